Background: an optimization exercise with open tools, aiming at a short achievable clock period and few clock cycles. Do not read the settings as production practice.
RTL that was checked went through simulation tests only; none was proved equivalent to the original.
Order is by start time. A run may have started before the one above it ended, and the first run may already hold edits.
Not every run is shown, and edits may drop behaviour that the tests do not exercise.
The RTL of run 3 was laid out without a check of its function.
In run 5 the design's own scripts or RTL, not TritonCTS, make the clock network.
The clock input has no modelled driver; a real chip could not lean on it and would need a root buffer or a full tree.
Power figures rest on the tool's default switching activity, not on a simulated workload.

==> design.v <==
module partial_full_adder1b (
    input a, b, c_i,
    output s, p, g
);
wire w1;
    xor U1 (w1, a, b);
    xor U2 (s, w1, c_i);
    or U3 (p, a, b);
    and U4 (g, a, b);
endmodule
module cla_adder8b(
    input [7:0] a, b,  
    input c_i,  
    output c_o,  
    output [7:0] s
  );
    wire c1, c2, c3, c4, c5, c6, c7;
    wire p0, p1, p2, p3, p4, p5, p6, p7;
    wire pc1, pc2, pc3, pc4, pc5, pc6, pc7, pc8;
    wire g1, g2, g3, g4, g5, g6, g7, g8;
    and p01 (pc1, p0, c_i);
    or c01 (c1, g1, pc1);
    and p02 (pc2, p1, c1);
    or c02 (c2, g2, pc2);
    and p03 (pc3, p2, c2);
    or c03 (c3, g3, pc3);
    and p04 (pc4, p3, c3);
    or c04 (c4, g4, pc4);
    and p05 (pc5, p4, c4);
    or c05 (c5, g5, pc5);
    and p06 (pc6, p5, c5);
    or c06 (c6, g6, pc6);
    and p07 (pc7, p6, c6);
    or c07 (c7, g7, pc7);
    and p08 (pc8, p7, c7);
    or c08 (c_o, g8, pc8);
    partial_full_adder1b u0 (.a(a[0]), .b(b[0]), .c_i, .s(s[0]), .p(p0), .g(g1));
    partial_full_adder1b u1 (.a(a[1]), .b(b[1]), .c_i(c1), .s(s[1]), .p(p1), .g(g2));
    partial_full_adder1b u2 (.a(a[2]), .b(b[2]), .c_i(c2), .s(s[2]), .p(p2), .g(g3));
    partial_full_adder1b u3 (.a(a[3]), .b(b[3]), .c_i(c3), .s(s[3]), .p(p3), .g(g4));
    partial_full_adder1b u4 (.a(a[4]), .b(b[4]), .c_i(c4), .s(s[4]), .p(p4), .g(g5));
    partial_full_adder1b u5 (.a(a[5]), .b(b[5]), .c_i(c5), .s(s[5]), .p(p5), .g(g6));
    partial_full_adder1b u6 (.a(a[6]), .b(b[6]), .c_i(c6), .s(s[6]), .p(p6), .g(g7));
    partial_full_adder1b u7 (.a(a[7]), .b(b[7]), .c_i(c7), .s(s[7]), .p(p7), .g(g8));
endmodule
module adder32b (
    input [31:0] a, b,
    input sub,
    output c_o,
    output [31:0] s
);
    wire [31:0] c;
    wire c1, c2, c3;
    assign c = b ^ {32{sub}};
    cla_adder8b u7_0 (.a(a[7:0]), .b(c[7:0]), .c_i(sub), .s(s[7:0]), .c_o(c1));
    cla_adder8b u15_8 (.a(a[15:8]), .b(c[15:8]), .c_i(c1), .s(s[15:8]), .c_o(c2));
    cla_adder8b u23_16 (.a(a[23:16]), .b(c[23:16]), .c_i(c2), .s(s[23:16]), .c_o(c3));
    cla_adder8b u31_24 (.a(a[31:24]), .b(c[31:24]), .c_i(c3), .s(s[31:24]), .c_o(c_o));
endmodule
module and32b (
    input [31:0] a, b,
    output [31:0] s
);
    assign s = a & b;
endmodule
module or32b (
    input [31:0] a, b,
    output [31:0] s
);
    assign s = a | b;
endmodule
module xor32b (
    input [31:0] a, b,
    output [31:0] s
);
    assign s = a ^ b;
endmodule
module left_lshifter (
    input [31:0] a, b,
    output [31:0] s
    );
    assign s = a << b[4:0];
endmodule
module right_shifter (
    input signed [31:0] a, b,
    input sra,
    output reg [31:0] s
);
    always @ (a, b, sra)
        if (sra == 1'b0) s = a >> b[4:0];
        else s = a >>> b[4:0];
endmodule
module comparator_eq (
  input wire [31:0] s,  
  output wire eq
);
  assign eq = ~(|s);
endmodule
module comparator_lt_unsigned (
  input wire c_o, eq,  
  output wire lu 
);
  assign lu = ~(c_o | eq);  
endmodule
module comparator_lt_signed (
  input wire a_sign, b_sign, s_sign, eq,
  output wire ls
);
  assign ls = (a_sign & ~b_sign) | (~eq & s_sign) & (~b_sign | a_sign);
endmodule
module comparator (
  input wire a_sign, b_sign, c_o,  
  input wire [31:0] s,  
  output wire eq, lu, ls
);
  comparator_eq E0 (.s, .eq);
  comparator_lt_unsigned CU0 (.c_o, .eq, .lu);
  comparator_lt_signed CS0 (.a_sign, .b_sign, .s_sign(s[31]), .eq, .ls);
endmodule
module alu (
  input [31:0] a, b,  
  input [2:0] func,  
  input sub_sra,  
  output reg [31:0] s,  
  output wire eq, lu, ls  
);
  wire [31:0] add, b_xor, b_and, b_or, shift_right, shift_left;
  wire c_o;
  adder32b a0 (.a, .b, .s(add), .sub(sub_sra), .c_o);
  and32b band0 (.a, .b, .s(b_and));
  or32b bor0 (.a, .b, .s(b_or));
  xor32b bxor0 (.a, .b, .s(b_xor));
  left_lshifter lefts0 (.a, .b, .s(shift_left));
  right_shifter rights0 (.a, .b, .sra(sub_sra), .s(shift_right));
  comparator c0 (.a_sign(a[31]), .b_sign(b[31]), .s(add), .c_o, .eq, .ls, .lu);
  always @(*) begin
    case (func)
      3'b000: s = add;
      3'b001: s = shift_left;
      3'b010: s = {31'b0, ls};
      3'b011: s = {31'b0, lu};
      3'b100: s = b_xor;
      3'b101: s = shift_right;
      3'b110: s = b_or;
      3'b111: s = b_and;
    endcase
  end
endmodule
module op_decoder (
    input [31:0] insn,
    output [9:0] code
);
wire WU0, WU1, WU2;
    and A0 (code[0], WU0, WU1, ~insn[4]);  
    and A1 (code[1], WU0, ~WU1, ~insn[4]);  
    and A2 (code[2], WU0, WU1, insn[4]);  
    and A3 (code[3], WU0, ~WU1, insn[4]);  
    and A4 (code[4], ~WU0, ~WU1, ~insn[4], WU2);  
    and A5 (code[5], ~WU0, WU1, insn[4]);  
    and A6 (code[6], ~WU0, WU1, ~insn[4]);  
    and A7 (code[7], ~WU0, ~WU1, insn[4], ~WU2);  
    and A8 (code[8], ~WU0, ~WU1, ~insn[4], ~WU2);  
    and A9 (code[9], ~WU0, ~WU1, insn[4], WU2);  
    and U0 (WU0, insn[0], insn[1], insn[2]);
    xor U1 (WU1, insn[6], insn[5], insn[3]);
    and U2 (WU2, insn[6], insn[5]);
endmodule
module immx (
    input [31:0] insn,  
    input [9:0] code,  
    output [31:0] imm  
);
reg [31:0] imm_r;
always @(insn) begin
    case (code)
        10'b0000000001: imm_r = {{12{insn[31]}}, insn[19:12], insn[20], insn[30:21], 1'b0};  
        10'b0000000010, 10'b0010000000, 10'b0100000000: imm_r = {{20{insn[31]}}, insn[31:20]};  
        10'b0000000100, 10'b0000001000: imm_r = {insn[31:12], 12'b0};  
        10'b0000010000: imm_r = {{20{insn[31]}}, insn[7], insn[30:25], insn[11:8], 1'b0};   
        10'b0001000000, 10'b1000000000: imm_r = {{20{insn[31]}}, insn[31:25], insn[11:7]};  
        default: imm_r = 32'hxxxxxxxx;  
    endcase
end
assign imm = imm_r;
endmodule
module decoder_b_insn (
  input wire [31:0] insn,  
  input wire EQ, LS, LU,  
  output reg pc_alu_sel  
);
  wire [2:0] func;  
  assign func = insn[14:12]; 
  always @(insn, EQ, LS, LU) begin
    case (func)
      3'b000: pc_alu_sel = (EQ);
      3'b001: pc_alu_sel = (~EQ);
      3'b100: pc_alu_sel = (LS);
      3'b101: pc_alu_sel = (~LS);
      3'b110: pc_alu_sel = (LU);
      3'b111: pc_alu_sel = (~LU);
      default: pc_alu_sel = 1'bx;
    endcase
  end
endmodule
module decoder_i_insn_alu (
  input wire [31:0] insn,  
  output wire sub_sra  
);
  wire [2:0] func;   
  assign func = insn[14:12];
  assign sub_sra = (~func[2] & func[1]) | (func[2] & ~func[1] & func[0] & insn[30]);
endmodule
module decoder_r_insn (
  input wire [31:0] insn,  
  output wire sub_sra  
);
  assign sub_sra = ((~insn[14]) & insn[13]) | insn[30]; 
endmodule
module gate (
  input wire [9:0] code, dec_data,
  output wire S
);
  assign S = |(code & dec_data);
endmodule
module insn_decoder_clks (
  input wire [31:0] insn,  
  input wire [9:0] code,  
  input wire ex,  
  input wire EQ, LS, LU,  
  output wire sub_sra, addr_sel, pc_next_sel, pc_alu_sel,
  output wire rd_we, mem_we  
);
  wire sub_sra_IA, sub_sra_R;
  wire pc_alu_sel_B;
  wire [9:0] addr_sel_c, pc_next_sel_c, sub_sra_c, pc_alu_sel_c, rd_we_c, mem_we_c;
  decoder_b_insn D0 (.insn(insn), .EQ(EQ), .LS(LS), .LU(LU), .pc_alu_sel(pc_alu_sel_B));
  decoder_i_insn_alu D1 (.insn(insn), .sub_sra(sub_sra_IA));
  decoder_r_insn D5 (.insn(insn), .sub_sra(sub_sra_R));
  assign addr_sel_c = {1'b0, ex, 1'b0, ex, 1'b0, 1'b0, 1'b0, 1'b0, 1'b0, 1'b0};
  assign pc_next_sel_c = {1'b1, 1'b0, 1'b0, 1'b0, 1'b0, 1'b0, 1'b0, 1'b0, 1'b1, ex};
  assign sub_sra_c = {1'b0, 1'b0, sub_sra_IA, 1'b0, sub_sra_R, 1'b1, 1'b0, 1'bx, 1'b0, 1'b0};
  assign pc_alu_sel_c = {1'b0, 1'b0, 1'b0, 1'b0, 1'b0, pc_alu_sel_B, 1'b0,  1'b0, 1'b0, ~ex};
  assign rd_we_c = {1'b0, ex, ex, 1'b0, ex, 1'b0, ex, ex, ex, ex};
  assign mem_we_c = {1'b0, 1'b0, 1'b0, ex, 1'b0, 1'b0, 1'b0, 1'b0, 1'b0, 1'b0};
  gate G0 (.code(code), .dec_data(addr_sel_c), .S(addr_sel));
  gate G1 (.code(code), .dec_data(pc_next_sel_c), .S(pc_next_sel));
  gate G2 (.code(code), .dec_data(sub_sra_c), .S(sub_sra));
  gate G3 (.code(code), .dec_data(pc_alu_sel_c), .S(pc_alu_sel));
  gate G4 (.code(code), .dec_data(rd_we_c), .S(rd_we));
  gate G5 (.code(code), .dec_data(mem_we_c), .S(mem_we));
endmodule
module alu_sel_a (code, alu_sel_a, insn);
input [9:0] code;
input [31:0] insn;
output alu_sel_a;
wire W1;
    assign W1 = (~code[9] & ~code[8] & ~code[7] & ~code[6] & ~code[5] & ~code[4] & ~code[3] & ~code[2] & ~code[1] & code[0]) | (~code[9] & ~code[8] & ~code[7] & ~code[6] & ~code[5] & ~code[4] & code[3] & ~code[2] & ~code[1] & ~code[0]) ;
    assign alu_sel_a = W1 | (code[9] & insn[20]);
endmodule
module alu_sel_b (code, alu_sel_b);
input [9:0] code;
output alu_sel_b;
    assign alu_sel_b = (code[9]|code[8]|code[7]|code[6]|code[5]|~code[4]|code[3]|code[2]|code[1]|code[0]) & (code[9]|code[8]|code[7]|code[6]|~code[5]|code[4]|code[3]|code[2]|code[1]|code[0]);
endmodule
module func_mux (
    code, insn, func
);
    input [2:0] insn;  
    input [9:0] code;  
    output [2:0] func;  
    and U0 (func[0], insn[0], ~code[0], ~code[1], ~code[3], ~code[6], ~code[8], ~code[4]);
    and U1 (func[1], insn[1], ~code[0], ~code[1], ~code[3], ~code[6], ~code[8], ~code[4]);
    and U2 (func[2], insn[2], ~code[0], ~code[1], ~code[3], ~code[6], ~code[8], ~code[4]);
endmodule
module rd_sel (code, rd_sel);
input [9:0] code;
output [1:0] rd_sel;
    assign rd_sel[1] = (code[9]|~code[8]|code[7]|code[6]|code[5]|code[4]|code[3]|code[2]|code[1]|code[0]) & (code[9]|code[8]|code[7]|code[6]|code[5]|code[4]|code[3]|~code[2]|code[1]|code[0]);
    assign rd_sel[0] = (~code[9] & ~code[8] & ~code[7] & ~code[6] & ~code[5] & ~code[4] & ~code[3] & ~code[2] & ~code[1] & code[0]) | (~code[9] & ~code[8] & ~code[7] & ~code[6] & ~code[5] & ~code[4] & ~code[3] & ~code[2] & code[1] & ~code[0]) | (~code[9] & ~code[8] & ~code[7] & ~code[6] & ~code[5] & ~code[4] & ~code[3] & code[2] & ~code[1] & ~code[0]);
endmodule
module control_unit (
  input ex,  
  input [31:0] insn,  
  input LU, LS, EQ,  
  output addr_sel, alu_sel_a, alu_sel_b, pc_next_sel,  pc_alu_sel,  
  output rd_we, mem_we, pc_en, insn_en,  
  output sub_sra,  
  output [31:0] imm,  
  output [1:0] mem_size,  
  output [2:0] mem_extend,  
  output [2:0] func,  
  output [1:0] rd_sel,  
  output [4:0] rs1, rs2, rd  
);
  wire [9:0] code;
  op_decoder OPD0 (.insn(insn), .code(code));
  immx IMMX0 (.insn(insn), .imm(imm), .code(code));  
  insn_decoder_clks IDC0 (.insn(insn), .code(code), .ex(ex), .EQ(EQ), .LS(LS), .LU(LU), .addr_sel(addr_sel), .pc_next_sel(pc_next_sel), .sub_sra(sub_sra), .pc_alu_sel(pc_alu_sel), .rd_we(rd_we), .mem_we(mem_we));  
  alu_sel_a ASA0 (.code(code), .alu_sel_a(alu_sel_a), .insn(insn));  
  alu_sel_b ASB0 (.code(code), .alu_sel_b(alu_sel_b));  
  func_mux F3M0 (.code(code), .insn(insn[14:12]), .func(func));  
  rd_sel RS0 (.code(code), .rd_sel(rd_sel));  
  assign rs1 = insn[19:15];
  assign rs2 = insn[24:20];
  assign rd = insn[11:7];
  assign mem_extend = insn[14:12];
  assign mem_size = insn[13:12];
  assign insn_en = ~ex;
  assign pc_en = ex;
endmodule
module memsx (
    input [2:0] mem_extend,  
    input [31:0] mem_value,  
    output [31:0] mem_extended  
);
reg [31:0] mem_extended_r;
always @(*) begin
    case (mem_extend)
        3'b000: mem_extended_r = {{24{mem_value[7]}},mem_value[7:0]};  
        3'b001: mem_extended_r = {{16{mem_value[15]}}, mem_value[15:0]};  
        3'b010: mem_extended_r = mem_value;  
        3'b100: mem_extended_r = {{24{1'b0}}, mem_value[7:0]};  
        3'b101: mem_extended_r = {{16{1'b0}}, mem_value[15:0]};  
        default: mem_extended_r = 32'hxxxxxxxx;
    endcase    
end
assign mem_extended = mem_extended_r;
endmodule
module mux2to1 (
  input select,  
  input [31:0] I0, I1,  
  output [31:0] data_o  
);
  reg [31:0] data_o_r;  
  always @(*) begin
    case (select)
      1'd0: data_o_r = I0;  
      1'd1: data_o_r = I1;  
    endcase
  end
  assign data_o = data_o_r;
endmodule
module mux4to1 (
  input [1:0] select,  
  input [31:0] I0, I1, I2, I3,  
  output [31:0] data_o  
);
  reg [31:0] data_o_r;  
  always @(*) begin
    case (select)
      2'd0: data_o_r = I0;  
      2'd1: data_o_r = I1;  
      2'd2: data_o_r = I2;  
      2'd3: data_o_r = I3;  
    endcase
  end
  assign data_o = data_o_r;
endmodule
module decoder #(
	parameter InputSize = 3  
) (
    input [InputSize - 1:0] data_i,  
    output reg [(1 << InputSize) - 1:0] data_o  
);
	always @* begin
		data_o = 0;
		data_o[data_i] = 1'b1; 
	end
endmodule
module register #(
    parameter Size = 1  
) (
    input clk,  
    input [Size - 1:0] data_i,  
    input load,  
    output reg [Size - 1:0] data_o  
);
    always @(posedge clk) begin
      if (load) data_o <= data_i;  
    end
endmodule
module regfile #(
    parameter Size = 32
) (
    input clk,  
    input load,  
    input [4:0] rd_addr,  
    input [4:0] rs1_addr,  
    input [4:0] rs2_addr,  
    input [Size - 1:0] rd_i,  
    output [Size - 1:0] rs1_o,  
    output [Size - 1:0] rs2_o  
);
    wire [Size - 1:0] rs[31:0];  
    wire [31:0] dec_o;
	wire [31:0] load_reg;  
    assign rs[0] = {Size{1'b0}};  
    assign load_reg = dec_o & {32{load}};
    assign rs1_o = rs[rs1_addr];
    assign rs2_o = rs[rs2_addr];
    decoder #(5) dec5to32 (.data_i(rd_addr), .data_o(dec_o));
    genvar i;
    generate
        for (i = 1; i < 32; i = i + 1) begin : registers
            register #(.Size(Size)) ri (.clk, .data_i(rd_i), .load(load_reg[i]), .data_o(rs[i]));
		end
	endgenerate   
endmodule
module reg32bit (
    input clk,  
    input rs_i,  
    input en,  
    input [31:0] data_i,
    output reg [31:0] data_o
);
    always @(posedge clk) begin
      if (rs_i) begin
        data_o <= 32'h00000000;
      end
      else if (en) begin
        data_o <= data_i;
      end
    end
endmodule
module dataflow (
  input clk,  
  input sub_sra,  
  input insn_en, pc_en, rd_we,  
  input reset,  
  input pc_next_sel,  
  input pc_alu_sel,  
  input alu_sel_a, alu_sel_b,  
  input addr_sel,  
  input [1:0] rd_sel,  
  input [2:0] func, mem_extend,  
  input [4:0] rs1, rs2, rd,  
  input [31:0] data_o,  
  input [31:0] imm,  
  output [31:0] addr,  
  output [31:0] insn_out,  
  output [31:0] rs2_mem_i,  
  output EQ, LS, LU  
);
  wire [31:0] mem_extended;  
  wire [31:0] insn;  
  wire [31:0] alu_val;  
  wire [31:0] pc;  
  wire [31:0] pc_inc;  
  wire [31:0] pc_selected;  
  wire [31:0] rd_val;  
  wire [31:0] pc_alu_selected;   
  wire [31:0] rs1_val;  
  wire [31:0] rs2_val;  
  wire [31:0] alu_val_a, alu_val_b;  
  wire pc_add_c_o;  
  memsx M0 (.mem_value(data_o), .mem_extended(mem_extended), .mem_extend(mem_extend));
  reg32bit INSNreg (.clk(clk), .rs_i(reset), .en(insn_en), .data_i({data_o[7:0], data_o[15:8], data_o[23:16], data_o[31:24]}), .data_o(insn));
  mux2to1 PCNEXTSEL (.select(pc_next_sel), .I0(pc_inc), .I1(alu_val), .data_o(pc_selected));
  reg32bit PCreg (.clk(clk), .rs_i(reset), .en(pc_en), .data_i(pc_selected), .data_o(pc));
  adder32b PCADD (.a(pc), .b(pc_alu_selected), .sub(1'b0), .s(pc_inc), .c_o(pc_add_c_o));
  mux2to1 PCALUSEL (.select(pc_alu_sel), .I0(32'h00000004), .I1(imm), .data_o(pc_alu_selected));
  mux4to1 RDSEL (.select(rd_sel), .I0(mem_extended), .I1(imm), .I2(alu_val), .I3(pc_inc), .data_o(rd_val));
  regfile #(.Size(32)) REG (.clk(clk), .load(rd_we), .rd_addr(rd), .rs1_addr(rs1), .rs2_addr(rs2), .rd_i(rd_val), .rs1_o(rs1_val), .rs2_o(rs2_val));
  mux2to1 ALUASEL (.select(alu_sel_a), .I0(rs1_val), .I1(pc), .data_o(alu_val_a));
  mux2to1 ALUBSEL (.select(alu_sel_b), .I0(rs2_val), .I1(imm), .data_o(alu_val_b));
  alu ALU0 (.a(alu_val_a), .b(alu_val_b), .func(func), .sub_sra(sub_sra), .s(alu_val), .eq(EQ), .ls(LS), .lu(LU));
  mux2to1 ADDRSEL (.select(addr_sel), .I0(pc), .I1(alu_val), .data_o(addr));
  assign rs2_mem_i = rs2_val;
  assign insn_out = insn;
endmodule
module phase_gen (
    input clk,
    input reset,  
    output reg ex
);
    always @(posedge clk) begin
      if (reset) ex <= 1'b0;
      else ex <= ~ex;
    end
endmodule
module cpu (
  input clk,
  input reset,  
	input wire [31:0] data_o,  
	output mem_we,  
	output [1:0] mem_size,
	output [31:0] addr, data_i
);
  wire sub_sra;  
  wire insn_en, pc_en, rd_we;  
  wire pc_next_sel;  
  wire pc_alu_sel;  
  wire alu_sel_a, alu_sel_b;  
  wire addr_sel;  
  wire [1:0] rd_sel;  
  wire [2:0] func, mem_extend;  
  wire [4:0] rs1, rs2, rd;  
  wire [31:0] insn, imm, dout, rs2_mem_i;  
  wire EQ, LS, LU;  
  wire ex;  
  phase_gen PH0 (.clk(clk), .reset(reset), .ex(ex));
  control_unit CONTROL0 (
    .addr_sel(addr_sel)
    ,.insn(insn)
    ,.pc_next_sel(pc_next_sel)
    ,.pc_alu_sel(pc_alu_sel)
    ,.sub_sra(sub_sra)
    ,.rd_we(rd_we)
    ,.mem_we(mem_we)
    ,.alu_sel_a(alu_sel_a)
    ,.alu_sel_b(alu_sel_b)
    ,.pc_en(pc_en)
    ,.insn_en(insn_en)
    ,.mem_size(mem_size)
    ,.mem_extend(mem_extend)
    ,.func(func)
    ,.rd_sel(rd_sel)
    ,.rs1(rs1)
    ,.rs2(rs2)
    ,.rd(rd)
    ,.EQ(EQ)
    ,.LS(LS)
    ,.LU(LU)
    ,.imm(imm)
    ,.ex(ex));
  dataflow DF0 (
    .clk(clk)
    ,.sub_sra(sub_sra)
    ,.insn_out(insn)
    ,.insn_en(insn_en)
    ,.pc_en(pc_en)
    ,.rd_we(rd_we)
    ,.reset(reset)
    ,.pc_next_sel(pc_next_sel)
    ,.pc_alu_sel(pc_alu_sel)
    ,.alu_sel_a(alu_sel_a)
    ,.alu_sel_b(alu_sel_b)
    ,.addr_sel(addr_sel)
    ,.rd_sel(rd_sel)
    ,.func(func)
    ,.mem_extend(mem_extend)
    ,.rs1(rs1)
    ,.rs2(rs2)
    ,.rd(rd)
    ,.data_o(data_o)
    ,.addr(addr)
    ,.rs2_mem_i(data_i)
    ,.EQ(EQ)
    ,.LS(LS)
    ,.LU(LU)
    ,.imm(imm)
  );
endmodule
==> run.sh <==
#!/bin/bash
# synth_recipe.tcl (not shown) runs the flow's synth.tcl, then flattens the netlist and writes it again
# the make line also repeats each setting of config.mk as NAME=value (left out here)
make -C /OpenROAD-flow-scripts/flow DESIGN_CONFIG=/design/flow/config.mk WORK_HOME=/design/flow/orfs CLKGATE_MAP_FILE= SYNTH_SCRIPT=/design/flow/synth_recipe.tcl finish
==> config.mk <==
export PLATFORM = sky130hd
export DESIGN_NAME = cpu
export DESIGN_NICKNAME = cpu
export VERILOG_FILES = /design/flow/design.v
export SDC_FILE = /design/flow/constraint.sdc
export NUM_CORES = 4
export LEC_CHECK = 0
export CAP_MARGIN = 20
export CORE_MARGIN = 2
export CORE_UTILIZATION = 40
export SLEW_MARGIN = 20
==> constraint.sdc <==
create_clock -name core_clock -period 28.0 [get_ports {clk}]
set_input_delay 5.6000 -clock core_clock [delete_from_list [all_inputs] [get_ports {clk}]]
set_output_delay 5.6000 -clock core_clock [all_outputs]
set_load 0.01 [all_outputs]
==> flow_summary_export.csv, run 1 <==
group,metric,value,unit
synthesis,ys_seq_elements,1057,
grt,grt_usage,0.5150,
drt,wirelength,393.8,mm
die,die_area,148800,µm²
sta,drv_slew,0,
critical_path,crit_path_top_delay_cell,"nor3_4",
drt,dr.pass1.iters,10,
flow_run,cap_violations,0,
placement,place.detailed.hpwl,269.2,mm
final_layout,nets,5793,
sta,slew_headroom,0.1388,
synthesis,yosys.area_share.simple,0.1463,
synthesis,syn_area,58280,µm²
final_layout,area_delta_synth_final,20.91,%
drt,drt-wirelength-per-cell,51.30,µm
grt,grt_pass1_vias,53815,
die,die_y,385.7,µm
critical_path,critPathMostFrequentCell,"fa_2",
sta,rsz0062_at_grt,"false",
critical_path,startpoint_type,"register",
synthesis,yosys_warnings,12,
die,core_area,145200,µm²
die,initial_core_util,0.4014,
clocking,cts_root_buffer,"clkbuf_16",
critical_path,cp.required,28.51,ns
drt,drcViolationCount,0,
critical_path,path_max_fanout,15,
clocking,cts_buffers,114,
critical_path,slowest_delay,0.55,ns
final_layout,final_area,70470,µm²
clocking,clk_latency,0.80,ns
drt,drtAntennaViolNets,0,
clocking,clk_pin_slew,0.07,ns
sta,setup_violations,0,
clocking,htreeDepth,3,
final_layout,final_layout_size_suffix_gt1_frac,0.2136,
power_and_ir_drop,power.leakage,0.02443,µW
drt,drtIter0Drc,12767,
critical_path,crit_type,"register to register",
synthesis,syn_nets,5323,
die,io_pins,101,
placement,place_congestion,1.068,
clocking,clockBufferDepth,3,
synthesis,synth-xor-area-share,0.006311,
synthesis,synth-async-reset-ratio,0,
synthesis,synthFlopType,"edfxtp_1",
grt,grt_antenna_before_repair,43,
sta,period_share,0.9802,
worst_hold_path,hold_path.class,"register to register",
synthesis,synth_area_per_cell,11.30,µm²
placement,placed_area,66000,µm²
sta,finalHoldViolCount,0,
sta,min_period,27.45,ns
sta,timing.fmax,36.44,MHz
synthesis,ys_seq_area_frac,0.5334,
power_and_ir_drop,p_per_area,70.64,nW/µm²
critical_path,cp-end-kind,"register",
grt,grt_max_degree,75,
synthesis,synthMuxAreaShare,0.03787,
clocking,cts_hold_buf,0,
sta,worstMarginPinSlew,1.292,ns
clocking,cts_tree,"yes",
synthesis,synth_top_family_by_area,"compound AO/OA/AOI/OAI gates",
drt,vias_per_cell,7.720,
synthesis,syn_inst,5156,
clocking,cts_sinks,1057,
status,status,"complete, no violations",
drt,vias,59262,
power_and_ir_drop,power,4978,µW
grt,overflow,0,
synthesis,synth.distinct_cells,108,
synthesis,synth-edff-count,992,
die,row_count,140,
die,die_width,385.7,µm
critical_path,cp.arrival,27.95,ns
sta,skew,0.08564,ns
grt,grt_pass1_wl,507.8,mm
synthesis,synthAdderAreaFrac,0.03641,
power_and_ir_drop,worst_ir_drop_vdd,0.05906,mV
placement,io_buffers,100,
synthesis,synth_compound_area_frac,0.2005,
[power by group]
group          switching (µW)  internal (µW)
Clock                     706            913
Combinational            1060            375
Sequential               18.4           1910
[cell families after synthesis]
| group | count (synthesis) |
|---|---|
| simple gates | 1604 |
| compound gates | 1574 |
| flops | 1057 |
| buf+inv | 536 |
| mux | 209 |
| fa+ha+maj | 133 |
| xor+xnor | 42 |
| other cells | 1 |
[state kept, by name (all words and copies together), names as in the netlist]
register / count
DF0.INSNreg.data_o: 32
DF0.REG.registers.ri.data_o: 992
DF0.PCreg.data_o: 32
PH0.ex: 1
[worst max-delay path: cells and delay by family (launching register included)]
kind,cells,cell delay [ns]
flip-flops,1,0.40
adder cells (fa/ha/maj),61,22.60
AND/OR/NAND/NOR,6,1.22
buffers and inverters,12,1.45
AO/OA/AOI/OAI,9,1.46
[cell usage after synthesis (72+ instances only)]
cell | n | area share
a2111oi_0 | 74 | 0.011
a211oi_1 | 85 | 0.011
a21oi_1 | 218 | 0.019
a221oi_1 | 97 | 0.015
a22o_1 | 96 | 0.014
a22oi_1 | 394 | 0.051
and3_1 | 268 | 0.029
buf_2 | 102 | 0.0088
clkbuf_1 | 255 | 0.016
edfxtp_1 | 992 | 0.51
ha_1 | 72 | 0.015
inv_1 | 110 | 0.0071
mux2i_1 | 167 | 0.029
nand2_1 | 230 | 0.015
nand3_1 | 218 | 0.019
nand4_1 | 103 | 0.011
nor2_1 | 359 | 0.023
nor3_1 | 112 | 0.0096
o21ai_0 | 168 | 0.014
[path summary, 6_finish.rpt]
check                    startpoint                                   to  slack, ns  cells past startpoint
max reg2reg  DF0.INSNreg.data_o[17]  DF0.REG.registers[20].ri.data_o[30]       0.55                     88
min reg2reg    DF0.PCreg.data_o[15]                 DF0.PCreg.data_o[15]       0.50                      2
min            DF0.PCreg.data_o[15]                 DF0.PCreg.data_o[15]       0.50                      2
max          DF0.INSNreg.data_o[17]  DF0.REG.registers[20].ri.data_o[30]       0.55                     88
[cell type report]
type                    count  area, µm²
fillers                 13127      74740
flip-flops and latches   1057      31130
multi-input cells        3564      26210
repair buffers            771       6261
clock buffers             139       3019
well taps                1917       2399
clock inverters            77      934.6
inverters                 118      445.4
diodes                     33      82.58
[stage by stage]
stage	setup WS [ns]	setup TNS, ns	cells	util	hold slack, ns
after CTS	0.05810	0	7638	0.4836	0.4992
after global routing	0.05108	0	7646	0.4848	0.5261
after detailed placement	-1.011	-76.38	7414	0.4545	0.4840
after global placement	-0.9464	-69.90	7412	0.4541	0.4829
after floorplan	0.007743	0	5156	-	0.4657
final	0.5543	0	7676	0.4853	0.5029
[cells in the final DEF (no fill, tap or decap), drive strengths merged, types with 46 or more instances in the layout]
master / Yosys / layout
nand4: 104 / 104
nand3: 218 / 218
clkdlybuf4s50: 0 / 99
clkbuf: 255 / 140
inv: 116 / 123
and3: 268 / 268
ha: 72 / 72
dfxtp: 65 / 65
fa: 61 / 61
a22oi: 394 / 394
clkinv: 2 / 46
mux2i: 168 / 168
edfxtp: 992 / 992
nor2: 368 / 368
a22o: 96 / 96
a211oi: 88 / 88
a2111oi: 77 / 77
a221oi: 98 / 98
nand2: 230 / 230
a21oi: 219 / 220
o21ai: 182 / 182
buf: 163 / 671
nor3: 114 / 114
[metal layers]
| layer | share of wire | global-route usage | vias up |
|---|---|---|---|
| li1 | - | - | 21672 |
| met2 | 0.39 | 0.7089 | 6574 |
| met1 | 0.34 | 0.6281 | 28927 |
| met4 | 0.10 | 0.4081 | 52 |
| met5 | 0.0023 | 0.02242 | - |
| met3 | 0.16 | 0.2167 | 2037 |
[what timing repair did]
item | CTS | global route
pin swaps | 24 | 59
gates cloned | 2 | 0
buffers inserted | 7 | 4
endpoints found under the setup margin | 127 | 95
resized for setup | 50 | 24
Testbench counts, summed over its fixed seeds: cycles 250,908.
==> run 2: changes to the inputs <==
==> design.v (replaced) <==
module cpu (
  input clk,
  input reset,  
  input wire [31:0] data_o,  
  output mem_we,  
  output [1:0] mem_size,
  output [31:0] addr, data_i
);
  parameter BTB_BITS = 4;  
  localparam NB = 1 << BTB_BITS;
  localparam TAGW = 30 - BTB_BITS;
  reg [31:0] addr_q;    
  reg        we_q;      
  reg [1:0]  size_q;
  reg [31:0] wdata_q;
  reg        mem_q;     
  reg        ld_q;      
  reg [4:0]  ldrd_q;    
  reg [2:0]  ldf3_q;
  reg [31:0] npc_q;     
  reg        lw_q;      
  reg [31:0] lwdata_q;
  reg [31:0] ir_q;      
  reg [31:0] irpc_q;    
  reg        irv_q;     
  reg        irpred_q;  
  reg        halt_q;    
  assign addr = addr_q;
  assign mem_we = we_q;
  assign mem_size = size_q;
  assign data_i = wdata_q;
  reg [NB-1:0]   bv;
  reg [TAGW-1:0] btag [0:NB-1];
  reg [29:0]     btgt [0:NB-1];
  wire [BTB_BITS-1:0] fidx = addr_q[BTB_BITS+1:2];
  wire fhit = bv[fidx] && (btag[fidx] == addr_q[31:BTB_BITS+2]);
  wire [31:0] fpc4 = addr_q + 32'd4;
  wire [31:0] pred_next = fhit ? {btgt[fidx], 2'b00} : fpc4;
  wire [31:0] ir = ir_q;
  wire [4:0] op = ir[6:2];
  wire [2:0] f3 = ir[14:12];
  wire [4:0] rs1 = ir[19:15];
  wire [4:0] rs2 = ir[24:20];
  wire [4:0] rd = ir[11:7];
  wire is_lui   = op == 5'b01101;
  wire is_auipc = op == 5'b00101;
  wire is_jal   = op == 5'b11011;
  wire is_jalr  = op == 5'b11001;
  wire is_br    = op == 5'b11000;
  wire is_ld    = op == 5'b00000;
  wire is_st    = op == 5'b01000;
  wire is_opi   = op == 5'b00100;
  wire is_op    = op == 5'b01100;
  wire is_sys   = op == 5'b11100;
  wire [31:0] immI = {{20{ir[31]}}, ir[31:20]};
  wire [31:0] immS = {{20{ir[31]}}, ir[31:25], ir[11:7]};
  wire [31:0] immB = {{19{ir[31]}}, ir[31], ir[7], ir[30:25], ir[11:8], 1'b0};
  wire [31:0] immU = {ir[31:12], 12'b0};
  wire [31:0] immJ = {{11{ir[31]}}, ir[31], ir[19:12], ir[20], ir[30:21], 1'b0};
  wire ev = irv_q & ~mem_q & ~halt_q;  
  reg [31:0] lv;  
  always @(*) begin
    case (ldf3_q)
      3'b000: lv = {{24{lwdata_q[7]}}, lwdata_q[7:0]};
      3'b001: lv = {{16{lwdata_q[15]}}, lwdata_q[15:0]};
      3'b100: lv = {24'b0, lwdata_q[7:0]};
      3'b101: lv = {16'b0, lwdata_q[15:0]};
      default: lv = lwdata_q;
    endcase
  end
  wire [32*32-1:0] rfw;
  wire weE;
  wire [31:0] resE;
  assign rfw[31:0] = 32'b0;
  genvar gi;
  generate
    for (gi = 1; gi < 32; gi = gi + 1) begin : g_rf
      reg [31:0] r;
      always @(posedge clk) begin
        if (weE && rd == gi) r <= resE;
        else if (lw_q && ldrd_q == gi) r <= lv;
      end
      assign rfw[gi*32 +: 32] = r;
    end
  endgenerate
  wire [31:0] rf1 = rfw[rs1*32 +: 32];
  wire [31:0] rf2 = rfw[rs2*32 +: 32];
  wire byp1 = lw_q && ldrd_q == rs1 && rs1 != 5'd0;
  wire byp2 = lw_q && ldrd_q == rs2 && rs2 != 5'd0;
  wire [31:0] rs1v = byp1 ? lv : rf1;
  wire [31:0] rs2v = byp2 ? lv : rf2;
  wire [31:0] a = rs1v;
  wire [31:0] b = is_op ? rs2v : (is_st ? immS : immI);
  wire [31:0] sum = a + b;
  wire [31:0] diff = a - b;
  wire signed [31:0] as = a;
  wire signed [31:0] bs = b;
  wire slt = as < bs;
  wire sltu = a < b;
  wire [4:0] sh = b[4:0];
  wire [31:0] sra = as >>> sh;
  reg [31:0] alu;
  always @(*) begin
    case (f3)
      3'd0: alu = (is_op & ir[30]) ? diff : sum;
      3'd1: alu = a << sh;
      3'd2: alu = {31'b0, slt};
      3'd3: alu = {31'b0, sltu};
      3'd4: alu = a ^ b;
      3'd5: alu = ir[30] ? sra : (a >> sh);
      3'd6: alu = a | b;
      default: alu = a & b;
    endcase
  end
  wire [31:0] pc4 = irpc_q + 32'd4;
  wire [31:0] pcimm = irpc_q + (is_jal ? immJ : is_br ? immB : immU);
  assign resE = is_lui ? immU : is_auipc ? pcimm : (is_jal | is_jalr) ? pc4 : alu;
  assign weE = ev & (is_lui | is_auipc | is_jal | is_jalr | is_op | is_opi) & (rd != 5'd0);
  wire beq = rs1v == rs2v;
  wire signed [31:0] rs1s = rs1v;
  wire signed [31:0] rs2s = rs2v;
  wire blt = rs1s < rs2s;
  wire bltu = rs1v < rs2v;
  reg cond;
  always @(*) begin
    case (f3)
      3'b000: cond = beq;
      3'b001: cond = ~beq;
      3'b100: cond = blt;
      3'b101: cond = ~blt;
      3'b110: cond = bltu;
      default: cond = ~bltu;
    endcase
  end
  wire taken = is_jal | is_jalr | (is_br & cond);
  wire [31:0] target = is_jalr ? sum : pcimm;
  wire [31:0] actual_next = taken ? target : pc4;
  wire mispred = taken ? (target != addr_q) : irpred_q;
  wire [31:0] fw = {data_o[7:0], data_o[15:8], data_o[23:16], data_o[31:24]};
  always @(posedge clk) begin
    if (reset) begin
      addr_q <= 32'b0;
      we_q <= 1'b0;
      mem_q <= 1'b0;
      ld_q <= 1'b0;
      lw_q <= 1'b0;
      irv_q <= 1'b0;
      halt_q <= 1'b0;
    end else if (halt_q) begin
      we_q <= 1'b0;
      lw_q <= 1'b0;
    end else if (mem_q) begin
      we_q <= 1'b0;
      mem_q <= 1'b0;
      ld_q <= 1'b0;
      addr_q <= npc_q;
      lw_q <= ld_q;
      lwdata_q <= data_o;
    end else begin
      lw_q <= 1'b0;
      if (ev && is_sys) begin
        halt_q <= 1'b1;
        irv_q <= 1'b0;
      end else if (ev && (is_ld || is_st)) begin
        mem_q <= 1'b1;
        ld_q <= is_ld;
        we_q <= is_st & ~(f3[1] & f3[0]);
        size_q <= f3[1:0];
        wdata_q <= rs2v;
        addr_q <= sum;
        ldrd_q <= rd;
        ldf3_q <= f3;
        if (mispred) begin
          irv_q <= 1'b0;
          npc_q <= pc4;
        end else begin
          ir_q <= fw;
          irpc_q <= addr_q;
          irv_q <= 1'b1;
          irpred_q <= fhit;
          npc_q <= pred_next;
        end
      end else if (ev && mispred) begin
        irv_q <= 1'b0;
        addr_q <= actual_next;
      end else begin
        ir_q <= fw;
        irpc_q <= addr_q;
        irv_q <= 1'b1;
        irpred_q <= fhit;
        addr_q <= pred_next;
      end
    end
  end
  wire [BTB_BITS-1:0] eidx = irpc_q[BTB_BITS+1:2];
  always @(posedge clk) begin
    if (reset) begin
      bv <= {NB{1'b0}};
    end else if (ev && !is_sys) begin
      if (taken) begin
        bv[eidx] <= 1'b1;
        btag[eidx] <= irpc_q[31:BTB_BITS+2];
        btgt[eidx] <= target[31:2];
      end else if (irpred_q) begin
        bv[eidx] <= 1'b0;
      end
    end
  end
endmodule
==> flow_summary_export.csv, run 2 <==
group,metric,value,unit
drt,wirelength,489.1,mm
final_layout,layout_commonest_cell,"edfxtp_1",
synthesis,yosys-top-cells-area,"edfxtp_1 (53%), mux4_2 (13%), a21oi_1 (3.9%)",
synthesis,synth.distinct_cells,102,
grt,grt_usage,0.3197,
synthesis,synth-async-reset-ratio,0,
worst_hold_path,hold_path.class,"register to register",
synthesis,synthFlopType,"edfxtp_1",
power_and_ir_drop,worst_ir_drop_vdd,0.06127,mV
drt,drcViolationCount,0,
clocking,clk_latency,0.96,ns
clocking,cts-resized-gates,0,
placement,place.detailed.hpwl,319.1,mm
synthesis,synth_commonest_cells,"edfxtp_1 (2055), nor2_1 (952), a21oi_1 (919), nand2_1 (885), mux4_2 (686)",
die,initial_core_util,0.4024,
critical_path,crit_type,"register to register",
power_and_ir_drop,switching_share,0.3138,
clocking,cts_hold_buf,0,
power_and_ir_drop,pwr-share-seq,0.421,
die,row_count,198,
grt,grt_pass1_vias,84698,
drt,drt-wirelength-per-cell,36.27,µm
die,die_y,545.2,µm
clocking,postCtsSetupRepairBufs,0,
sta,setup_tns,0,ns
critical_path,cp.arrival,11.53,ns
final_layout,regMostFlops,"g_rf.r",
clocking,cts_root_buffer,"clkbuf_16",
synthesis,syn_area,117100,µm²
critical_path,path_max_fanout,98,
final_layout,multi_input_area,50840,µm²
clocking,clk_pin_slew,0.06,ns
synthesis,ys_seq_elements,2113,
drt,vias_per_cell,6.599,
final_layout,reg_top3,"g_rf.r: 992 flops, btgt: 480 flops, btag: 416 flops",
critical_path,cp.required,28.51,ns
placement,dpl.cell_count,13062,
synthesis,synth_top_area_share,0.5268,
critical_path,ff2ff_setup_slack,16.99,ns
clocking,cts_buffers,227,
sta,skew,0.1053,ns
placement,place_congestion,1.008,
synthesis,synth_area_per_cell,12.24,µm²
power_and_ir_drop,power_frac_comb,0.223,
sta,drv_slew,0,
final_layout,largest_register_ffs,992,
die,die_width,545.2,µm
synthesis,syn_inst,9572,
die,die_area,297200,µm²
power_and_ir_drop,p_sw,2679,µW
sta,rsz0062_at_grt,"false",
sta,min_period,11.02,ns
placement,io_buffers,100,
final_layout,ff_latch_area,62890,µm²
synthesis,ys_seq_area_frac,0.5367,
grt,grt_antenna_before_repair,20,
drt,vias,88983,
power_and_ir_drop,p_per_area,65.31,nW/µm²
status,status,"complete, no violations",
synthesis,synth_top_area_cell,"edfxtp_1",
final_layout,final_layout_size_suffix_gt1_frac,0.1836,
sta,finalHoldViolCount,0,
final_layout,stdcell_count,13485,
synthesis,synth-edff-count,2055,
critical_path,startpoint_type,"register",
die,core_area,291100,µm²
synthesis,yosys_warnings,1,
final_layout,nets,9593,
drt,drtAntennaViolNets,0,
sta,timing.fmax,90.79,MHz
grt,grt_pass1_wl,676.4,mm
drt,dr.pass1.iters,9,
clocking,htreeDepth,4,
final_layout,layout_common_cells,"edfxtp_1 (2055), nor2_1 (920), a21oi_1 (912)",
power_and_ir_drop,clkPwrFrac,0.357,
sta,slew_headroom,0.1252,
clocking,clockBufferDepth,4,
synthesis,syn_nets,9773,
power_and_ir_drop,power.leakage,0.04507,µW
final_layout,area_delta_synth_final,11.62,%
sta,setup_violations,0,
critical_path,cp-end-kind,"register",
flow_run,cap_violations,0,
die,io_pins,101,
drt,drtIter0Drc,14099,
synthesis,post-synth-top-count-cell,"edfxtp_1",
sta,period_share,0.3934,
grt,overflow,0,
clocking,cts_tree,"yes",
grt,grt_max_degree,112,
clocking,cts_sinks,2113,
sta,worstMarginPinSlew,1.301,ns
final_layout,n_fill_cell,26028,
power_and_ir_drop,p_int,5860,µW
==> run 2: changes by cell type in the layout (fill, tap and decap cells not counted), sizes merged, moves of 270 or more <==
cell    delta
edfxtp  +1063
a21oi    +730
mux4     +681
nand2    +655
nor2     +584
o21ai    +500
a22oi    -318
mux2i    +282
buf      -270
==> run 2: per-layer routing <==
layer  part of all wire  GRT usage  wire length (µm)
met5            0.00030          0               148
met4              0.084     0.2159             41240
met3               0.11    0.07315             54380
met2               0.45     0.5030            222200
met1               0.35     0.3929            171100
==> run 2: final cells by class <==
cell class | instances | share of cell area
Sequential cell | 2113 | 0.4809
Multi-Input combinational cell | 6382 | 0.3888
Clock buffer | 271 | 0.04535
Tap cell | 3900 | 0.03732
Timing Repair Buffer | 501 | 0.03185
Clock inverter | 145 | 0.01084
Inverter | 167 | 0.004794
Antenna cell | 6 | 0.0001148
==> run 2: final timing paths <==
| path | startpoint | end | depth (start not counted) |
|---|---|---|---|
| max | ir_q[16] | irpc_q[6] | 25 |
| min | npc_q[27] | addr_q[27] | 2 |
| min reg2reg | npc_q[27] | addr_q[27] | 2 |
| max reg2reg | ir_q[16] | irpc_q[6] | 25 |
==> run 2: metrics by stage <==
step | total power, µW | setup WS, ns | utilization | area, µm² | hold WS [ns]
after global placement | 5489 | 17.65 | 0.4238 | 123400 | 0.4713
after floorplan | 4716 | 16.08 | - | 117100 | 0.4244
after CTS | 8502 | 17.49 | 0.4491 | 130700 | 0.4766
final | 8539 | 16.99 | 0.4492 | 130800 | 0.4933
after detailed placement | 5494 | 17.49 | 0.4238 | 123400 | 0.4808
after global routing | 8733 | 16.95 | 0.4492 | 130700 | 0.5104
==> run 2: worst max-delay path: stages, from the launching register on <==
cell       delay, ns
edfxtp_1        0.32
buf_4           0.62
buf_12          0.49
buf_4           0.79
buf_4           0.81
mux4_2          0.41
mux2i_1         0.13
mux2i_1         0.11
o2bb2ai_1       0.46
o21ai_1         0.13
buf_4           0.21
ha_1            0.41
inv_1           0.16
nor2_1          0.25
o211ai_1        0.39
o21a_1          0.38
o31ai_1         0.27
xnor2_1         0.15
buf_4           0.20
mux2_2          0.45
xor2_1          0.30
nor4_1          0.70
o2111ai_1       0.50
and2_2          0.69
nor3_2          0.32
buf_4           0.57
==> run 2: cells by family (layout without fill, tap and decap cells) <==
kind of cell	count (synthesis)	in the layout	synth area share
AO/OA/AOI/OAI	2374	2374	0.1224
AND/OR/NAND/NOR	2356	2356	0.08534
flip-flops	2113	2113	0.5367
multiplexers	1288	1288	0.1850
buffers and inverters	1077	1084	0.03748
XOR/XNOR	197	197	0.01508
adder cells (fa/ha/maj)	167	167	0.01803
other	0	6	0
==> run 2: power by group through the flow <==
stage	clock [µW]	sequential (µW)	combinational [µW]
detailed placement	0	3660	1840
global placement	0	3660	1830
CTS	3070	3590	1840
global route	3190	3590	1950
finish	3050	3590	1900
floorplan	0	3630	1090
Testbench counts for the RTL of run 2, summed over its fixed seeds: cycles 147,209.
==> run 3: changes to the inputs <==
--- a/design.v
+++ b/design.v
@@ -7,8 +7,10 @@
   output [31:0] addr, data_i
 );
   parameter BTB_BITS = 4;  
+  parameter [1:0] INIT_CTR = 2'b10;
   localparam NB = 1 << BTB_BITS;
-  localparam TAGW = 30 - BTB_BITS;
+  parameter TAGW = 8;   
+  localparam TGTW = 12;  
   reg [31:0] addr_q;    
   reg        we_q;      
   reg [1:0]  size_q;
@@ -31,11 +33,12 @@
   assign data_i = wdata_q;
   reg [NB-1:0]   bv;
   reg [TAGW-1:0] btag [0:NB-1];
-  reg [29:0]     btgt [0:NB-1];
+  reg [TGTW-1:0] btgt [0:NB-1];
+  reg [1:0]      bctr [0:NB-1];  
   wire [BTB_BITS-1:0] fidx = addr_q[BTB_BITS+1:2];
-  wire fhit = bv[fidx] && (btag[fidx] == addr_q[31:BTB_BITS+2]);
+  wire fhit = bv[fidx] && bctr[fidx][1] && (btag[fidx] == addr_q[BTB_BITS+TAGW+1:BTB_BITS+2]);
   wire [31:0] fpc4 = addr_q + 32'd4;
-  wire [31:0] pred_next = fhit ? {btgt[fidx], 2'b00} : fpc4;
+  wire [31:0] pred_next = fhit ? {addr_q[31:TGTW+2], btgt[fidx], 2'b00} : fpc4;
   wire [31:0] ir = ir_q;
   wire [4:0] op = ir[6:2];
   wire [2:0] f3 = ir[14:12];
@@ -193,15 +196,21 @@
     end
   end
   wire [BTB_BITS-1:0] eidx = irpc_q[BTB_BITS+1:2];
+  wire ehit = bv[eidx] && (btag[eidx] == irpc_q[BTB_BITS+TAGW+1:BTB_BITS+2]);
+  wire ectl = is_br | is_jal | is_jalr;
+  wire [1:0] ectr = bctr[eidx];
   always @(posedge clk) begin
     if (reset) begin
       bv <= {NB{1'b0}};
-    end else if (ev && !is_sys) begin
-      if (taken) begin
+    end else if (ev && !mem_q && !halt_q) begin
+      if (ectl && taken) begin
         bv[eidx] <= 1'b1;
-        btag[eidx] <= irpc_q[31:BTB_BITS+2];
-        btgt[eidx] <= target[31:2];
-      end else if (irpred_q) begin
+        btag[eidx] <= irpc_q[BTB_BITS+TAGW+1:BTB_BITS+2];
+        btgt[eidx] <= target[TGTW+1:2];
+        bctr[eidx] <= !ehit ? INIT_CTR : (ectr == 2'b11) ? 2'b11 : ectr + 2'b01;
+      end else if (ectl && ehit) begin
+        bctr[eidx] <= (ectr == 2'b00) ? 2'b00 : ectr - 2'b01;
+      end else if (!ectl && irpred_q) begin
         bv[eidx] <= 1'b0;
       end
     end
==> flow/run.sh (new file) <==
#!/bin/bash
# Own layout flow: the standard ORFS flow (standard.sh, unchanged synthesis), run with
# repair_timing asked for extra setup slack (SETUP_SLACK_MARGIN) so that it optimises the
# paths towards a short clock period. The SDC, clock period and I/O constraints are unchanged.
# make's full output goes to flow_standard.log; ORFS's per-step logs stay under orfs/logs.
set -euo pipefail
MARGIN=$(cat flow/margin.txt)
bash standard.sh SETUP_SLACK_MARGIN="$MARGIN" finish > flow_standard.log 2>&1
==> flow/margin.txt (new file) <==
21
==> standard.sh (new file) <==
#!/bin/bash
# synth_recipe.tcl (not shown) runs the flow's synth.tcl, then flattens the netlist and writes it again
# the make line also repeats each setting of config.mk as NAME=value (left out here)
make -C /OpenROAD-flow-scripts/flow DESIGN_CONFIG=/design/flow/config.mk WORK_HOME=/design/flow/orfs CLKGATE_MAP_FILE= SYNTH_SCRIPT=/design/flow/synth_recipe.tcl "${@:-finish}"
--- a/config.mk
+++ b/config.mk
@@ -5,6 +5,7 @@
 export SDC_FILE = /design/flow/constraint.sdc
 export NUM_CORES = 4
 export LEC_CHECK = 0
+export ABC_CLOCK_PERIOD_IN_PS = 5000
 export CAP_MARGIN = 20
 export CORE_MARGIN = 2
 export CORE_UTILIZATION = 40
removed: run.sh
==> flow_summary_export.csv, run 3 <==
group,metric,value,unit
flow_run,cap_violations,0,
final_layout,area_delta_synth_final,19.13,%
clocking,clk_pin_slew,0.07,ns
drt,drt-wirelength-per-cell,38.64,µm
synthesis,syn_inst,8835,
clocking,clk_latency,0.90,ns
synthesis,synth_top_area_cell,"edfxtp_1",
critical_path,cp.required,22.40,ns
synthesis,syn_nets,9036,
grt,grt_pass1_wl,643.7,mm
synthesis,yosys_warnings,1,
die,initial_core_util,0.4012,
grt,overflow,0,
critical_path,ff2ff_setup_slack,20.90,ns
drt,drtIter0Drc,15596,
final_layout,nets,9177,
clocking,cts_tree,"yes",
synthesis,yosys-top-cells-area,"edfxtp_1 (46%), mux4_2 (14%), a21oi_1 (4.4%)",
power_and_ir_drop,worst_ir_drop_vdd,0.06523,mV
grt,grt_antenna_before_repair,37,
placement,place.detailed.hpwl,289.9,mm
critical_path,startpoint_type,"register",
die,die_y,500.2,µm
critical_path,crit_path_top_delay_cell,"edfxtp_1",
drt,drcViolationCount,0,
final_layout,layout_common_cells,"edfxtp_1 (1511), nand2_1 (892), nor2_1 (835)",
sta,timing.fmax,137.6,MHz
drt,drtAntennaViolNets,0,
synthesis,synth.distinct_cells,111,
grt,grt_max_degree,62,
final_layout,largest_register_ffs,992,
sta,drv_slew,0,
synthesis,synth-async-reset-ratio,0,
critical_path,crit_type,"register to output pin",
die,io_pins,101,
drt,wirelength,477.3,mm
worst_hold_path,hold_path.class,"register to register",
critical_path,path_max_fanout,1,
sta,worstMarginPinSlew,1.320,ns
power_and_ir_drop,power,7161,µW
grt,grt_pass1_vias,80155,
clocking,clockBufferDepth,3,
placement,io_buffers,100,
die,row_count,182,
die,die_width,500.2,µm
synthesis,ys_seq_area_frac,0.4733,
sta,slew_headroom,0.1167,
status,status,"complete, no violations",
sta,rsz0062_at_grt,"true",
clocking,htreeDepth,4,
sta,setup_tns,0,ns
placement,place_congestion,1.081,
critical_path,path_cells,"buf_6",
sta,period_share,0.2595,
final_layout,layout_commonest_cell,"edfxtp_1",
sta,finalHoldViolCount,0,
final_layout,regMostFlops,"g_rf.r",
critical_path,crit_buf_inv,1,
final_layout,final_layout_size_suffix_gt1_frac,0.2642,
sta,finalWorstSetupSlack,20.74,ns
clocking,cts_hold_buf,0,
synthesis,synth_top_area_share,0.4607,
synthesis,synth_area_per_cell,11.15,µm²
sta,setup_violations,0,
grt,grt_usage,0.3667,
critical_path,slowest_delay,0.59,ns
drt,vias,85948,
clocking,cts_root_buffer,"clkbuf_16",
die,core_area,245500,µm²
synthesis,post-synth-top-count-cell,"edfxtp_1",
synthesis,syn_area,98490,µm²
synthesis,synthFlopType,"edfxtp_1",
die,die_area,250200,µm²
clocking,cts_sinks,1573,
critical_path,crit_family,"flip-flops",
final_layout,reg_top3,"g_rf.r: 992 flops, btgt: 192 flops, btag: 128 flops",
clocking,cts_buffers,177,
placement,place_ws,17.07,ns
sta,skew,0.1020,ns
synthesis,synth_commonest_cells,"edfxtp_1 (1511), nand2_1 (907), nor2_1 (897), a21oi_1 (859), o21ai_0 (641)",
drt,dr.pass1.iters,8,
synthesis,ys_seq_elements,1573,
power_and_ir_drop,power.leakage,0.04114,µW
synthesis,synth-edff-count,1511,
drt,vias_per_cell,6.958,
power_and_ir_drop,p_per_area,61.04,nW/µm²
sta,min_period,7.265,ns
critical_path,cp.arrival,1.66,ns
critical_path,cp-end-kind,"output pin",
==> run 3: cell types whose count changed after synthesis, moves of 30 or more <==
cell / delta
mux2i_1: -152
clkbuf_1: -67
o31ai_1: +48
nor2_1: -55
a21oi_1: -60
o21ai_2: +30
nor3_1: +56
edfxtp_1: -544
mux4_2: -64
buf_2: +35
==> run 3: per-layer routing <==
metal	track usage	vias to the layer above	routed length, µm
li1	-	34041	-
met4	0.2698	32	44260
met3	0.1298	1955	73100
met2	0.5356	7727	201100
met1	0.4472	42193	158600
met5	0	-	225
==> run 3: logic make-up (layout without fill, tap and decap cells) <==
kind of cell,after synthesis,count (layout),share of synthesized area
other,0,15,0
DFF,1573,1573,0.4733
muxes,1064,1064,0.1892
and+or+nand+nor,2407,2424,0.1058
adders and majority gates,167,167,0.02144
buffers and inverters,1057,1317,0.04514
xor gates and xnor gates,186,186,0.01682
AOI/OAI and AO/OA,2381,2387,0.1483
==> run 3: cell type report <==
class | instances | area, µm²
multi-input cells | 6228 | 50920
clock buffers | 225 | 4692
inverters | 171 | 680.7
well taps | 3220 | 4029
clock inverters | 96 | 1219
repair buffers | 825 | 9026
flip-flops and latches | 1573 | 46730
diodes | 15 | 37.54
fillers | 21684 | 128100
==> run 3: path summary, 6_finish.rpt <==
| kind | cells past startpoint | end | from |
|---|---|---|---|
| worst max-delay path | 1 | data_i[9] | wdata_q[9] |
| worst min-delay path | 2 | register | register |
| worst max register to register | 22 | bctr[11][1] | ir_q[17] |
| worst min register to register | 2 | register | register |
==> run 3: per-stage QoR <==
step / instances / instance area, µm² / hold WS [ns] / util
CTS: 12175 / 114800 / 0.4779 / 0.4678
finish: 12353 / 117300 / 0.4764 / 0.4780
detailed placement: 11627 / 103400 / 0.4612 / 0.4212
floorplan: 8835 / 98660 / 0.4244 / -
global placement: 11626 / 103400 / 0.4568 / 0.4211
global route: 12341 / 117300 / 0.4933 / 0.4778
==> run 3: timing repair <==
action                                  in CTS  in global routing
endpoints found under the hold margin        0                  0
pin swaps                                   55                 83
gates resized for setup                    872                206
setup buffers                              165                127
endpoints found under the setup margin    1784               1038
cloned                                      62                 27
==> run 3: power by group <==
group          internal (µW)  switching [µW]
clock                   1370            1060
combinational            751            1350
sequential              2600            39.0
total                   4720            2440
==> run 4: changes to the inputs <==
==> design.v (replaced) <==
module cpu (
  input clk,
  input reset,  
  input wire [31:0] data_o,  
  output mem_we,  
  output [1:0] mem_size,
  output [31:0] addr, data_i
);
  parameter BTB_BITS = 4;  
  parameter [1:0] INIT_CTR = 2'b10;  
  parameter TAGW = 8;   
  localparam TGTW = 12;  
  localparam NB = 1 << BTB_BITS;
  reg [31:0] addr_q;    
  reg [31:0] pc_q;      
  reg        we_q;      
  reg [1:0]  size_q;
  reg [31:0] wdata_q;
  reg        mem_q;     
  reg        ld_q;      
  reg [31:0] ldoh_q;    
  reg [2:0]  ldf3_q;    
  reg [31:0] ir_q;      
  reg [31:0] s1oh_q, s2oh_q, rdoh_q;  
  reg [31:0] irpc_q;    
  reg        irv_q;     
  reg        irpred_q;  
  reg        halt_q;    
  assign addr = addr_q;
  assign mem_we = we_q;
  assign mem_size = size_q;
  assign data_i = wdata_q;
  reg [NB-1:0]   bv;
  reg [TAGW-1:0] btag [0:NB-1];
  reg [TGTW-1:0] btgt [0:NB-1];
  reg [1:0]      bctr [0:NB-1];  
  wire [BTB_BITS-1:0] fidx = pc_q[BTB_BITS+1:2];
  wire fhit = bv[fidx] && bctr[fidx][1] && (btag[fidx] == pc_q[BTB_BITS+TAGW+1:BTB_BITS+2]);
  wire [31:0] fpc4 = pc_q + 32'd4;
  wire [31:0] pred_next = fhit ? {pc_q[31:TGTW+2], btgt[fidx], 2'b00} : fpc4;
  wire [31:0] ir = ir_q;
  wire [4:0] op = ir[6:2];
  wire [2:0] f3 = ir[14:12];
  wire is_lui   = op == 5'b01101;
  wire is_auipc = op == 5'b00101;
  wire is_jal   = op == 5'b11011;
  wire is_jalr  = op == 5'b11001;
  wire is_br    = op == 5'b11000;
  wire is_ld    = op == 5'b00000;
  wire is_st    = op == 5'b01000;
  wire is_opi   = op == 5'b00100;
  wire is_op    = op == 5'b01100;
  wire is_sys   = op == 5'b11100;
  wire [31:0] immI = {{20{ir[31]}}, ir[31:20]};
  wire [31:0] immS = {{20{ir[31]}}, ir[31:25], ir[11:7]};
  wire [31:0] immB = {{19{ir[31]}}, ir[31], ir[7], ir[30:25], ir[11:8], 1'b0};
  wire [31:0] immU = {ir[31:12], 12'b0};
  wire [31:0] immJ = {{11{ir[31]}}, ir[31], ir[19:12], ir[20], ir[30:21], 1'b0};
  wire ev = irv_q & ~mem_q & ~halt_q;  
  reg [31:0] lv;  
  always @(*) begin
    case (ldf3_q)
      3'b000: lv = {{24{data_o[7]}}, data_o[7:0]};
      3'b001: lv = {{16{data_o[15]}}, data_o[15:0]};
      3'b100: lv = {24'b0, data_o[7:0]};
      3'b101: lv = {16'b0, data_o[15:0]};
      default: lv = data_o;
    endcase
  end
  wire weE;
  wire [31:0] resE;
  wire ldw = mem_q & ld_q;
  wire [31:0] wval = mem_q ? lv : resE;
  wire [32*32-1:0] rfw;
  assign rfw[31:0] = 32'b0;
  genvar gi;
  generate
    for (gi = 1; gi < 32; gi = gi + 1) begin : g_rf
      reg [31:0] r;
      always @(posedge clk) begin
        if ((weE & rdoh_q[gi]) | (ldw & ldoh_q[gi])) r <= wval;
      end
      assign rfw[gi*32 +: 32] = r;
    end
  endgenerate
  reg [31:0] rs1v, rs2v;
  integer k;
  always @(*) begin
    rs1v = 32'b0;
    rs2v = 32'b0;
    for (k = 1; k < 32; k = k + 1) begin
      rs1v = rs1v | ({32{s1oh_q[k]}} & rfw[k*32 +: 32]);
      rs2v = rs2v | ({32{s2oh_q[k]}} & rfw[k*32 +: 32]);
    end
  end
  wire [31:0] a = rs1v;
  wire [31:0] b = is_op ? rs2v : (is_st ? immS : immI);
  wire [31:0] sum = a + b;
  wire [31:0] diff = a - b;
  wire signed [31:0] as = a;
  wire signed [31:0] bs = b;
  wire slt = as < bs;
  wire sltu = a < b;
  wire [4:0] sh = b[4:0];
  wire [31:0] sra = as >>> sh;
  reg [31:0] alu;
  always @(*) begin
    case (f3)
      3'd0: alu = (is_op & ir[30]) ? diff : sum;
      3'd1: alu = a << sh;
      3'd2: alu = {31'b0, slt};
      3'd3: alu = {31'b0, sltu};
      3'd4: alu = a ^ b;
      3'd5: alu = ir[30] ? sra : (a >> sh);
      3'd6: alu = a | b;
      default: alu = a & b;
    endcase
  end
  wire [31:0] pc4 = irpc_q + 32'd4;
  wire [31:0] pcimm = irpc_q + (is_jal ? immJ : is_br ? immB : immU);
  assign resE = is_lui ? immU : is_auipc ? pcimm : (is_jal | is_jalr) ? pc4 : alu;
  assign weE = ev & (is_lui | is_auipc | is_jal | is_jalr | is_op | is_opi);
  wire signed [31:0] rs1s = rs1v;
  wire signed [31:0] rs2s = rs2v;
  wire beq = rs1v == rs2v;
  wire blt = rs1s < rs2s;
  wire bltu = rs1v < rs2v;
  reg cond;
  always @(*) begin
    case (f3)
      3'b000: cond = beq;
      3'b001: cond = ~beq;
      3'b100: cond = blt;
      3'b101: cond = ~blt;
      3'b110: cond = bltu;
      default: cond = ~bltu;
    endcase
  end
  wire taken = is_jal | is_jalr | (is_br & cond);
  wire [31:0] ea = rs1v + (is_st ? immS : immI);  
  wire [31:0] target = is_jalr ? ea : pcimm;
  wire [31:0] actual_next = taken ? target : pc4;
  wire [31:0] ta = is_jalr ? rs1v : irpc_q;
  wire [31:0] tb = is_jalr ? immI : is_jal ? immJ : immB;
  wire [31:0] tc = ta ^ tb ^ pc_q;
  wire [31:0] tco = (ta & tb) | ((ta ^ tb) & tc);
  wire target_ok = ~tc[0] & (tco[30:0] == tc[31:1]);
  wire mispred = taken ? ~target_ok : irpred_q;
  wire [31:0] fw = {data_o[7:0], data_o[15:8], data_o[23:16], data_o[31:24]};
  wire ir_load = ~mem_q & ~halt_q;  
  always @(posedge clk) begin
    if (ir_load) begin
      ir_q <= fw;
      irpc_q <= pc_q;
      irpred_q <= fhit;
      s1oh_q <= 32'b1 << fw[19:15];
      s2oh_q <= 32'b1 << fw[24:20];
      rdoh_q <= 32'b1 << fw[11:7];
    end
  end
  wire ex_mem = ev & (is_ld | is_st);
  always @(posedge clk) begin
    if (reset) begin
      irv_q <= 1'b0;
      halt_q <= 1'b0;
      mem_q <= 1'b0;
      we_q <= 1'b0;
    end else begin
      if (ir_load) irv_q <= ~(ev & (mispred | is_sys));
      if (ev & is_sys) halt_q <= 1'b1;
      mem_q <= ex_mem;
      we_q <= ex_mem & is_st & ~(f3[1] & f3[0]);
    end
  end
  wire [31:0] next_fetch = (ev & mispred) ? actual_next : pred_next;
  always @(posedge clk) begin
    if (reset) begin
      pc_q <= 32'b0;
      addr_q <= 32'b0;
    end else if (mem_q | halt_q) begin
      addr_q <= pc_q;
    end else begin
      pc_q <= next_fetch;
      addr_q <= ex_mem ? ea : next_fetch;
    end
  end
  always @(posedge clk) begin
    if (ex_mem) begin
      ld_q <= is_ld;
      ldoh_q <= rdoh_q;
      ldf3_q <= f3;
    end
  end
  always @(posedge clk) begin
    size_q <= f3[1:0];
    wdata_q <= rs2v;
  end
  wire [BTB_BITS-1:0] eidx = irpc_q[BTB_BITS+1:2];
  wire ehit = bv[eidx] && (btag[eidx] == irpc_q[BTB_BITS+TAGW+1:BTB_BITS+2]);
  wire ectl = is_br | is_jal | is_jalr;
  wire [1:0] ectr = bctr[eidx];
  always @(posedge clk) begin
    if (reset) begin
      bv <= {NB{1'b0}};
    end else if (ev) begin
      if (ectl && taken) begin
        bv[eidx] <= 1'b1;
        btag[eidx] <= irpc_q[BTB_BITS+TAGW+1:BTB_BITS+2];
        btgt[eidx] <= target[TGTW+1:2];
        bctr[eidx] <= !ehit ? INIT_CTR : (ectr == 2'b11) ? 2'b11 : ectr + 2'b01;
      end else if (ectl && ehit) begin
        bctr[eidx] <= (ectr == 2'b00) ? 2'b00 : ectr - 2'b01;
      end else if (!ectl && irpred_q) begin
        bv[eidx] <= 1'b0;
      end
    end
  end
endmodule
==> flow/margin.txt (replaced) <==
21.5
--- a/config.mk
+++ b/config.mk
@@ -8,5 +8,5 @@
 export ABC_CLOCK_PERIOD_IN_PS = 5000
 export CAP_MARGIN = 20
 export CORE_MARGIN = 2
-export CORE_UTILIZATION = 40
+export CORE_UTILIZATION = 45
 export SLEW_MARGIN = 20
==> flow_summary_export.csv, run 4 <==
group,metric,value,unit
final_layout,stdcell_count,9793,
synthesis,synthAdderAreaFrac,0.03739,
synthesis,synth.distinct_cells,104,
drt,wirelength,442.5,mm
grt,grt_usage,0.4468,
die,core_area,187200,µm²
critical_path,cp.arrival,7.75,ns
drt,drcViolationCount,0,
synthesis,post-synth-top-count-cell,"edfxtp_1",
die,initial_core_util,0.4519,
critical_path,path_max_fanout,8,
clocking,cts_root_buffer,"clkbuf_16",
drt,drtIter0Drc,16650,
clocking,clk_latency,0.88,ns
sta,slew_headroom,-0.1079,
sta,rsz0062_at_grt,"true",
drt,drtAntennaViolNets,0,
sta,drv_slew,3,
synthesis,synthFlopType,"edfxtp_1",
drt,dr.pass1.iters,12,
synthesis,synth_compound_area_frac,0.1836,
clocking,clk_pin_slew,0.06,ns
clocking,clockBufferDepth,3,
critical_path,crit_path_top_delay_cell,"nor4_1",
sta,worstMarginPinSlew,1.662,ns
synthesis,ys_seq_elements,1661,
grt,grt_antenna_before_repair,25,
placement,place.detailed.hpwl,255.9,mm
critical_path,crit_type,"input port to register",
final_layout,largest_register_ffs,992,
power_and_ir_drop,p_per_area,74.64,nW/µm²
die,die_width,437.6,µm
critical_path,crit_family,"compound AO/OA/AOI/OAI gates",
synthesis,synth-xor-area-share,0.01936,
sta,period_share,0.2561,
critical_path,critPathMostFrequentCell,"buf_12",
die,row_count,159,
die,die_area,191500,µm²
synthesis,synth_top_family_by_area,"compound AO/OA/AOI/OAI gates",
synthesis,synth_top_area_share,0.5448,
synthesis,synth_top_area_cell,"edfxtp_1",
grt,grt_max_degree,82,
power_and_ir_drop,worst_ir_drop_vdd,0.05818,mV
die,die_y,437.6,µm
sta,min_period,7.172,ns
sta,timing.fmax,139.4,MHz
sta,skew,0.06676,ns
synthesis,synth-edff-count,1535,
critical_path,startpoint_type,"input port",
clocking,htreeDepth,4,
final_layout,n_fill_cell,15645,
sta,setup_tns,0,ns
synthesis,syn_nets,7064,
critical_path,crit_buf_inv,5,
synthesis,synth_commonest_cells,"edfxtp_1 (1535), a22oi_1 (735), nor2_1 (418), nand2_1 (366), clkbuf_1 (345)",
synthesis,ys_seq_area_frac,0.5747,
placement,io_buffers,100,
power_and_ir_drop,power.leakage,0.03456,µW
critical_path,ff2ff_setup_slack,20.98,ns
synthesis,yosys-top-cells-area,"edfxtp_1 (54%), a22oi_1 (6.5%), mux4_2 (3.8%)",
synthesis,yosys.area_share.simple,0.08974,
drt,vias,75838,
critical_path,slowest_delay,0.25,ns
flow_run,cap_violations,1,
grt,grt_pass1_vias,69468,
critical_path,cp-end-kind,"register",
synthesis,syn_area,84600,µm²
placement,place_congestion,1.069,
final_layout,nets,7385,
final_layout,final_layout_size_suffix_gt1_frac,0.1995,
sta,finalHoldViolCount,0,
critical_path,cp.required,28.58,ns
worst_hold_path,hold_path.class,"register to register",
clocking,cts_buffers,172,
sta,setup_violations,0,
grt,overflow,0,
synthesis,syn_inst,6799,
final_layout,reg_top3,"g_rf.r: 992 flops, btgt: 192 flops, btag: 128 flops",
final_layout,regMostFlops,"g_rf.r",
final_layout,layout_common_cells,"edfxtp_1 (1535), a22oi_1 (734), nor2_1 (378)",
synthesis,yosys_warnings,1,
synthesis,synthMuxAreaShare,0.06352,
grt,grt_pass1_wl,586.3,mm
synthesis,synth_area_per_cell,12.44,µm²
power_and_ir_drop,power,7494,µW
synthesis,synth-async-reset-ratio,0,
critical_path,path_cells,"buf_12 -> mux2i_2 -> or3_4 -> buf_12 -> buf_12 -> buf_12 -> nand2_8 -> a21oi_2 -> o21ai_2 -> a21oi_2 -> o21ai_1 -> nor4_1 -> o211ai_1 -> buf_6 -> o2111a_2",
drt,vias_per_cell,7.744,
placement,dpl.cell_count,9165,
die,io_pins,101,
status,violations,"max-capacitance violations, max-slew violations",
final_layout,layout_commonest_cell,"edfxtp_1",
final_layout,area_delta_synth_final,18.69,%
status,status,"finished with violations",
clocking,cts_tree,"yes",
drt,drt-wirelength-per-cell,45.18,µm
clocking,cts_sinks,1661,
run 4: report_power, final:
group | total, µW | leakage [µW] | switching, µW | internal [µW]
clock | 2350 | 0.00277 | 1030 | 1310
sequential | 2940 | 0.0154 | 64.0 | 2880
combinational | 2210 | 0.0163 | 1530 | 675
total | 7490 | 0.0346 | 2630 | 4870
run 4: cell type report:
type,instances,area (µm²),area share
diodes,35,87.58,0.0008723
clock buffers,216,4666,0.04647
clock inverters,101,1018,0.01014
inverters,177,689.4,0.006866
multi-input cells,4519,36030,0.3588
flip-flops and latches,1661,48720,0.4852
well taps,2495,3122,0.03109
repair buffers,588,6078,0.06053
repair inverters,1,7.507,0.00007476
run 4: worst paths after layout:
check / from / cells after the start / to
max: data_o[15] / 15 / g_rf[3].r[29]
min reg2reg: ir_q[12] / 0 / size_q[0]
max reg2reg: s1oh_q[11] / 21 / g_rf[11].r[24]
min: ir_q[12] / 0 / size_q[0]
run 4: kinds of logic after synthesis:
kind of cell | after synthesis
compound gates | 2148
xor+xnor | 187
fa+ha+maj | 232
buf+inv | 666
flops | 1661
mux | 347
simple gates | 1558
run 4: metal layers:
layer	track usage	up-vias	wire length [µm]	part of all wire
li1	-	28122	-	-
met1	0.5406	36810	145700	0.33
met2	0.6055	8343	171300	0.39
met3	0.2296	2537	80510	0.18
met4	0.3225	26	44150	0.10
met5	0.01739	-	809	0.0018
run 4: through the flow:
| step | cell area (µm²) | hold slack, ns | setup slack [ns] | utilization |
|---|---|---|---|---|
| 2_1_floorplan | 85380 | 0.4019 | 20.50 | - |
| 3_3_place_gp | 89480 | 0.3516 | 19.27 | 0.4780 |
| 3_5_place_dp | 89540 | 0.3805 | 19.25 | 0.4783 |
| 4_1_cts | 98700 | 0.3922 | 20.94 | 0.5272 |
| 5_1_grt | 100300 | 0.3965 | 20.77 | 0.5359 |
| 6_report | 100400 | 0.3819 | 20.83 | 0.5364 |
run 4: what timing repair did:
action / 4_1_cts / 5_1_grt
cloned: 59 / 4
endpoints found under the setup margin: 1486 / 1343
pin swaps: 61 / 58
resized for setup: 665 / 135
buffers inserted: 135 / 69
hold buffers: 0 / 0
Testbench counts for the RTL of run 4, summed over its fixed seeds: cycles 145,442.
==> run 5: changes to the inputs <==
--- a/design.v
+++ b/design.v
@@ -19,7 +19,10 @@
   reg        mem_q;     
   reg        ld_q;      
   reg [31:0] ldoh_q;    
+  reg [4:0]  ldrd_q;    
   reg [2:0]  ldf3_q;    
+  reg        lw_q;      
+  reg [31:0] lw_data_q;
   reg [31:0] ir_q;      
   reg [31:0] s1oh_q, s2oh_q, rdoh_q;  
   reg [31:0] irpc_q;    
@@ -38,25 +41,41 @@
   wire fhit = bv[fidx] && bctr[fidx][1] && (btag[fidx] == pc_q[BTB_BITS+TAGW+1:BTB_BITS+2]);
   wire [31:0] fpc4 = pc_q + 32'd4;
   wire [31:0] pred_next = fhit ? {pc_q[31:TGTW+2], btgt[fidx], 2'b00} : fpc4;
+  wire [31:0] fw = {data_o[7:0], data_o[15:8], data_o[23:16], data_o[31:24]};
+  wire ir_load;  
+  wire [4:0] fop = fw[6:2];
+  wire [31:0] f_immI = {{20{fw[31]}}, fw[31:20]};
+  wire [31:0] f_immS = {{20{fw[31]}}, fw[31:25], fw[11:7]};
+  wire [31:0] f_immB = {{19{fw[31]}}, fw[31], fw[7], fw[30:25], fw[11:8], 1'b0};
+  wire [31:0] f_immU = {fw[31:12], 12'b0};
+  wire [31:0] f_immJ = {{11{fw[31]}}, fw[31], fw[19:12], fw[20], fw[30:21], 1'b0};
+  reg is_lui, is_auipc, is_jal, is_jalr, is_br, is_ld, is_st, is_opi, is_op, is_sys;
+  reg [31:0] imm_alu;  
+  reg [31:0] imm_pc;   
+  always @(posedge clk) begin
+    if (ir_load) begin
+      is_lui   <= fop == 5'b01101;
+      is_auipc <= fop == 5'b00101;
+      is_jal   <= fop == 5'b11011;
+      is_jalr  <= fop == 5'b11001;
+      is_br    <= fop == 5'b11000;
+      is_ld    <= fop == 5'b00000;
+      is_st    <= fop == 5'b01000;
+      is_opi   <= fop == 5'b00100;
+      is_op    <= fop == 5'b01100;
+      is_sys   <= fop == 5'b11100;
+      imm_alu  <= (fop == 5'b01000) ? f_immS : f_immI;
+      imm_pc   <= (fop == 5'b11011) ? f_immJ : (fop == 5'b11000) ? f_immB : f_immU;
+    end
+  end
   wire [31:0] ir = ir_q;
-  wire [4:0] op = ir[6:2];
   wire [2:0] f3 = ir[14:12];
-  wire is_lui   = op == 5'b01101;
-  wire is_auipc = op == 5'b00101;
-  wire is_jal   = op == 5'b11011;
-  wire is_jalr  = op == 5'b11001;
-  wire is_br    = op == 5'b11000;
-  wire is_ld    = op == 5'b00000;
-  wire is_st    = op == 5'b01000;
-  wire is_opi   = op == 5'b00100;
-  wire is_op    = op == 5'b01100;
-  wire is_sys   = op == 5'b11100;
-  wire [31:0] immI = {{20{ir[31]}}, ir[31:20]};
-  wire [31:0] immS = {{20{ir[31]}}, ir[31:25], ir[11:7]};
-  wire [31:0] immB = {{19{ir[31]}}, ir[31], ir[7], ir[30:25], ir[11:8], 1'b0};
   wire [31:0] immU = {ir[31:12], 12'b0};
-  wire [31:0] immJ = {{11{ir[31]}}, ir[31], ir[19:12], ir[20], ir[30:21], 1'b0};
-  wire ev = irv_q & ~mem_q & ~halt_q;  
+  wire uses_rs2 = is_op | is_st | is_br;
+  wire hazard = lw_q & (ldrd_q != 5'd0) &
+                ((ldrd_q == ir[19:15]) | (uses_rs2 & (ldrd_q == ir[24:20])));
+  wire stall = mem_q | halt_q | hazard;  
+  wire ev = irv_q & ~stall;  
   reg [31:0] lv;  
   always @(*) begin
     case (ldf3_q)
@@ -69,8 +88,11 @@
   end
   wire weE;
   wire [31:0] resE;
-  wire ldw = mem_q & ld_q;
-  wire [31:0] wval = mem_q ? lv : resE;
+  always @(posedge clk) begin
+    lw_data_q <= lv;
+    if (reset) lw_q <= 1'b0;
+    else lw_q <= mem_q & ld_q;
+  end
   wire [32*32-1:0] rfw;
   assign rfw[31:0] = 32'b0;
   genvar gi;
@@ -78,7 +100,8 @@
     for (gi = 1; gi < 32; gi = gi + 1) begin : g_rf
       reg [31:0] r;
       always @(posedge clk) begin
-        if ((weE & rdoh_q[gi]) | (ldw & ldoh_q[gi])) r <= wval;
+        if (weE & rdoh_q[gi]) r <= resE;
+        else if (lw_q & ldoh_q[gi]) r <= lw_data_q;
       end
       assign rfw[gi*32 +: 32] = r;
     end
@@ -94,7 +117,7 @@
     end
   end
   wire [31:0] a = rs1v;
-  wire [31:0] b = is_op ? rs2v : (is_st ? immS : immI);
+  wire [31:0] b = is_op ? rs2v : imm_alu;
   wire [31:0] sum = a + b;
   wire [31:0] diff = a - b;
   wire signed [31:0] as = a;
@@ -117,7 +140,7 @@
     endcase
   end
   wire [31:0] pc4 = irpc_q + 32'd4;
-  wire [31:0] pcimm = irpc_q + (is_jal ? immJ : is_br ? immB : immU);
+  wire [31:0] pcimm = irpc_q + imm_pc;
   assign resE = is_lui ? immU : is_auipc ? pcimm : (is_jal | is_jalr) ? pc4 : alu;
   assign weE = ev & (is_lui | is_auipc | is_jal | is_jalr | is_op | is_opi);
   wire signed [31:0] rs1s = rs1v;
@@ -137,17 +160,16 @@
     endcase
   end
   wire taken = is_jal | is_jalr | (is_br & cond);
-  wire [31:0] ea = rs1v + (is_st ? immS : immI);  
+  wire [31:0] ea = rs1v + imm_alu;  
   wire [31:0] target = is_jalr ? ea : pcimm;
   wire [31:0] actual_next = taken ? target : pc4;
   wire [31:0] ta = is_jalr ? rs1v : irpc_q;
-  wire [31:0] tb = is_jalr ? immI : is_jal ? immJ : immB;
+  wire [31:0] tb = is_jalr ? imm_alu : imm_pc;
   wire [31:0] tc = ta ^ tb ^ pc_q;
   wire [31:0] tco = (ta & tb) | ((ta ^ tb) & tc);
   wire target_ok = ~tc[0] & (tco[30:0] == tc[31:1]);
   wire mispred = taken ? ~target_ok : irpred_q;
-  wire [31:0] fw = {data_o[7:0], data_o[15:8], data_o[23:16], data_o[31:24]};
-  wire ir_load = ~mem_q & ~halt_q;  
+  assign ir_load = ~stall;
   always @(posedge clk) begin
     if (ir_load) begin
       ir_q <= fw;
@@ -177,7 +199,7 @@
     if (reset) begin
       pc_q <= 32'b0;
       addr_q <= 32'b0;
-    end else if (mem_q | halt_q) begin
+    end else if (stall) begin
       addr_q <= pc_q;
     end else begin
       pc_q <= next_fetch;
@@ -188,6 +210,7 @@
     if (ex_mem) begin
       ld_q <= is_ld;
       ldoh_q <= rdoh_q;
+      ldrd_q <= ir[11:7];
       ldf3_q <= f3;
     end
   end
@@ -199,20 +222,39 @@
   wire ehit = bv[eidx] && (btag[eidx] == irpc_q[BTB_BITS+TAGW+1:BTB_BITS+2]);
   wire ectl = is_br | is_jal | is_jalr;
   wire [1:0] ectr = bctr[eidx];
+  reg u_set, u_clr, u_ctr_only;
+  reg [BTB_BITS-1:0] u_idx;
+  reg [TAGW-1:0] u_tag;
+  reg [TGTW-1:0] u_tgt;
+  reg [1:0] u_ctr;
+  always @(posedge clk) begin
+    if (reset) begin
+      u_set <= 1'b0;
+      u_clr <= 1'b0;
+      u_ctr_only <= 1'b0;
+    end else begin
+      u_set <= ev & ectl & taken;
+      u_ctr_only <= ev & ectl & ~taken & ehit;
+      u_clr <= ev & ~ectl & irpred_q;
+    end
+    u_idx <= eidx;
+    u_tag <= irpc_q[BTB_BITS+TAGW+1:BTB_BITS+2];
+    u_tgt <= target[TGTW+1:2];
+    u_ctr <= taken ? (!ehit ? INIT_CTR : (ectr == 2'b11) ? 2'b11 : ectr + 2'b01)
+                   : ((ectr == 2'b00) ? 2'b00 : ectr - 2'b01);
+  end
   always @(posedge clk) begin
     if (reset) begin
       bv <= {NB{1'b0}};
-    end else if (ev) begin
-      if (ectl && taken) begin
-        bv[eidx] <= 1'b1;
-        btag[eidx] <= irpc_q[BTB_BITS+TAGW+1:BTB_BITS+2];
-        btgt[eidx] <= target[TGTW+1:2];
-        bctr[eidx] <= !ehit ? INIT_CTR : (ectr == 2'b11) ? 2'b11 : ectr + 2'b01;
-      end else if (ectl && ehit) begin
-        bctr[eidx] <= (ectr == 2'b00) ? 2'b00 : ectr - 2'b01;
-      end else if (!ectl && irpred_q) begin
-        bv[eidx] <= 1'b0;
-      end
+    end else if (u_set) begin
+      bv[u_idx] <= 1'b1;
+      btag[u_idx] <= u_tag;
+      btgt[u_idx] <= u_tgt;
+      bctr[u_idx] <= u_ctr;
+    end else if (u_ctr_only) begin
+      bctr[u_idx] <= u_ctr;
+    end else if (u_clr) begin
+      bv[u_idx] <= 1'b0;
     end
   end
 endmodule
==> flow/run.sh (replaced) <==
#!/bin/bash
# Own layout flow: the standard ORFS flow (standard.sh, unchanged synthesis), with
#  - repair_timing asked for extra setup slack (SETUP_SLACK_MARGIN), so that it optimises
#    the paths towards a short clock period (the SDC, clock period and I/O constraints are
#    unchanged);
#  - a two-level clock tree built by flow/manual_cts.tcl (ORFS's PRE_CTS_TCL hook) in
#    place of TritonCTS's three-level one, for a shorter clock insertion delay; it also
#    moves each output port's flip-flop next to the port's buffer;
#  - port buffers of buf_4 (not the delay cells buffer_ports picks by default), and
#    repair allowed to swap a cell for one of another footprint (MATCH_CELL_FOOTPRINT 0);
#  - a last max-slew/max-capacitance repair after global routing (flow/post_grt.tcl).
# make's full output goes to flow_standard.log; ORFS's per-step logs stay under orfs/logs.
set -euo pipefail
MARGIN=$(cat flow/margin.txt)
bash standard.sh SETUP_SLACK_MARGIN="$MARGIN" PRE_CTS_TCL="$PWD/flow/manual_cts.tcl" \
  MATCH_CELL_FOOTPRINT=0 "BUFFER_PORTS_ARGS=-buffer_cell sky130_fd_sc_hd__buf_4" \
  POST_GLOBAL_ROUTE_TCL="$PWD/flow/post_grt.tcl" finish > flow_standard.log 2>&1
==> flow/manual_cts.tcl (new file) <==
# Clock tree built by hand, in place of TritonCTS: a two- or three-level tree of
# clkbuf_16. The clock port drives 4 first-level buffers (one per quarter of the sinks),
# each of which drives the leaf buffers of its quarter (through a middle level when a
# quarter has more than max_leaves); each leaf buffer drives a cluster of about
# leaf_sinks flip-flops. Clusters start as equal-count strips of the sinks sorted by
# position and are then made compact by k-means (Lloyd) iterations, so every leaf
# drives a short net.
# Sourced as ORFS's PRE_CTS_TCL hook; clock_tree_synthesis then does nothing.

proc mcts_split {items n key} {
  # items: list of {x y payload}; split into n groups of near-equal count by key (0=x, 1=y)
  set sorted [lsort -real -index $key $items]
  set total [llength $sorted]
  set groups {}
  for {set g 0} {$g < $n} {incr g} {
    set a [expr {($g * $total) / $n}]
    set b [expr {(($g + 1) * $total) / $n - 1}]
    lappend groups [lrange $sorted $a $b]
  }
  return $groups
}

proc mcts_center {items} {
  set sx 0.0; set sy 0.0
  foreach it $items { set sx [expr {$sx + [lindex $it 0]}]; set sy [expr {$sy + [lindex $it 1]}] }
  set n [llength $items]
  return [list [expr {$sx / $n}] [expr {$sy / $n}]]
}

# a cluster whose bounding box half-perimeter is over maxhp (dbu) is cut in two
# across its longer side, until every piece is small enough
proc mcts_compact {cl maxhp} {
  if {[llength $cl] < 4} { return [list $cl] }
  set xs [lsort -real [lmap s $cl {lindex $s 0}]]
  set ys [lsort -real [lmap s $cl {lindex $s 1}]]
  set w [expr {[lindex $xs end] - [lindex $xs 0]}]
  set h [expr {[lindex $ys end] - [lindex $ys 0]}]
  if {$w + $h <= $maxhp} { return [list $cl] }
  set parts [mcts_split $cl 2 [expr {$w >= $h ? 0 : 1}]]
  return [concat [mcts_compact [lindex $parts 0] $maxhp] [mcts_compact [lindex $parts 1] $maxhp]]
}

# Lloyd iterations on clusters (lists of {x y payload}); returns compact clusters.
proc mcts_kmeans {clusters iters} {
  set cs {}
  foreach cl $clusters { lappend cs [mcts_center $cl] }
  set items [concat {*}$clusters]
  for {set it 0} {$it < $iters} {incr it} {
    set k [llength $cs]
    set buckets [lrepeat $k {}]
    foreach s $items {
      set sx [lindex $s 0]; set sy [lindex $s 1]
      set best 0; set bd 1e18; set i 0
      foreach c $cs {
        set d [expr {abs($sx - [lindex $c 0]) + abs($sy - [lindex $c 1])}]
        if {$d < $bd} { set bd $d; set best $i }
        incr i
      }
      lset buckets $best [concat [lindex $buckets $best] [list $s]]
    }
    set cs {}
    set nb {}
    foreach b $buckets { if {[llength $b] > 0} { lappend cs [mcts_center $b]; lappend nb $b } }
    set clusters $nb
  }
  return $clusters
}

proc mcts_place {inst x y} {
  set block [ord::get_db_block]
  set master [$inst getMaster]
  set w [$master getWidth]
  set h [$master getHeight]
  $inst setLocation [expr {int($x - $w / 2)}] [expr {int($y - $h / 2)}]
  $inst setPlacementStatus PLACED
}

proc manual_clock_tree {} {
  set leaf_sinks 18
  set maxhp [expr {100000 * 1000}]
  set max_leaves 30
  
  set nroot 4
  set block [ord::get_db_block]
  set db [ord::get_db]
  set buf [$db findMaster sky130_fd_sc_hd__clkbuf_16]
  set clknet [$block findNet clk]

  # sinks: every instance pin on the clock net
  set sinks {}
  foreach it [$clknet getITerms] {
    set inst [$it getInst]
    set bb [$inst getBBox]
    set x [expr {([$bb xMin] + [$bb xMax]) / 2.0}]
    set y [expr {([$bb yMin] + [$bb yMax]) / 2.0}]
    lappend sinks [list $x $y $it]
  }
  set n [llength $sinks]
  set nleaf [expr {int(ceil(double($n) / $leaf_sinks))}]
  # leaves per root quarter, and strips inside a quarter
  set per_root [expr {int(ceil(double($nleaf) / $nroot))}]
  set rows [expr {int(ceil(sqrt($per_root)))}]
  puts "manual CTS: $n sinks, $nroot roots, $per_root leaves each ($rows strips)"

  set li 0
  set ri 0
  set mi 0
  # quarters: 2 strips by y, each split in 2 by x
  foreach half [mcts_split $sinks 2 1] {
    foreach quarter [mcts_split $half 2 0] {
      set rnet [odb::dbNet_create $block "clknet_mr_$ri"]
      $rnet setSigType CLOCK
      set rinst [odb::dbInst_create $block $buf "clkbuf_mr_$ri"]
      [$rinst findITerm A] connect $clknet
      [$rinst findITerm X] connect $rnet
      set leaves {}
      # leaf clusters: strips by y, each cut by x
      set qn [llength $quarter]
      set nl $per_root
      set rr [expr {min($rows, $nl)}]
      set strips [mcts_split $quarter $rr 1]
      set left $nl
      set si 0
      set qpieces {}
      foreach strip $strips {
        set cols [expr {int(round(double($left) / ($rr - $si)))}]
        if {$cols < 1} { set cols 1 }
        set left [expr {$left - $cols}]
        incr si
        set pieces {}
        foreach cl0 [mcts_split $strip $cols 0] {
          if {[llength $cl0] == 0} { continue }
          set pieces [concat $pieces [mcts_compact $cl0 $maxhp]]
        }
        set qpieces [concat $qpieces $pieces]
      }
      foreach cl [mcts_kmeans $qpieces 10] {
          set lnet [odb::dbNet_create $block "clknet_ml_$li"]
          $lnet setSigType CLOCK
          set linst [odb::dbInst_create $block $buf "clkbuf_ml_$li"]
          [$linst findITerm X] connect $lnet
          foreach s $cl {
            set it [lindex $s 2]
            $it disconnect
            $it connect $lnet
          }
          set c [mcts_center $cl]
          mcts_place $linst [lindex $c 0] [lindex $c 1]
          lappend leaves [list [lindex $c 0] [lindex $c 1] $linst]
          incr li
      }
      # A root drives its leaves directly, or, when it has more than max_leaves, through
      # a middle level of buffers that each drive a group of nearby leaves.
      if {[llength $leaves] <= $max_leaves} {
        foreach l $leaves { [[lindex $l 2] findITerm A] connect $rnet }
        set c [mcts_center $leaves]
      } else {
        set ng [expr {int(ceil(double([llength $leaves]) / $max_leaves))}]
        set gr [expr {int(ceil(sqrt($ng)))}]
        set gleft $ng
        set mids {}
        set gi 0
        foreach gstrip [mcts_split $leaves $gr 1] {
          set gc [expr {int(round(double($gleft) / ($gr - $gi)))}]
          if {$gc < 1} { set gc 1 }
          set gleft [expr {$gleft - $gc}]
          incr gi
          foreach grp [mcts_split $gstrip $gc 0] {
            if {[llength $grp] == 0} { continue }
            set mnet [odb::dbNet_create $block "clknet_mm_$mi"]
            $mnet setSigType CLOCK
            set minst [odb::dbInst_create $block $buf "clkbuf_mm_$mi"]
            [$minst findITerm A] connect $rnet
            [$minst findITerm X] connect $mnet
            foreach l $grp { [[lindex $l 2] findITerm A] connect $mnet }
            set mc [mcts_center $grp]
            mcts_place $minst [lindex $mc 0] [lindex $mc 1]
            lappend mids [list [lindex $mc 0] [lindex $mc 1] $minst]
            incr mi
          }
        }
        set c [mcts_center $mids]
      }
      mcts_place $rinst [lindex $c 0] [lindex $c 1]
      incr ri
    }
  }
  puts "manual CTS: $ri first-level, $mi middle and $li leaf buffers"
}

# Each output port's flip-flop, when it drives only the port's buffer, is moved next
# to that buffer (detailed placement then legalises it), so the flip-flop to output
# path is a short wire.
proc move_output_flops {} {
  set block [ord::get_db_block]
  set core [$block getCoreArea]
  set cx [expr {([$core xMin] + [$core xMax]) / 2}]
  set cy [expr {([$core yMin] + [$core yMax]) / 2}]
  set moved 0
  foreach bt [$block getBTerms] {
    if {[$bt getIoType] ne "OUTPUT"} { continue }
    set net [$bt getNet]
    if {$net eq "NULL"} { continue }
    set drv ""
    foreach it [$net getITerms] { if {[$it isOutputSignal]} { set drv $it } }
    if {$drv eq ""} { continue }
    set obuf [$drv getInst]
    set a ""
    foreach it [$obuf getITerms] { if {[$it isInputSignal]} { set a $it } }
    if {$a eq ""} { continue }
    set anet [$a getNet]
    if {$anet eq "NULL"} { continue }
    set q ""
    set loads 0
    foreach it [$anet getITerms] { if {[$it isOutputSignal]} { set q $it } else { incr loads } }
    if {$q eq "" || $loads != 1} { continue }
    set ff [$q getInst]
    if {![[$ff getMaster] isSequential]} { continue }
    set bb [$obuf getBBox]
    set bx [expr {([$bb xMin] + [$bb xMax]) / 2}]
    set by [expr {([$bb yMin] + [$bb yMax]) / 2}]
    # one cell further into the core than the buffer
    set dx [expr {$cx - $bx}]
    set dy [expr {$cy - $by}]
    set step 4000
    if {abs($dx) > abs($dy)} {
      set nx [expr {$bx + ($dx > 0 ? $step : -$step)}]
      set ny $by
    } else {
      set nx $bx
      set ny [expr {$by + ($dy > 0 ? $step : -$step)}]
    }
    mcts_place $ff $nx $ny
    incr moved
  }
  puts "moved $moved output flip-flops next to their port buffers"
}

move_output_flops
manual_clock_tree
rename clock_tree_synthesis mcts_unused_clock_tree_synthesis
proc clock_tree_synthesis {args} {
  puts "clock tree built by manual_cts.tcl"
  set_propagated_clock [all_clocks]
}
==> flow/margin.txt (replaced) <==
21.6
==> flow/post_grt.tcl (new file) <==
# POST_GLOBAL_ROUTE_TCL hook: after ORFS's repairs on global-route parasitics (the last
# of which is repair_timing), repair max slew and max capacitance once more with wider
# margins, so that the detailed route's real wires stay within the library's limits.
log_cmd estimate_parasitics -global_routing
repair_design -slew_margin 40 -cap_margin 40 -verbose
log_cmd global_route -start_incremental
log_cmd detailed_placement
log_cmd global_route -end_incremental
--- a/config.mk
+++ b/config.mk
@@ -6,7 +6,7 @@
 export NUM_CORES = 4
 export LEC_CHECK = 0
 export ABC_CLOCK_PERIOD_IN_PS = 5000
-export CAP_MARGIN = 20
+export CAP_MARGIN = 30
 export CORE_MARGIN = 2
 export CORE_UTILIZATION = 45
-export SLEW_MARGIN = 20
+export SLEW_MARGIN = 30
==> flow_summary_export.csv, run 5 <==
group,metric,value,unit
final_layout,largest_register_ffs,992,
die,initial_core_util,0.4522,
final_layout,reg_top3,"g_rf.r: 992 flops, btgt: 192 flops, btag: 128 flops",
grt,grt_max_degree,136,
clocking,cts_hold_buf,0,
worst_hold_path,hold_path.class,"register to register",
grt,grt_usage,0.4586,
sta,drv_slew,0,
critical_path,cp.arrival,1.18,ns
critical_path,reg2reg_depth,23,
die,die_y,476.2,µm
synthesis,yosys-top-cells-area,"edfxtp_1 (47%), a22oi_1 (5.1%), mux2_2 (4.5%)",
drt,drtAntennaViolNets,0,
placement,io_buffers,100,
final_layout,layout_common_cells,"edfxtp_1 (1580), nand2_1 (794), a22oi_1 (683)",
synthesis,post-synth-top-count-cell,"edfxtp_1",
drt,vias,91159,
synthesis,syn_nets,9279,
critical_path,crit_type,"register to output pin",
synthesis,synth_top_area_share,0.4729,
synthesis,ys_seq_elements,1768,
grt,overflow,0,
synthesis,synth-edff-count,1580,
synthesis,synth-xor-area-share,0.01632,
clocking,clk_latency,0.73,ns
drt,drcViolationCount,0,
synthesis,synth_top_family_by_area,"compound AO/OA/AOI/OAI gates",
final_layout,layout_commonest_cell,"edfxtp_1",
critical_path,reg2reg_from,"s2oh_q[12]",
synthesis,synth_top_area_cell,"edfxtp_1",
synthesis,yosys_warnings,1,
drt,drtIter0Drc,19632,
drt,drt-wirelength-per-cell,45.90,µm
final_layout,final_area,110700,µm²
sta,min_period,6.780,ns
sta,period_share,0.2421,
placement,place_congestion,1.063,
drt,dr.pass1.iters,15,
final_layout,area_delta_synth_final,10.38,%
die,die_area,226800,µm²
power_and_ir_drop,p_per_area,138.7,nW/µm²
synthesis,synthFlopType,"edfxtp_1",
critical_path,crit_family,"flip-flops",
final_layout,final_layout_size_suffix_gt1_frac,0.2015,
synthesis,ys_seq_area_frac,0.5104,
drt,vias_per_cell,7.673,
synthesis,syn_inst,9013,
synthesis,syn_area,100300,µm²
worst_hold_path,whs_path_depth,0,
power_and_ir_drop,power.leakage,0.03827,µW
critical_path,cp-end-kind,"output pin",
sta,skew,0.1538,ns
clocking,clk_pin_slew,0.11,ns
drt,wirelength,545.4,mm
critical_path,path_cells,"buf_6",
grt,grt_antenna_before_repair,55,
clocking,postCtsSetupRepairBufs,67,
worst_hold_path,min_from,"ir_q[11]",
sta,finalHoldViolCount,0,
die,core_area,221900,µm²
sta,timing.fmax,147.5,MHz
synthesis,synth.distinct_cells,107,
final_layout,ff_latch_area,51350,µm²
critical_path,crit_buf_inv,1,
power_and_ir_drop,worst_ir_drop_vdd,0.1223,mV
grt,grt_pass1_vias,83050,
critical_path,cp.required,22.40,ns
placement,placed_area,104900,µm²
final_layout,regMostFlops,"g_rf.r",
synthesis,synth_compound_area_frac,0.1877,
sta,setup_violations,0,
sta,slew_headroom,0.3439,
critical_path,crit_path_top_delay_cell,"dfxtp_2",
status,status,"complete, no violations",
synthesis,synthAdderAreaFrac,0.03155,
final_layout,n_fill_cell,19643,
worst_hold_path,worstHoldEndpoint,"ldrd_q[4]",
grt,grt_pass1_wl,718.2,mm
placement,place.detailed.hpwl,332.9,mm
sta,setup_tns,0,ns
die,die_width,476.2,µm
critical_path,startpoint_type,"register",
sta,worstMarginPinSlew,0.9842,ns
critical_path,reg2reg_to,"g_rf[11].r[20]",
flow_run,cap_violations,0,
critical_path,slowest_delay,0.33,ns
synthesis,synth_commonest_cells,"edfxtp_1 (1580), nand2_1 (868), a22oi_1 (684), o21ai_0 (565), clkbuf_1 (545)",
critical_path,path_max_fanout,1,
die,io_pins,101,
synthesis,synthMuxAreaShare,0.1058,
final_layout,nets,9117,
die,row_count,173,
synthesis,synth-async-reset-ratio,0,
critical_path,ff2ff_setup_slack,21.39,ns
synthesis,yosys.area_share.simple,0.1028,
final_layout,multi_input_area,46280,µm²
clocking,cts-resized-gates,281,
synthesis,synth_area_per_cell,11.13,µm²
run 5: changes by cell type after synthesis, sizes merged, moves of 48 or more:
cell	previous run	this run
clkbuf	345	558
dfxtp	126	188
o21ai	247	646
o31ai	25	133
nand3	247	196
nor2	420	498
mux2	21	430
and2	26	74
a22oi	735	684
buf	144	326
a31oi	33	95
nand2	367	868
run 5: worst max-delay path by stage:
stage,end,cells past startpoint,slack (ns),startpoint
6_report,addr[10],1,21.22,addr_q[10]
4_1_cts,addr[10],1,21.21,addr_q[10]
3_5_place_dp,imm_pc[21],6,20.28,data_o[29]
3_3_place_gp,g_rf[1].r[22],21,20.17,s2oh_q[25]
2_1_floorplan,imm_pc[20],7,20.96,data_o[28]
run 5: through the flow:
stage	power, µW	setup WS [ns]	hold WS (ns)	util	cells
6_report	15360	21.22	0.4278	0.4992	11881
3_3_place_gp	12570	20.17	0.4053	0.4720	11583
3_5_place_dp	12610	20.28	0.4045	0.4727	11587
2_1_floorplan	8557	20.96	0.3635	-	9013
4_1_cts	14330	21.21	0.4294	0.4930	11777
run 5: cell families (layout without fill, tap and decap cells):
kind of cell | Yosys count | in the layout
AOI/OAI and AO/OA | 2702 | 2703
and+or+nand+nor | 2235 | 2254
DFF | 1768 | 1768
buffers and inverters | 1102 | 918
muxes | 787 | 787
adders and majority gates | 232 | 232
xor gates and xnor gates | 187 | 187
other | 0 | 57
run 5: report_power, final:
group	total, µW	internal, µW	switching (µW)
Clock	1500	646	856
Combinational	10100	2960	7150
Sequential	3750	3350	407
run 5: per-layer routing:
layer,share of wire,vias up,track usage
met4,0.099,48,0.3318
met1,0.34,44103,0.5593
li1,-,34534,-
met2,0.40,9495,0.6338
met5,0.0021,-,0.02983
met3,0.16,2979,0.2086
run 5: final cells by class:
type | instances | area share
well taps | 2975 | 0.03361
repair buffers | 596 | 0.05224
plain buffers | 104 | 0.02350
inverters | 218 | 0.007863
multi-input cells | 6163 | 0.4179
diodes | 57 | 0.001288
flip-flops and latches | 1768 | 0.4636
Testbench counts for the RTL of run 5, summed over its fixed seeds: cycles 145,473.

==> static timing again, ports no longer ideal <==
Ports are ideal in the flow. The routed layouts listed here were re-timed in OpenROAD. Step 1 assumes that a clkbuf_16 drives the clock port and a buf_2 every other input. Step 2 times the ports against the registers' clock, not the clock port: input delays grow and output delays shrink by t, the midpoint of the rising clock arrivals with the driver on. Three values: ideal ports, drivers, drivers and shift; two values: the first two.
run | t, ns | setup slack, ns | worst hold slack (ns) | cell pins on the clock port's net
run 1 | 0.839 | 0.554 / 0.554 / 0.554 | 0.503 / 0.503 / 0.503 | 1
run 2 | 1.008 | 16.985 / 16.985 / 16.985 | 0.493 / 0.493 / 0.493 | 1
run 3 | 0.955 | 20.735 / 20.627 / 20.118 | 0.476 / 0.476 / 0.476 | 1
run 4 | 0.927 | 20.828 / 20.748 / 19.820 | 0.382 / 0.382 / 0.382 | 1
run 5 | 0.897 | 21.220 / 20.980 / 20.890 | 0.428 / 0.428 / 0.428 | 4
For run 4, which loses most, drivers alone change the setup slack by -0.080 ns; drivers and shift together by -1.008 ns.
